Context: an optimization exercise on an open-source flow, tuned for small area and few clock cycles. The choices shown serve that exercise and are no tape-out recipe.
Function was checked by simulation only, so behaviour that the tests miss may differ from the original.
Runs are listed by start time; runs that overlapped did not see each other's results, and the first one shown may already differ from the original design.
Not every run is shown, and edits may drop behaviour that the tests do not exercise.
Power is estimated from default activity; no workload was simulated. No driver is modelled on the clock port, so clocking that relies on it looks cheaper here than on a real chip.

===== design/flow/config.mk =====
export PLATFORM = sky130hd
export DESIGN_NAME = axi_lite_memory
export DESIGN_NICKNAME = axi_lite_memory
export VERILOG_FILES = /design/flow/design.v
export SDC_FILE = /design/flow/constraint.sdc
export NUM_CORES = 4
export LEC_CHECK = 0
export CAP_MARGIN = 20
export CORE_MARGIN = 2
export CORE_UTILIZATION = 40
export PLACE_DENSITY = 0.6
export SLEW_MARGIN = 20

===== design/flow/constraint.sdc =====
create_clock -name core_clock -period 5.0 [get_ports {clk}]
set_input_delay 1.0000 -clock core_clock [delete_from_list [all_inputs] [get_ports {clk}]]
set_output_delay 1.0000 -clock core_clock [all_outputs]
set_load 0.01 [all_outputs]

===== design/flow/design.v =====
module axi_lite_memory #(
	parameter   AXIL_DATA_WIDTH = 32,
			    AXIL_ADDR_WIDTH = 4
)(
	input wire  						clk,
	input wire  						reset,
	input wire  						arvalid,
	input wire [AXIL_ADDR_WIDTH-1:0]	araddr,
	input wire  						rready,
	output reg  						arready,
	output reg  						rvalid,
	output reg [AXIL_DATA_WIDTH-1:0]	rdata,
	output wire [1:0]					rresp,
	input wire  						awvalid,
	input wire [AXIL_ADDR_WIDTH-1:0]	awaddr,
	input wire  						wvalid,
	input wire [AXIL_DATA_WIDTH-1:0]	wdata,
	input wire [AXIL_DATA_WIDTH/8-1:0]	wstrb,
	input wire  						bready,
	output reg  						awready,
	output reg  						wready,
	output reg  						bvalid,
	output wire [1:0]					bresp
);
	localparam MEMORY_DEPTH = 2**AXIL_ADDR_WIDTH;
	reg [AXIL_DATA_WIDTH-1:0] mem [0:MEMORY_DEPTH-1];  
    reg [AXIL_ADDR_WIDTH-1:0] araddr_nxt, awaddr_nxt; 
    reg [AXIL_ADDR_WIDTH-1:0] araddr_buff, awaddr_buff;
    reg [AXIL_DATA_WIDTH-1:0] wdata_nxt;
    reg [AXIL_DATA_WIDTH-1:0] wdata_buff;
    reg [AXIL_DATA_WIDTH/8-1:0]	wstrb_nxt;
    reg [AXIL_DATA_WIDTH/8-1:0] wstrb_buff;
    reg ar_have, aw_have, w_have;
    reg r_free;    
    reg do_write;  
    integer i;
    assign bresp = 2'b00;  
    assign rresp = 2'b00;  
    always @(*)
    begin
        if (arready == 1)
        begin
            araddr_nxt = araddr;
        end
        else
        begin
            araddr_nxt = araddr_buff;
        end
        if (awready == 1)
        begin
            awaddr_nxt = awaddr;
        end
        else
        begin
            awaddr_nxt = awaddr_buff;
        end
        if (wready == 1)
        begin
            wdata_nxt = wdata;
            wstrb_nxt = wstrb;
        end
        else
        begin
            wdata_nxt = wdata_buff;
            wstrb_nxt = wstrb_buff;
        end
        ar_have  = (arvalid == 1) || (arready == 0);
        aw_have  = (awvalid == 1) || (awready == 0);
        w_have   = (wvalid == 1) || (wready == 0);
        r_free   = (rvalid == 0) || (rready == 1);
        do_write = aw_have && w_have && ((bvalid == 0) || (bready == 1));
    end
	always @(posedge clk)
	begin
		if(!reset)
		begin
			rvalid <= 1'b0;
			bvalid <= 1'b0;
			arready <= 1'b1;
			awready <= 1'b1;
			wready <= 1'b1;
		end
		else
		begin
			if (r_free)
			begin
			    rvalid <= ar_have;
			    arready <= 1'b1;
			    if (ar_have)
			    begin
				    rdata <= mem[araddr_nxt];  
			    end
			end
			else if ((arvalid == 1) && (arready == 1))
			begin
			    araddr_buff <= araddr;
			    arready <= 1'b0;
			end
			if (do_write)
			begin
			    for (i = 0; i < AXIL_DATA_WIDTH/8; i = i + 1)
			    begin
			        if (wstrb_nxt[i])
			            mem[awaddr_nxt][8*i +: 8] <= wdata_nxt[8*i +: 8];  
			    end
			    bvalid <= 1'b1;
			    awready <= 1'b1;
			    wready <= 1'b1;
			end
			else
			begin
			    if ((bvalid == 1) && (bready == 1))
			    begin
			        bvalid <= 1'b0;
			    end
			    if ((awvalid == 1) && (awready == 1))
			    begin
			        awaddr_buff <= awaddr;
			        awready <= 1'b0;
			    end
			    if ((wvalid == 1) && (wready == 1))
			    begin
			        wdata_buff <= wdata;
			        wstrb_buff <= wstrb;
			        wready <= 1'b0;
			    end
			end
		end
	end
endmodule

===== design/flow/run.sh =====
#!/bin/bash
# synth_recipe.tcl (not shown) runs the flow's synth.tcl, then flattens the netlist and writes it again
# the make line also repeats each setting of config.mk as NAME=value (left out here)
make -C /OpenROAD-flow-scripts/flow DESIGN_CONFIG=/design/flow/config.mk WORK_HOME=/design/flow/orfs CLKGATE_MAP_FILE= SYNTH_SCRIPT=/design/flow/synth_recipe.tcl finish

==> impl_metrics.csv, run 1 <==
group,metric,value,unit
logic_synthesis,synth_area_per_cell,18.2,µm²
setup_path,critPathKind,"reg -> reg",
setup_path,endpoint_kind_of_the_worst_setup_timing_path,"flip-flop",
cts,cts_setup_buffers,0,
logic_synthesis,synth_simple_gate_area_share,3.23,%
logic_synthesis,synthCells,1253,
floorplan,die-area,58800,µm²
logic_synthesis,synth-compound-area-share,4.03,%
detailed_routing,totalWireLength,49400,µm
cts,clock_tree.htree_level_count,2,
sta,post-route-min-period,3.43,ns
placement,routabilityCongestion,0.781,
setup_path,setup.reg_to_reg.worst_slack,1.57,ns
cts,tritoncts,"done",
placement,hpwl,32900,µm
logic_synthesis,netlist.top_cell.by_area,"sky130_fd_sc_hd__edfxtp_1",
grt,grt_start_max_net_pins,39,
logic_synthesis,muxShareOfSynthArea,13.2,%
run,cap_viol_max_count,0,
sta,final_critical_path_share_of_the_clock_period,68.6,%
cts,cts-root-to-sink-buffers,3,
floorplan,placeableCoreArea,56300,µm²
floorplan,std_cell_rows,87,
grt,groute.usage.overall,16.6,%
floorplan,io_pins,92,
logic_synthesis,asyncSetResetFlopFracSynth,0,%
sta,setup_viol,0,
setup_path,cells_along_the_critical_path,"mux2i_4 -> buf_12 -> buf_4 -> mux2i_1 -> o22ai_1 -> or4_1",
sta,timing.max_slew.rel_slack,39.6,%
detailed_routing,drt-wirelength-per-cell,22.7,µm
final_layout,diodes,0,
pwr,p_leak,9.10,nW
pwr,power_per_cell_area,398,nW/µm²
cts,post_cts.resized_instances,0,
detailed_routing,route.detailed.vias_per_inst,5.25,
sta,tns,0,ns
logic_synthesis,synth_top_family_by_area,"multiplexers",
final_layout,final_design_area_no_fill,26600,µm²
grt,initial_antenna_violation_count,0,
final_layout,syn2layout_area_growth,16.9,%
cts,post_cts_hold_buffer_count,0,
cts,clk_pin_slew_worst_paths,0.06,ns
logic_synthesis,mappedNetlistArea,22800,µm²
grt,grt_pass1_vias,11700,
detailed_routing,drc,0,
setup_path,maximum_fanout_count_along_the_critical_path,17,
logic_synthesis,yosysSeqAreaShare,78.0,%
floorplan,die_h,243,µm
final_layout,final_layout_size_suffix_gt1_share,12.2,%
cts,source_to_sink_clock_delay_at_the_later_pin_of_the_worst_skew_pair,0.61,ns
sta,timing_hold_violations_final,0,
grt,grt_remaining_overflow,0,
setup_path,cpMaxStageDelayCell,"sky130_fd_sc_hd__dfxtp_1",
grt,grt_first_pass_wirelength,73300,µm
placement,placedInstanceArea,24700,µm²
placement,dp_slack,1.07,ns
detailed_routing,drt-pass1-iter-count,6,
sta,least_margin_pin_slew,0.906,ns
placement,io_buffers,87,
floorplan,start_util,40.4,%
sta,finalWorstSetupSlack,1.57,ns
status,status,"no timing/DRC/antenna violations",
detailed_routing,via_count,11500,
sta,peak_freq,291,MHz
pwr,total_power,10.6,mW
logic_synthesis,number_of_flops_mapped_to_enable_cells_by_yosys,588,
placement,dp.cells,2076,
logic_synthesis,synth.lib_cells_used.distinct,25,
final_layout,num-nets-final,1431,
sta,grt_setup_unrepaired,"false",
sta,clock-skew-final,0.0137,ns
sta,report.final.slew_viol_count,0,
logic_synthesis,synth-seq-cells,593,
logic_synthesis,yosys-top-cells-area,"sky130_fd_sc_hd__edfxtp_1 (78%), sky130_fd_sc_hd__mux2i_1 (11%), sky130_fd_sc_hd__o22ai_1 (3.6%), sky130_fd_sc_hd__mux2_2 (1.8%), sky130_fd_sc_hd__nor2_1 (1.1%)",
logic_synthesis,post_synth_xor_area_fraction,0,%
cts,cts_sinks,593,
logic_synthesis,synth_top_flop_cell,"sky130_fd_sc_hd__edfxtp_1",
final_layout,final_cell_count_no_fill,2181,
setup_path,crit_path_start_kind,"flip-flop",
detailed_routing,antenna_violation_net_count_after_detailed_routing,0,
logic_synthesis,proportion_of_netlist_area_held_by_the_largest_area_contributor,77.6,%
setup_path,timing.critical_path.arrival,3.76,ns
pwr,ir_drop,262,µV
setup_path,critPathRequiredTime,5.33,ns
logic_synthesis,synthesis.yosys.warnings,1,
setup_path,max_stage_delay,0.84,ns
cts,cts-root-buf,"sky130_fd_sc_hd__clkbuf_16",
cts,cts_made_buffers,58,
logic_synthesis,synth_adder_area_share,0,%
floorplan,die_w,243,µm
min_path,min-delay-path-class,"reg -> reg",
detailed_routing,initialDrtViolationCount,806,
## cell usage after synthesis (7+ instances only)
master	n
sky130_fd_sc_hd__o22ai_1	130
sky130_fd_sc_hd__edfxtp_1	588
sky130_fd_sc_hd__nand2_1	26
sky130_fd_sc_hd__or4_1	32
sky130_fd_sc_hd__clkbuf_1	12
sky130_fd_sc_hd__mux2i_1	258
sky130_fd_sc_hd__mux2_2	37
sky130_fd_sc_hd__o21ai_1	8
sky130_fd_sc_hd__nor2_1	67
sky130_fd_sc_hd__nand2b_1	7
sky130_fd_sc_hd__buf_2	50
## layout by cell type, fill, tap and decap left out, types with 12 or more instances in the layout
cell and instances:
sky130_fd_sc_hd__edfxtp_1 588, sky130_fd_sc_hd__mux2i_1 257, sky130_fd_sc_hd__o22ai_1 130, sky130_fd_sc_hd__clkdlybuf4s50_1 87, sky130_fd_sc_hd__nor2_1 66, sky130_fd_sc_hd__clkbuf_16 61, sky130_fd_sc_hd__mux2_2 37, sky130_fd_sc_hd__buf_4 37
sky130_fd_sc_hd__or4_1 32, sky130_fd_sc_hd__nand2_1 26, sky130_fd_sc_hd__clkinv_2 12, sky130_fd_sc_hd__clkinv_1 12
## per-layer routing
| metal | track usage (%) | up-vias | share of wire, % |
|---|---|---|---|
| li1 | - | 5278 | - |
| met1 | 22.3 | 5807 | 44 |
| met2 | 27.4 | 298 | 48 |
| met3 | 3.32 | 69 | 5.9 |
| met4 | 4.90 | 0 | 2.1 |
| met5 | 0 | - | 0 |
## path summary, 6_finish.rpt
path	startpoint	endpoint	cells after the start
max reg2reg	arready	rdata[16]	6
min reg2reg	bvalid	bvalid	2
max	arready	rdata[16]	6
min	bvalid	bvalid	2
## state kept, by name, indices dropped and copies added (netlist names)
signal and count:
mem 512, rdata 32, wdata_buff 32, araddr_buff 4, awaddr_buff 4, wstrb_buff 4, arready 1, awready 1
bvalid 1, rvalid 1, wready 1
## through the flow
step / utilization, % / hold slack [ns]
after floorplan: - / 0.526
after global placement: 43.9 / 0.666
after detailed placement: 43.9 / 0.673
after CTS: 47.3 / 0.682
after global routing: 47.3 / 0.696
final: 47.3 / 0.692
## logic make-up (layout without fill, tap and decap cells)
kind of cell | after synthesis | after routing
other cells | 1 | 4
compound gates | 146 | 146
mux | 295 | 295
buf+inv | 72 | 241
simple gates | 146 | 146
flops | 593 | 593
## worst max-delay path, delay by kind of cell, from the launching register on
family | cells | cell delay, ns
DFF | 1 | 0.84
buffers and inverters | 2 | 0.58
muxes | 2 | 1.07
AOI/OAI and AO/OA | 1 | 0.10
and+or+nand+nor | 1 | 0.55
## final cells by class
cell class / count / area [µm²]
Clock buffer: 72 / 1570
Sequential cell: 593 / 17800
Tap cell: 756 / 946
Multi-Input combinational cell: 591 / 4720
Timing Repair Buffer: 130 / 1270
Fill cell: 4752 / 29700
Inverter: 6 / 22.5
Clock inverter: 33 / 332
## power by group
part / switching, mW / leakage (nW) / total (mW) / internal, mW
registers: 0.0268 / 5.35 / 5.61 / 5.58
clock network: 1.78 / 0.934 / 4.35 / 2.57
logic: 0.394 / 2.81 / 0.632 / 0.238
total: 2.20 / 9.10 / 10.6 / 8.39
Testbench counts, summed over its fixed seeds: cycles 21,423.
==> run 2: changes to the inputs <==
==> design/flow/design.v (replaced) <==
module axi_lite_memory #(
	parameter   AXIL_DATA_WIDTH = 32,
			    AXIL_ADDR_WIDTH = 4
)(
	input wire  						clk,
	input wire  						reset,
	input wire  						arvalid,
	input wire [AXIL_ADDR_WIDTH-1:0]	araddr,
	input wire  						rready,
	output reg  						arready,
	output reg  						rvalid,
	output reg [AXIL_DATA_WIDTH-1:0]	rdata,
	output wire [1:0]					rresp,
	input wire  						awvalid,
	input wire [AXIL_ADDR_WIDTH-1:0]	awaddr,
	input wire  						wvalid,
	input wire [AXIL_DATA_WIDTH-1:0]	wdata,
	input wire [AXIL_DATA_WIDTH/8-1:0]	wstrb,
	input wire  						bready,
	output reg  						awready,
	output reg  						wready,
	output reg  						bvalid,
	output wire [1:0]					bresp
);
	localparam MEMORY_DEPTH = 2**AXIL_ADDR_WIDTH;
	reg [AXIL_DATA_WIDTH-1:0] mem [0:MEMORY_DEPTH-1];  
	reg [MEMORY_DEPTH-1:0] rsel;  
	reg b_free;
	reg do_write;
	integer i;
	assign bresp = 2'b00;
	assign rresp = 2'b00;
	always @(*)
	begin
		arready  = (rvalid == 1'b0) || (rready == 1'b1);
		b_free   = (bvalid == 1'b0) || (bready == 1'b1);
		awready  = wvalid && b_free;
		wready   = awvalid && b_free;
		do_write = awvalid && wvalid && b_free;
		rdata    = {AXIL_DATA_WIDTH{1'b0}};
		for (i = 0; i < MEMORY_DEPTH; i = i + 1)
			rdata = rdata | (mem[i] & {AXIL_DATA_WIDTH{rsel[i]}});
	end
	always @(posedge clk)
	begin
		if (arready)
			for (i = 0; i < MEMORY_DEPTH; i = i + 1)
				rsel[i] <= (araddr == i);
		if (!reset)
		begin
			rvalid <= 1'b0;
			bvalid <= 1'b0;
		end
		else
		begin
			if (arready)
				rvalid <= arvalid;
			if (b_free)
				bvalid <= do_write;
		end
		if (do_write)
		begin
			for (i = 0; i < AXIL_DATA_WIDTH/8; i = i + 1)
			begin
				if (wstrb[i])
					mem[awaddr][8*i +: 8] <= wdata[8*i +: 8];
			end
		end
	end
endmodule
==> run 2 against run 1 <==
Still clean on timing, DRC and antenna; setup slack got worse by 0.67 ns; synthesized cell count is 21% lower; sequential cell count decreased by 63; synthesized area is 15% lower; critical path type is now reg -> out; largest power group unchanged; highest routed layer unchanged.
==> impl_metrics.csv, run 2 <==
group,metric,value,unit
status,status,"no timing/DRC/antenna violations",
placement,routabilityCongestion,0.789,
sta,peak_freq,244,MHz
logic_synthesis,synth_adder_area_share,0,%
logic_synthesis,netlist.top_cell.by_area,"sky130_fd_sc_hd__edfxtp_1",
cts,cts-root-buf,"sky130_fd_sc_hd__clkbuf_16",
logic_synthesis,synth_area_per_cell,19.4,µm²
floorplan,start_util,40.5,%
sta,timing.max_slew.rel_slack,32.1,%
detailed_routing,initialDrtViolationCount,1034,
logic_synthesis,yosys.cell_count.top_type,"sky130_fd_sc_hd__edfxtp_1",
setup_path,reg2regPathDepth,3,
logic_synthesis,synth_top_family_by_area,"compound AO/OA/AOI/OAI gates",
cts,post_cts_hold_buffer_count,0,
detailed_routing,via_count,10300,
cts,cts_sinks,530,
grt,grt_start_max_net_pins,33,
logic_synthesis,synth_top_flop_cell,"sky130_fd_sc_hd__edfxtp_1",
cts,cts_made_buffers,51,
logic_synthesis,yosysSeqAreaShare,82.4,%
logic_synthesis,asyncSetResetFlopFracSynth,0,%
sta,grt_setup_unrepaired,"false",
setup_path,max_stage_delay,0.70,ns
setup_path,path_delay_family,"buffers and inverters",
logic_synthesis,muxShareOfSynthArea,0,%
cts,cts-root-to-sink-buffers,3,
sta,post-route-min-period,4.10,ns
sta,tns,0,ns
grt,groute.usage.overall,18.9,%
final_layout,largest_reg_flops,512,
detailed_routing,totalWireLength,47500,µm
logic_synthesis,proportion_of_netlist_area_held_by_the_largest_area_contributor,82.2,%
final_layout,num-nets-final,1152,
logic_synthesis,synth_simple_gate_area_share,3.65,%
final_layout,fillerInstances,3990,
setup_path,crit_path_start_kind,"flip-flop",
setup_path,path_depth,5,
floorplan,die-area,50000,µm²
sta,report.final.slew_viol_count,0,
detailed_routing,antenna_violation_net_count_after_detailed_routing,0,
setup_path,maximum_fanout_count_along_the_critical_path,17,
floorplan,die_h,224,µm
final_layout,largest_register,"mem",
logic_synthesis,yosys-top-cells-area,"sky130_fd_sc_hd__edfxtp_1 (82%), sky130_fd_sc_hd__a221oi_1 (5.8%), sky130_fd_sc_hd__a22o_1 (5.8%), sky130_fd_sc_hd__nor2_1 (1.5%), sky130_fd_sc_hd__buf_6 (1.4%)",
logic_synthesis,synth-compound-area-share,11.7,%
setup_path,critPathKind,"reg -> out",
logic_synthesis,synthesis.yosys.warnings,1,
final_layout,final_layout_size_suffix_gt1_share,8.07,%
placement,hpwl,29600,µm
final_layout,syn2layout_area_growth,15.7,%
sta,final_critical_path_share_of_the_clock_period,82.0,%
pwr,power_per_cell_area,416,nW/µm²
setup_path,critPathRequiredTime,4.00,ns
grt,grt_pass1_vias,10200,
cts,cts_setup_buffers,0,
setup_path,rr_startpoint,"bvalid",
grt,grt_remaining_overflow,0,
setup_path,worstPathBufferInverterCount,2,
final_layout,largest_registers,"mem x512, rsel x16",
final_layout,final_util,46.8,%
sta,least_margin_pin_slew,1.02,ns
logic_synthesis,synth.lib_cells_used.distinct,24,
cts,clk_pin_slew_worst_paths,0.06,ns
cts,tritoncts,"done",
cts,clock_tree.htree_level_count,2,
setup_path,worst_r2r_endpoint,"mem[14][3]",
min_path,min-delay-path-class,"reg -> reg",
floorplan,std_cell_rows,80,
setup_path,timing.critical_path.arrival,3.10,ns
placement,io_buffers,87,
setup_path,setup.reg_to_reg.worst_slack,2.46,ns
sta,clock-skew-final,0.0208,ns
logic_synthesis,mappedNetlistArea,19300,µm²
pwr,ir_drop,221,µV
logic_synthesis,synthCells,995,
cts,post_cts.resized_instances,0,
logic_synthesis,post_synth_xor_area_fraction,0,%
grt,grt_first_pass_wirelength,69300,µm
setup_path,cpMaxStageDelayCell,"sky130_fd_sc_hd__edfxtp_1",
setup_path,endpoint_kind_of_the_worst_setup_timing_path,"primary output",
logic_synthesis,synth-seq-cells,530,
cts,source_to_sink_clock_delay_at_the_later_pin_of_the_worst_skew_pair,0.57,ns
setup_path,endpoint,"rdata[31]",
final_layout,mostFrequentLayoutCell,"sky130_fd_sc_hd__edfxtp_1",
logic_synthesis,number_of_flops_mapped_to_enable_cells_by_yosys,528,
pwr,p_leak,6.90,nW
logic_synthesis,synth_common_cells,"sky130_fd_sc_hd__edfxtp_1 (528), sky130_fd_sc_hd__a221oi_1 (127), sky130_fd_sc_hd__a22o_1 (127), sky130_fd_sc_hd__nor2_1 (75), sky130_fd_sc_hd__nand4_1 (37)",
detailed_routing,drt-pass1-iter-count,8,
setup_path,timing.critical_path.from,"rsel[1]",
final_layout,layout.cells.most_common_list,"sky130_fd_sc_hd__edfxtp_1 (528), sky130_fd_sc_hd__a22o_1 (127), sky130_fd_sc_hd__a221oi_1 (127), sky130_fd_sc_hd__clkdlybuf4s50_1 (87), sky130_fd_sc_hd__nor2_1 (75)",
detailed_routing,drc,0,
floorplan,die_w,224,µm
floorplan,io_pins,92,
detailed_routing,drt-wirelength-per-cell,27.0,µm
setup_path,cells_along_the_critical_path,"buf_4 -> a22o_2 -> a221oi_1 -> nand4_1 -> clkdlybuf4s50_1",
detailed_routing,route.detailed.vias_per_inst,5.85,
run,cap_viol_max_count,0,
sta,timing_hold_violations_final,0,
floorplan,placeableCoreArea,47600,µm²
sta,setup_viol,0,
grt,initial_antenna_violation_count,0,
[run 2: layer usage]
layer,vias up,GRT usage [%],share of wire [%]
met2,474,30.1,47
met4,0,4.88,2.2
met3,79,3.25,7.8
li1,4469,-,-
met5,-,0,0
met1,5255,27.3,43
[run 2: how the worst min path moves through the flow]
| stage | startpoint | end | slack [ns] | cells after the start |
|---|---|---|---|---|
| 3_5_place_dp | bvalid | bvalid | 0.58 | 2 |
| 3_3_place_gp | bvalid | bvalid | 0.58 | 2 |
| 5_1_grt | bvalid | bvalid | 0.61 | 2 |
| 6_report | bvalid | bvalid | 0.58 | 2 |
| 4_1_cts | bvalid | bvalid | 0.58 | 2 |
| 2_1_floorplan | bvalid | bvalid | 0.58 | 2 |
[run 2: worst reg2reg max path: cells and delay by family (launching register included)]
| family | cells | cell delay [ns] |
|---|---|---|
| and+or+nand+nor | 3 | 1.85 |
| DFF | 1 | 0.32 |
[run 2: stage by stage]
step / hold slack (ns) / cell area (µm²) / power [mW] / std cells / setup WS, ns
2_1_floorplan: 0.582 / 19300 / 5.28 / 998 / 2.48
3_3_place_gp: 0.578 / 20700 / 5.60 / 1663 / 1.40
3_5_place_dp: 0.579 / 20700 / 5.60 / 1663 / 1.23
4_1_cts: 0.585 / 22300 / 9.32 / 1755 / 0.875
5_1_grt: 0.611 / 22300 / 9.55 / 1755 / 0.796
6_report: 0.580 / 22300 / 9.28 / 1756 / 0.899
[run 2: area by class of cell]
| cell class | instances | area (µm²) | share of cell area, % |
|---|---|---|---|
| Multi-Input combinational cell | 411 | 2980 | 13.4 |
| Clock buffer | 64 | 1390 | 6.22 |
| Inverter | 1 | 3.75 | 0.0168 |
| Timing Repair Buffer | 106 | 1010 | 4.54 |
| Tap cell | 615 | 769 | 3.45 |
| Clock inverter | 28 | 251 | 1.13 |
| Antenna cell | 1 | 2.50 | 0.0112 |
| Sequential cell | 530 | 15900 | 71.3 |
[run 2: logic make-up (layout without fill, tap and decap cells)]
group                  Yosys count  count (layout)
AO/OA/AOI/OAI                  258             258
flip-flops                     530             530
other                            1               5
buffers and inverters           57             199
AND/OR/NAND/NOR                149             149
[run 2: power by group]
part           switching, mW  total (mW)  internal, mW
sequential            0.0259        4.94          4.91
clock                   1.57        3.77          2.21
combinational          0.349       0.564         0.215
total                   1.94        9.28          7.34
Testbench counts for the RTL of run 2, summed over its fixed seeds: cycles 21,542.
==> run 3: changes to the inputs <==
--- a/design/flow/config.mk
+++ b/design/flow/config.mk
@@ -9,4 +9,5 @@
 export CORE_MARGIN = 2
 export CORE_UTILIZATION = 40
+export CTS_BUF_LIST = sky130_fd_sc_hd__clkbuf_4
 export PLACE_DENSITY = 0.6
 export SLEW_MARGIN = 20
==> run 3 against run 2 <==
Via count grew 4.1%; register-to-register slack gained 0.04 ns; clock-buffer cell count grew 122; critical path depth is the same; sequential share of layout area grew 0.24 points; sequential power is essentially flat; final cell count grew 6.7%; hold slack is essentially flat; routed wire length grew 0.82%; synthesized cell count is the same; setup slack lost 0.27 ns; largest cell class unchanged.
==> impl_metrics.csv, run 3 <==
group,metric,value,unit
cts,source_to_sink_clock_delay_at_the_later_pin_of_the_worst_skew_pair,0.83,ns
sta,timing_hold_violations_final,0,
final_layout,layout.cells.most_common_list,"sky130_fd_sc_hd__edfxtp_1 (528), sky130_fd_sc_hd__clkbuf_4 (186), sky130_fd_sc_hd__a22o_1 (127), sky130_fd_sc_hd__a221oi_1 (127), sky130_fd_sc_hd__clkdlybuf4s50_1 (87)",
final_layout,final_design_area_no_fill,22200,µm²
cts,cts-root-buf,"sky130_fd_sc_hd__clkbuf_4",
min_path,min_path_cells,2,
final_layout,largest_reg_flops,512,
sta,report.final.slew_viol_count,0,
floorplan,io_pins,92,
placement,io_buffers,87,
logic_synthesis,asyncSetResetFlopFracSynth,0,%
floorplan,placeableCoreArea,47600,µm²
logic_synthesis,netlist.top_cell.by_area,"sky130_fd_sc_hd__edfxtp_1",
detailed_routing,antenna_violation_net_count_after_detailed_routing,0,
sta,timing.max_slew.rel_slack,32.4,%
setup_path,crit_path_start_kind,"flip-flop",
setup_path,timing.critical_path.arrival,3.37,ns
pwr,switching_share,22.0,%
setup_path,critPathKind,"reg -> out",
placement,placedInstanceArea,20700,µm²
sta,peak_freq,229,MHz
setup_path,critPathRequiredTime,4.00,ns
grt,groute.usage.overall,19.4,%
setup_path,setup.reg_to_reg.worst_slack,2.50,ns
setup_path,endpoint_kind_of_the_worst_setup_timing_path,"primary output",
final_layout,multiInputGateArea,2980,µm²
detailed_routing,drc,0,
logic_synthesis,synth_common_cells,"sky130_fd_sc_hd__edfxtp_1 (528), sky130_fd_sc_hd__a221oi_1 (127), sky130_fd_sc_hd__a22o_1 (127), sky130_fd_sc_hd__nor2_1 (75), sky130_fd_sc_hd__nand4_1 (37)",
final_layout,final_layout_size_suffix_gt1_share,17.4,%
sta,post-route-min-period,4.37,ns
cts,clock_tree.htree_level_count,4,
cts,cts_sinks,530,
grt,initial_antenna_violation_count,1,
floorplan,die_w,224,µm
pwr,p_leak,7.04,nW
logic_synthesis,yosysSeqAreaShare,82.4,%
floorplan,start_util,40.5,%
logic_synthesis,yosys-top-cells-area,"sky130_fd_sc_hd__edfxtp_1 (82%), sky130_fd_sc_hd__a221oi_1 (5.8%), sky130_fd_sc_hd__a22o_1 (5.8%), sky130_fd_sc_hd__nor2_1 (1.5%), sky130_fd_sc_hd__buf_6 (1.4%)",
detailed_routing,drt-pass1-iter-count,6,
cts,cts_setup_buffers,0,
sta,final_critical_path_share_of_the_clock_period,87.5,%
detailed_routing,route.detailed.vias_per_inst,5.71,
floorplan,die-area,50000,µm²
setup_path,reg2regPathDepth,3,
grt,grt_first_pass_wirelength,70100,µm
final_layout,num-nets-final,1235,
logic_synthesis,mappedNetlistArea,19300,µm²
logic_synthesis,synth.lib_cells_used.distinct,24,
logic_synthesis,synth-seq-cells,530,
grt,grt_start_max_net_pins,33,
logic_synthesis,number_of_flops_mapped_to_enable_cells_by_yosys,528,
grt,grt_remaining_overflow,0,
logic_synthesis,yosys.cell_count.top_type,"sky130_fd_sc_hd__edfxtp_1",
final_layout,fillerInstances,4111,
cts,post_cts_hold_buffer_count,0,
pwr,power_per_cell_area,402,nW/µm²
sta,whs,0.581,ns
floorplan,die_h,224,µm
grt,grt_pass1_vias,10900,
cts,clk_pin_slew_worst_paths,0.06,ns
cts,cts-root-to-sink-buffers,3,
pwr,part_of_the_power_in_combinational_logic,6.3,%
final_layout,layout.area.seq,15900,µm²
cts,post_cts.resized_instances,0,
cts,tritoncts,"done",
detailed_routing,via_count,10700,
setup_path,maximum_fanout_count_along_the_critical_path,17,
detailed_routing,drt-wirelength-per-cell,25.5,µm
sta,clock-skew-final,0.0388,ns
pwr,sequentialPowerShare,55.3,%
cts,cts_made_buffers,134,
pwr,net-switching-power,1.97,mW
placement,routabilityCongestion,0.789,
pwr,p_int,6.98,mW
placement,hpwl,29600,µm
pwr,ir_drop,156,µV
logic_synthesis,synthesis.yosys.warnings,1,
floorplan,std_cell_rows,80,
detailed_routing,totalWireLength,47800,µm
sta,grt_setup_unrepaired,"false",
sta,setup_viol,0,
final_layout,syn2layout_area_growth,15.3,%
pwr,total_power,8.94,mW
final_layout,largest_registers,"mem x512, rsel x16",
sta,tns,0,ns
logic_synthesis,proportion_of_netlist_area_held_by_the_largest_area_contributor,82.2,%
min_path,min-delay-path-class,"reg -> reg",
final_layout,largest_register,"mem",
sta,least_margin_pin_slew,1.01,ns
logic_synthesis,synthCells,995,
logic_synthesis,synth_top_flop_cell,"sky130_fd_sc_hd__edfxtp_1",
final_layout,mostFrequentLayoutCell,"sky130_fd_sc_hd__edfxtp_1",
pwr,clock_power_share,38.4,%
run,cap_viol_max_count,0,
detailed_routing,initialDrtViolationCount,1035,
logic_synthesis,synth_area_per_cell,19.4,µm²
status,status,"no timing/DRC/antenna violations",
-- run 3: cell counts after synthesis --
Identical to the previous run, type by type.
-- run 3: final timing paths --
kind,start,end
worst max-delay path,rsel[1],rdata[31]
worst min-delay path,bvalid,bvalid
worst max register to register,bvalid,mem[11][6]
worst min register to register,bvalid,bvalid
-- run 3: cells by family (layout without fill, tap and decap cells) --
kind of cell    Yosys count  after routing  share of synthesized area (%)
buf+inv                  57            317                           2.17
compound gates          258            258                           11.7
simple gates            149            149                           3.65
other cells               1              5                         0.0194
flops                   530            530                           82.4
-- run 3: worst max-delay path, stage by stage, from the launching register on --
cell	delay, ns
sky130_fd_sc_hd__edfxtp_1	0.73
sky130_fd_sc_hd__buf_4	0.37
sky130_fd_sc_hd__a22o_2	0.28
sky130_fd_sc_hd__a221oi_1	0.38
sky130_fd_sc_hd__nand4_1	0.25
sky130_fd_sc_hd__clkdlybuf4s50_1	0.55
-- run 3: through the flow --
| step | std cells | setup slack, ns | util [%] |
|---|---|---|---|
| floorplan | 998 | 2.48 | - |
| detailed placement | 1663 | 1.23 | 43.4 |
| global placement | 1663 | 1.40 | 43.4 |
| finish | 1874 | 0.625 | 46.7 |
| CTS | 1873 | 0.590 | 46.7 |
| global route | 1874 | 0.528 | 46.7 |
-- run 3: area by class of cell --
| type | count | share of cell area (%) |
|---|---|---|
| clock inverter | 24 | 0.760 |
| tap | 615 | 3.46 |
| multi-input combinational | 411 | 13.4 |
| sequential | 530 | 71.5 |
| timing repair buffer | 106 | 4.56 |
| inverter | 1 | 0.0169 |
| antenna | 1 | 0.0113 |
| clock buffer | 186 | 6.28 |
-- run 3: power groups by stage --
stage          clock network (mW)  logic (mW)  registers [mW]
6_report                     3.44       0.563            4.94
5_1_grt                      3.74       0.600            4.94
4_1_cts                      3.52       0.570            4.94
3_5_place_dp                    0       0.568            5.03
3_3_place_gp                    0       0.566            5.03
2_1_floorplan                   0       0.262            5.02
-- run 3: layer usage --
| metal | routed length (µm) | global-route usage (%) |
|---|---|---|
| met2 | 22800 | 30.3 |
| met1 | 20200 | 26.7 |
| met5 | 0 | 0 |
| met4 | 1000 | 7.20 |
| met3 | 3810 | 4.47 |
==> run 4: changes to the inputs <==
==> design/flow/flow/run.sh (new file) <==
#!/bin/bash
# Standard ORFS layout, with two changes that only shrink buffering:
#  - ports are buffered with the smallest buffer (buf_1) instead of clkdlybuf4s50_1;
#  - CTS uses clkbuf_16 leaf clusters of up to 28 sinks and no dummy loads.
set -euo pipefail
cd "$(dirname "$0")/.."
export BUFFER_PORTS_ARGS="-buffer_cell sky130_fd_sc_hd__buf_1"
export CTS_ARGS="-sink_clustering_enable -repair_clock_nets -dont_use_dummy_load -buf_list sky130_fd_sc_hd__clkbuf_16 -sink_clustering_size 28 -sink_clustering_max_diameter 200"
bash standard.sh finish > flow_standard.log 2>&1
==> design/flow/standard.sh (new file) <==
#!/bin/bash
# synth_recipe.tcl (not shown) runs the flow's synth.tcl, then flattens the netlist and writes it again
# the make line also repeats each setting of config.mk as NAME=value (left out here)
make -C /OpenROAD-flow-scripts/flow DESIGN_CONFIG=/design/flow/config.mk WORK_HOME=/design/flow/orfs CLKGATE_MAP_FILE= SYNTH_SCRIPT=/design/flow/synth_recipe.tcl "${@:-finish}"
--- a/design/flow/config.mk
+++ b/design/flow/config.mk
@@ -9,5 +9,4 @@
 export CORE_MARGIN = 2
 export CORE_UTILIZATION = 40
-export CTS_BUF_LIST = sky130_fd_sc_hd__clkbuf_4
 export PLACE_DENSITY = 0.6
 export SLEW_MARGIN = 20
removed: design/flow/run.sh
==> run 4 against run 3 <==
Critical endpoint is now rdata[18]; non-clock buffer count decreased by 1; highest routed layer unchanged; still clean on timing, DRC and antenna; setup slack improved by 0.74 ns; die area stayed put; routed wire length fell by 2.2%.
==> impl_metrics.csv, run 4 <==
group,metric,value,unit
sta,clock-skew-final,0.0210,ns
cts,cts_made_buffers,22,
detailed_routing,drt-pass1-iter-count,5,
grt,grt_start_max_net_pins,33,
setup_path,critPathRequiredTime,4.00,ns
sta,post-route-min-period,3.63,ns
sta,least_margin_pin_slew,0.969,ns
placement,dp.cells,1662,
sta,whs,0.607,ns
min_path,min-delay-path-class,"reg -> reg",
grt,global_route.peak_usage_layer,"met2",
logic_synthesis,synth_common_cells,"sky130_fd_sc_hd__edfxtp_1 (528), sky130_fd_sc_hd__a221oi_1 (127), sky130_fd_sc_hd__a22o_1 (127), sky130_fd_sc_hd__nor2_1 (75), sky130_fd_sc_hd__nand4_1 (37)",
final_layout,multiInputGateArea,2980,µm²
detailed_routing,initialDrtViolationCount,958,
logic_synthesis,netlist.top_cell.by_area,"sky130_fd_sc_hd__edfxtp_1",
cts,tritoncts,"done",
logic_synthesis,synthCells,995,
final_layout,mostFrequentLayoutCell,"sky130_fd_sc_hd__edfxtp_1",
cts,cts_setup_buffers,0,
grt,grt.met2_usage,30.6,%
detailed_routing,antenna_violation_net_count_after_detailed_routing,0,
logic_synthesis,number_of_flops_mapped_to_enable_cells_by_yosys,528,
final_layout,final_cell_count_no_fill,1684,
cts,clock_tree.htree_level_count,1,
detailed_routing,route.detailed.vias_per_inst,5.96,
cts,cts-root-to-sink-buffers,3,
setup_path,maximum_fanout_count_along_the_critical_path,17,
placement,placedInstanceArea,20100,µm²
detailed_routing,via_count,10000,
placement,hpwl,29800,µm
cts,cts_sinks,530,
final_layout,final_design_area_no_fill,20700,µm²
logic_synthesis,mappedNetlistArea,19300,µm²
detailed_routing,totalWireLength,46800,µm
grt,grt_util_met1,26.3,%
floorplan,die_h,224,µm
setup_path,worstPathBufferInverterCount,2,
logic_synthesis,yosys.cell_count.top_type,"sky130_fd_sc_hd__edfxtp_1",
grt,groute.usage.overall,18.5,%
floorplan,std_cell_rows,80,
logic_synthesis,synth-seq-cells,530,
cts,source_to_sink_clock_delay_at_the_later_pin_of_the_worst_skew_pair,0.56,ns
setup_path,path_delay_family,"flip-flops",
setup_path,critPathKind,"reg -> out",
sta,grt_setup_unrepaired,"false",
final_layout,layout.cells.most_common_list,"sky130_fd_sc_hd__edfxtp_1 (528), sky130_fd_sc_hd__a22o_1 (127), sky130_fd_sc_hd__a221oi_1 (127), sky130_fd_sc_hd__buf_1 (87), sky130_fd_sc_hd__nor2_1 (75)",
setup_path,max_stage_delay,0.70,ns
sta,setup_viol,0,
final_layout,largest_reg_flops,512,
final_layout,largest_register,"mem",
detailed_routing,drc,0,
setup_path,endpoint_kind_of_the_worst_setup_timing_path,"primary output",
floorplan,die-area,50000,µm²
setup_path,crit_path_start_kind,"flip-flop",
sta,tns,0,ns
logic_synthesis,yosys-top-cells-area,"sky130_fd_sc_hd__edfxtp_1 (82%), sky130_fd_sc_hd__a221oi_1 (5.8%), sky130_fd_sc_hd__a22o_1 (5.8%), sky130_fd_sc_hd__nor2_1 (1.5%), sky130_fd_sc_hd__buf_6 (1.4%)",
sta,final_critical_path_share_of_the_clock_period,72.6,%
final_layout,final_layout_size_suffix_gt1_share,4.02,%
pwr,ir_drop,248,µV
floorplan,io_pins,92,
cts,clk_pin_slew_worst_paths,0.11,ns
logic_synthesis,synth_top_flop_cell,"sky130_fd_sc_hd__edfxtp_1",
grt,grt_pass1_vias,9956,
cts,cts-root-buf,"sky130_fd_sc_hd__clkbuf_16",
pwr,power_per_cell_area,360,nW/µm²
sta,timing_hold_violations_final,0,
logic_synthesis,yosysSeqAreaShare,82.4,%
sta,peak_freq,275,MHz
grt,initial_antenna_violation_count,0,
logic_synthesis,synth_area_per_cell,19.4,µm²
cts,post_cts_hold_buffer_count,0,
sta,timing.max_slew.rel_slack,35.2,%
run,cap_viol_max_count,0,
pwr,p_leak,6.11,nW
final_layout,syn2layout_area_growth,7.15,%
final_layout,layout.area.seq,15900,µm²
floorplan,start_util,40.5,%
grt,grt_first_pass_wirelength,67400,µm
setup_path,cells_along_the_critical_path,"buf_4 -> a22o_1 -> a221oi_1 -> nand4_1 -> buf_1",
setup_path,cpMaxStageDelayCell,"sky130_fd_sc_hd__edfxtp_1",
final_layout,largest_registers,"mem x512, rsel x16",
logic_synthesis,synth.lib_cells_used.distinct,24,
placement,io_buffers,87,
status,status,"no timing/DRC/antenna violations",
floorplan,placeableCoreArea,47600,µm²
floorplan,die_w,224,µm
grt,met3_usage,2.28,%
sta,report.final.slew_viol_count,0,
final_layout,num-nets-final,1122,
logic_synthesis,synthesis.yosys.warnings,1,
final_layout,diodes,0,
cts,post_cts.resized_instances,0,
logic_synthesis,asyncSetResetFlopFracSynth,0,%
detailed_routing,drt-wirelength-per-cell,27.8,µm
placement,routabilityCongestion,0.798,
final_layout,fillerInstances,4172,
grt,grt_remaining_overflow,0,
setup_path,timing.critical_path.arrival,2.63,ns
logic_synthesis,proportion_of_netlist_area_held_by_the_largest_area_contributor,82.2,%
-- run 4: cell counts after synthesis --
Identical to the previous run, type by type.
-- run 4: per-layer routing --
metal | share of wire, % | vias to the layer above
met2 | 48 | 402
met4 | 2.2 | 0
met1 | 43 | 5215
met3 | 6.8 | 53
li1 | - | 4365
met5 | 0 | -
-- run 4: final cells by class --
type	instances	area share, %
multi-input combinational	411	14.4
tap	615	3.72
inverter	1	0.0182
clock buffer	22	2.66
timing repair buffer	105	2.23
sequential	530	76.9
-- run 4: tightest hold or removal path, stage by stage (launching register included) --
cell and delay, ns:
sky130_fd_sc_hd__dfxtp_1 0.34, sky130_fd_sc_hd__nand2b_2 0.13, sky130_fd_sc_hd__a21boi_0 0.10
-- run 4: worst paths after layout --
kind | from | to | slack [ns] | depth (start not counted)
worst max-delay path | rsel[15] | rdata[18] | 1.37 | 5
worst min-delay path | bvalid | bvalid | 0.61 | 2
worst max register to register | bvalid | mem[9][27] | 2.51 | 3
worst min register to register | bvalid | bvalid | 0.61 | 2
-- run 4: cells by family (layout without fill, tap and decap cells) --
kind of cell,after synthesis,after routing,synth area share (%)
flip-flops,530,530,82.4
AO/OA/AOI/OAI,258,258,11.7
AND/OR/NAND/NOR,149,149,3.65
buffers and inverters,57,128,2.17
other,1,4,0.0194
-- run 4: where the power goes --
part	switching (mW)	leakage, nW	internal, mW	total, mW
combinational	0.363	1.04	0.143	0.506
sequential	0.00941	4.81	4.91	4.92
clock	1.22	0.271	0.794	2.01
total	1.59	6.11	5.84	7.43
-- run 4: per-stage QoR --
step | worst slack, ns | util, % | total power [mW]
after floorplan | 2.48 | - | 5.28
after global placement | 1.73 | 42.2 | 5.53
after detailed placement | 1.69 | 42.2 | 5.53
after CTS | 1.32 | 43.4 | 7.47
after global routing | 1.21 | 43.4 | 7.65
final | 1.37 | 43.4 | 7.43
==> run 5: changes to the inputs <==
--- a/design/flow/design.v
+++ b/design/flow/design.v
@@ -25,7 +25,14 @@
 	localparam MEMORY_DEPTH = 2**AXIL_ADDR_WIDTH;
 	reg [AXIL_DATA_WIDTH-1:0] mem [0:MEMORY_DEPTH-1];  
-	reg [MEMORY_DEPTH-1:0] rsel;  
-	reg b_free;
-	reg do_write;
+	reg [MEMORY_DEPTH-1:0] rsel;
+	reg [AXIL_ADDR_WIDTH-1:0]   awaddr_buff;
+	reg [AXIL_DATA_WIDTH-1:0]   wdata_buff;
+	reg [AXIL_DATA_WIDTH/8-1:0] wstrb_buff;
+	reg aw_full, w_full;
+	reg commit;    
+	reg aw_wait;   
+	reg w_wait;    
+	reg b_free;    
+	reg aw_take, w_take, complete;
 	integer i;
 	assign bresp = 2'b00;
@@ -34,11 +41,16 @@
 	begin
 		arready  = (rvalid == 1'b0) || (rready == 1'b1);
-		b_free   = (bvalid == 1'b0) || (bready == 1'b1);
-		awready  = wvalid && b_free;
-		wready   = awvalid && b_free;
-		do_write = awvalid && wvalid && b_free;
 		rdata    = {AXIL_DATA_WIDTH{1'b0}};
 		for (i = 0; i < MEMORY_DEPTH; i = i + 1)
 			rdata = rdata | (mem[i] & {AXIL_DATA_WIDTH{rsel[i]}});
+		commit   = aw_full && w_full;
+		aw_wait  = w_full && !commit;
+		w_wait   = aw_full && !commit;
+		b_free   = (bvalid == 1'b0) || (bready == 1'b1);
+		awready  = (!aw_full || commit) && (b_free || !(wvalid || aw_wait));
+		wready   = (!w_full || commit) && (b_free || !(awvalid || w_wait));
+		aw_take  = awvalid && awready;
+		w_take   = wvalid && wready;
+		complete = (aw_take && (w_take || aw_wait)) || (w_take && w_wait);
 	end
 	always @(posedge clk)
@@ -47,8 +59,17 @@
 			for (i = 0; i < MEMORY_DEPTH; i = i + 1)
 				rsel[i] <= (araddr == i);
+		if (aw_take)
+			awaddr_buff <= awaddr;
+		if (w_take)
+		begin
+			wdata_buff <= wdata;
+			wstrb_buff <= wstrb;
+		end
 		if (!reset)
 		begin
-			rvalid <= 1'b0;
-			bvalid <= 1'b0;
+			rvalid  <= 1'b0;
+			bvalid  <= 1'b0;
+			aw_full <= 1'b0;
+			w_full  <= 1'b0;
 		end
 		else
@@ -57,12 +78,14 @@
 				rvalid <= arvalid;
 			if (b_free)
-				bvalid <= do_write;
+				bvalid <= complete;
+			aw_full <= aw_take || (aw_full && !commit);
+			w_full  <= w_take || (w_full && !commit);
 		end
-		if (do_write)
+		if (commit)
 		begin
 			for (i = 0; i < AXIL_DATA_WIDTH/8; i = i + 1)
 			begin
-				if (wstrb[i])
-					mem[awaddr][8*i +: 8] <= wdata[8*i +: 8];
+				if (wstrb_buff[i])
+					mem[awaddr_buff][8*i +: 8] <= wdata_buff[8*i +: 8];
 			end
 		end
==> design/flow/flow/run.sh (replaced) <==
#!/bin/bash
# Standard ORFS layout, with two changes that only shrink buffering:
#  - ports are buffered with the smallest buffer (buf_1) instead of clkdlybuf4s50_1;
#  - CTS uses clkbuf_16 leaf clusters of up to 32 sinks and no dummy loads.
set -euo pipefail
cd "$(dirname "$0")/.."
export BUFFER_PORTS_ARGS="-buffer_cell sky130_fd_sc_hd__buf_1"
export CTS_ARGS="-sink_clustering_enable -repair_clock_nets -dont_use_dummy_load -buf_list sky130_fd_sc_hd__clkbuf_16 -sink_clustering_size 32 -sink_clustering_max_diameter 200"
bash standard.sh finish > flow_standard.log 2>&1
==> run 5 against run 4 <==
Sequential share of layout area increased by 0.29 points; final cell count rose by 7.8%; clock power rose by 4%; synthesized cell count increased by 6.4%; critical path depth did not move; die area grew 6.7%; highest routed layer is now met5; clock-buffer cell count shrank 1; routed wire length rose by 11%; total power is 7.5% higher; critical path type unchanged; via count is 8.1% higher.
==> impl_metrics.csv, run 5 <==
group,metric,value,unit
detailed_routing,drt-pass1-iter-count,6,
setup_path,critPathRequiredTime,4.00,ns
setup_path,path_delay_family,"flip-flops",
final_layout,mostFrequentLayoutCell,"sky130_fd_sc_hd__edfxtp_1",
cts,cts_setup_buffers,0,
final_layout,final_design_area_no_fill,22200,µm²
logic_synthesis,mappedNetlistArea,20600,µm²
setup_path,timing.critical_path.arrival,2.70,ns
sta,clock-skew-final,0.0176,ns
grt,grt_start_max_net_pins,37,
final_layout,largest_registers,"mem x512, wdata_buff x32, rsel x16",
pwr,clock_power_share,26.3,%
setup_path,endpoint_kind_of_the_worst_setup_timing_path,"primary output",
cts,cts-root-to-sink-buffers,3,
detailed_routing,route.detailed.vias_per_inst,5.97,
detailed_routing,antenna_violation_net_count_after_detailed_routing,0,
floorplan,die_h,231,µm
sta,peak_freq,270,MHz
floorplan,io_pins,92,
sta,setup_viol,0,
run,cap_viol_max_count,0,
detailed_routing,via_count,10800,
setup_path,reg2regPathDepth,2,
logic_synthesis,number_of_flops_mapped_to_enable_cells_by_yosys,568,
setup_path,timing.critical_path.from,"rsel[6]",
cts,clock_tree.htree_level_count,1,
pwr,net-switching-power,1.74,mW
final_layout,num-nets-final,1189,
detailed_routing,drt-wirelength-per-cell,28.6,µm
sta,timing.max_slew.rel_slack,20.7,%
logic_synthesis,yosys-top-cells-area,"sky130_fd_sc_hd__edfxtp_1 (83%), sky130_fd_sc_hd__a22o_1 (5.4%), sky130_fd_sc_hd__a221oi_1 (5.3%), sky130_fd_sc_hd__nor2_1 (1.4%), sky130_fd_sc_hd__nand4_1 (1.0%)",
placement,hpwl,30400,µm
final_layout,final_cell_count_no_fill,1816,
logic_synthesis,asyncSetResetFlopFracSynth,0,%
setup_path,rr_startpoint,"aw_full",
setup_path,cells_along_the_critical_path,"buf_4 -> a22o_1 -> a221oi_1 -> nand4_1 -> buf_1",
setup_path,endpoint,"rdata[8]",
cts,cts_made_buffers,21,
sta,post-route-min-period,3.70,ns
cts,post_cts.resized_instances,0,
pwr,power_per_cell_area,360,nW/µm²
setup_path,maximum_fanout_count_along_the_critical_path,19,
logic_synthesis,synth-seq-cells,572,
setup_path,setup.reg_to_reg.worst_slack,2.35,ns
grt,grt_first_pass_wirelength,74200,µm
sta,least_margin_pin_slew,1.19,ns
pwr,switching_share,21.7,%
logic_synthesis,proportion_of_netlist_area_held_by_the_largest_area_contributor,82.8,%
pwr,total_power,7.99,mW
pwr,p_leak,6.57,nW
detailed_routing,totalWireLength,51900,µm
cts,post_cts_hold_buffer_count,0,
pwr,p_int,6.25,mW
min_path,min-delay-path-class,"in -> reg",
grt,initial_antenna_violation_count,0,
placement,routabilityCongestion,0.788,
cts,clk_pin_slew_worst_paths,0.12,ns
floorplan,die-area,53300,µm²
floorplan,placeableCoreArea,51100,µm²
logic_synthesis,yosysSeqAreaShare,83.2,%
sta,report.final.slew_viol_count,0,
placement,io_buffers,87,
final_layout,largest_register,"mem",
sta,timing_hold_violations_final,0,
final_layout,layout.cells.most_common_list,"sky130_fd_sc_hd__edfxtp_1 (568), sky130_fd_sc_hd__a22o_1 (128), sky130_fd_sc_hd__a221oi_1 (124), sky130_fd_sc_hd__buf_1 (87), sky130_fd_sc_hd__nor2_1 (62)",
setup_path,critPathKind,"reg -> out",
setup_path,worstPathBufferInverterCount,2,
final_layout,diodes,0,
logic_synthesis,synth_top_flop_cell,"sky130_fd_sc_hd__edfxtp_1",
sta,finalWorstSetupSlack,1.30,ns
floorplan,die_w,231,µm
cts,source_to_sink_clock_delay_at_the_later_pin_of_the_worst_skew_pair,0.57,ns
setup_path,crit_path_start_kind,"flip-flop",
grt,grt_remaining_overflow,0,
pwr,part_of_the_power_in_combinational_logic,5.4,%
setup_path,cpMaxStageDelayCell,"sky130_fd_sc_hd__edfxtp_1",
final_layout,final_util,43.4,%
grt,groute.usage.overall,19.3,%
detailed_routing,initialDrtViolationCount,1341,
final_layout,largest_reg_flops,512,
sta,whs,0.589,ns
final_layout,final_layout_size_suffix_gt1_share,5.63,%
sta,tns,0,ns
logic_synthesis,synth_common_cells,"sky130_fd_sc_hd__edfxtp_1 (568), sky130_fd_sc_hd__a22o_1 (128), sky130_fd_sc_hd__a221oi_1 (124), sky130_fd_sc_hd__nor2_1 (77), sky130_fd_sc_hd__nand4_1 (33)",
pwr,sequentialPowerShare,68.2,%
grt,grt_pass1_vias,10600,
logic_synthesis,synth.lib_cells_used.distinct,27,
logic_synthesis,synthesis.yosys.warnings,1,
cts,cts_sinks,572,
setup_path,worst_r2r_endpoint,"mem[6][19]",
placement,placedInstanceArea,21700,µm²
setup_path,path_depth,5,
status,status,"no timing/DRC/antenna violations",
final_layout,syn2layout_area_growth,7.76,%
sta,grt_setup_unrepaired,"false",
cts,cts-root-buf,"sky130_fd_sc_hd__clkbuf_16",
logic_synthesis,yosys.cell_count.top_type,"sky130_fd_sc_hd__edfxtp_1",
logic_synthesis,synth_area_per_cell,19.4,µm²
logic_synthesis,synthCells,1059,
floorplan,std_cell_rows,83,
placement,dp_slack,1.88,ns
cts,tritoncts,"done",
floorplan,start_util,40.3,%
setup_path,max_stage_delay,0.77,ns
detailed_routing,drc,0,
logic_synthesis,netlist.top_cell.by_area,"sky130_fd_sc_hd__edfxtp_1",
sta,final_critical_path_share_of_the_clock_period,74.0,%
final_layout,fillerInstances,4430,
placement,dp.cells,1795,
pwr,ir_drop,240,µV
## run 5: cell count changes in the layout (fill, tap and decap cells not counted), sizes merged, moves of 3 or more
| cell | before | now |
|---|---|---|
| nand4 | 37 | 33 |
| nor2b | 3 | 7 |
| buf | 105 | 110 |
| nand2b | 6 | 9 |
| a21oi | 0 | 4 |
| edfxtp | 528 | 568 |
| nand3 | 7 | 10 |
| inv | 1 | 4 |
## run 5: logic make-up (layout without fill, tap and decap cells)
group / after synthesis / count (layout) / share of synthesized area (%)
DFF: 572 / 572 / 83.2
buffers and inverters: 61 / 135 / 1.79
other: 1 / 4 / 0.0182
AOI/OAI and AO/OA: 270 / 270 / 11.5
and+or+nand+nor: 155 / 155 / 3.53
## run 5: area by class of cell
class | instances | area [µm²] | area share [%]
Sequential cell | 572 | 17100 | 77.2
Multi-Input combinational cell | 429 | 3150 | 14.2
Timing Repair Buffer | 110 | 515 | 2.32
Clock buffer | 21 | 526 | 2.37
Inverter | 4 | 15.0 | 0.0676
Tap cell | 680 | 851 | 3.83
## run 5: how the worst min path moves through the flow
| stage | start | end | slack [ns] | cells past startpoint |
|---|---|---|---|---|
| global route | wdata[24] | wdata_buff[24] | 0.57 | 1 |
| detailed placement | w_full | w_full | 0.59 | 2 |
| finish | wdata[31] | wdata_buff[31] | 0.59 | 1 |
| global placement | w_full | w_full | 0.58 | 2 |
| CTS | wdata[31] | wdata_buff[31] | 0.58 | 1 |
| floorplan | w_full | w_full | 0.52 | 2 |
## run 5: power by group through the flow
stage                     clock network (mW)  registers (mW)  logic [mW]
final                                   2.10            5.45       0.434
after floorplan                            0            5.50       0.274
after global routing                    2.28            5.47       0.472
after global placement                     0            5.55       0.435
after CTS                               2.13            5.45       0.439
after detailed placement                   0            5.56       0.437
## run 5: per-layer routing
| layer | global-route usage (%) | share of wire (%) | routed length, µm |
|---|---|---|---|
| met5 | 0.643 | 0.087 | 45 |
| met2 | 30.1 | 46 | 23900 |
| met4 | 4.21 | 1.9 | 966 |
| met3 | 4.37 | 9.1 | 4730 |
| met1 | 27.6 | 43 | 22300 |
Testbench counts for the RTL of run 5, summed over its fixed seeds: cycles 21,542.
==> run 6: changes to the inputs <==
==> design/flow/flow/run.sh (replaced) <==
#!/bin/bash
# Standard ORFS layout (standard.sh), with three changes:
#  - synthesis maps logic with an area-oriented abc script (flow/my_synth.tcl);
#  - ports are buffered with the smallest buffer (buf_1) instead of clkdlybuf4s50_1;
#  - CTS uses clkbuf_16 leaf clusters of up to 32 sinks and no dummy loads.
set -euo pipefail
cd "$(dirname "$0")/.."
work=$PWD
export MY_ABC_SCRIPT=$work/flow/area_map.abc
export FLOW_SYNTH_TCL=$work/synth_recipe.tcl
export BUFFER_PORTS_ARGS="-buffer_cell sky130_fd_sc_hd__buf_1"
export CTS_ARGS="-sink_clustering_enable -repair_clock_nets -dont_use_dummy_load -buf_list sky130_fd_sc_hd__clkbuf_16 -sink_clustering_size 32 -sink_clustering_max_diameter 200"
bash standard.sh SYNTH_SCRIPT=$work/flow/my_synth.tcl finish > flow_standard.log 2>&1
==> design/flow/flow/area_map.abc (new file) <==
&get -n
&st
&dch
&nf -a
&st
&dch
&nf -a
&put
==> design/flow/flow/my_synth.tcl (new file) <==
# The standard flow's synthesis (synth_recipe.tcl, which sources ORFS's synth.tcl) with one change:
# abc's technology-mapping script is an area-oriented one (area_map.abc) instead of
# ORFS's abc_speed.script. Flip-flop mapping (dfflibmap), flattening and renaming
# are the standard flow's own, so the registers are the standard synthesis's.
proc abc {args} {
  set i [lsearch -exact $args -script]
  if {$i >= 0 && [string match *abc_speed.script [lindex $args [expr {$i + 1}]]]} {
    lset args [expr {$i + 1}] $::env(MY_ABC_SCRIPT)
  }
  yosys abc {*}$args
}
source $::env(FLOW_SYNTH_TCL)
==> run 6 against run 5 <==
Clock-buffer cell count did not move; critical path depth is the same; die area fell by 2.8%; combinational power fell by 5.5%; critical endpoint is now rdata[5]; global-route usage up 0.90 points; hold slack better by 0.0047 ns; sequential share of layout area grew 0.93 points; largest cell class unchanged.
==> impl_metrics.csv, run 6 <==
group,metric,value,unit
run,cap_viol_max_count,0,
setup_path,endpoint_kind_of_the_worst_setup_timing_path,"primary output",
grt,initial_antenna_violation_count,0,
floorplan,std_cell_rows,81,
setup_path,path_delay_family,"flip-flops",
grt,grt_remaining_overflow,0,
sta,clock-skew-final,0.00711,ns
logic_synthesis,synth_common_cells,"sky130_fd_sc_hd__edfxtp_1 (568), sky130_fd_sc_hd__a222oi_1 (108), sky130_fd_sc_hd__nor2_1 (77), sky130_fd_sc_hd__a22oi_1 (50), sky130_fd_sc_hd__nand2_1 (32)",
setup_path,critPathKind,"reg -> out",
cts,source_to_sink_clock_delay_at_the_later_pin_of_the_worst_skew_pair,0.56,ns
final_layout,num-nets-final,1175,
sta,final_critical_path_share_of_the_clock_period,75.2,%
setup_path,cpMaxStageDelayCell,"sky130_fd_sc_hd__edfxtp_1",
sta,report.final.slew_viol_count,0,
cts,cts-root-buf,"sky130_fd_sc_hd__clkbuf_16",
final_layout,fillerInstances,4182,
logic_synthesis,synth_area_per_cell,20.3,µm²
logic_synthesis,synthesis.yosys.warnings,1,
cts,cts_sinks,572,
sta,tns,0,ns
pwr,power_per_cell_area,363,nW/µm²
placement,dp.cells,1762,
floorplan,die-area,51800,µm²
placement,routabilityCongestion,0.777,
placement,hpwl,30100,µm
detailed_routing,totalWireLength,52100,µm
logic_synthesis,mappedNetlistArea,20000,µm²
cts,cts_setup_buffers,0,
detailed_routing,drt-pass1-iter-count,8,
final_layout,mostFrequentLayoutCell,"sky130_fd_sc_hd__edfxtp_1",
status,status,"no timing/DRC/antenna violations",
sta,grt_setup_unrepaired,"false",
sta,peak_freq,266,MHz
logic_synthesis,synth_simple_gate_area_share,5.22,%
floorplan,die_h,228,µm
grt,grt_start_max_net_pins,37,
cts,clk_pin_slew_worst_paths,0.11,ns
floorplan,die_w,228,µm
logic_synthesis,synth.lib_cells_used.distinct,23,
placement,placedInstanceArea,21400,µm²
sta,timing_hold_violations_final,0,
grt,groute.usage.overall,20.2,%
logic_synthesis,yosys.cell_count.top_type,"sky130_fd_sc_hd__edfxtp_1",
pwr,p_leak,6.40,nW
setup_path,rr_startpoint,"aw_full",
sta,post-route-min-period,3.76,ns
detailed_routing,antenna_violation_net_count_after_detailed_routing,0,
final_layout,diodes,0,
grt,grt_first_pass_wirelength,74100,µm
final_layout,largest_reg_flops,512,
min_path,holdPathEnd,"wdata_buff[9]",
logic_synthesis,synth_top_family_by_area,"compound AO/OA/AOI/OAI gates",
logic_synthesis,yosys-top-cells-area,"sky130_fd_sc_hd__edfxtp_1 (85%), sky130_fd_sc_hd__a222oi_1 (5.4%), sky130_fd_sc_hd__a22oi_1 (1.9%), sky130_fd_sc_hd__nor2_1 (1.4%), sky130_fd_sc_hd__and4_1 (0.88%)",
pwr,ir_drop,211,µV
logic_synthesis,asyncSetResetFlopFracSynth,0,%
logic_synthesis,synthCells,986,
cts,tritoncts,"done",
final_layout,multiInputGateArea,2870,µm²
final_layout,final_layout_size_suffix_gt1_share,5.53,%
setup_path,crit_path_start_kind,"flip-flop",
setup_path,max_stage_delay,0.90,ns
detailed_routing,drt-wirelength-per-cell,29.2,µm
final_layout,layout.area.seq,17100,µm²
setup_path,maximum_fanout_count_along_the_critical_path,20,
logic_synthesis,post_synth_xor_area_fraction,0,%
setup_path,setup.reg_to_reg.worst_slack,2.42,ns
min_path,hp-start,"wdata[9]",
setup_path,worst_r2r_endpoint,"mem[10][15]",
cts,post_cts.resized_instances,0,
detailed_routing,route.detailed.vias_per_inst,6.02,
final_layout,largest_registers,"mem x512, wdata_buff x32, rsel x16",
setup_path,worstPathBufferInverterCount,2,
final_layout,final_design_area_no_fill,21900,µm²
final_layout,layout.cells.most_common_list,"sky130_fd_sc_hd__edfxtp_1 (568), sky130_fd_sc_hd__a222oi_1 (108), sky130_fd_sc_hd__buf_1 (87), sky130_fd_sc_hd__nor2_1 (66), sky130_fd_sc_hd__a22oi_1 (50)",
logic_synthesis,number_of_flops_mapped_to_enable_cells_by_yosys,568,
detailed_routing,via_count,10700,
logic_synthesis,proportion_of_netlist_area_held_by_the_largest_area_contributor,85.2,%
floorplan,start_util,40.7,%
floorplan,io_pins,92,
min_path,min-delay-path-class,"in -> reg",
floorplan,placeableCoreArea,49200,µm²
sta,timing.max_slew.rel_slack,23.4,%
logic_synthesis,yosysSeqAreaShare,85.6,%
setup_path,reg2regPathDepth,2,
logic_synthesis,netlist.top_cell.by_area,"sky130_fd_sc_hd__edfxtp_1",
detailed_routing,drc,0,
final_layout,final_util,44.6,%
setup_path,critPathRequiredTime,4.00,ns
sta,least_margin_pin_slew,1.14,ns
logic_synthesis,synth-compound-area-share,8.93,%
sta,setup_viol,0,
cts,cts_made_buffers,21,
setup_path,timing.critical_path.arrival,2.76,ns
logic_synthesis,synth_top_flop_cell,"sky130_fd_sc_hd__edfxtp_1",
min_path,min_path_cells,1,
detailed_routing,initialDrtViolationCount,1886,
final_layout,final_cell_count_no_fill,1786,
logic_synthesis,muxShareOfSynthArea,0,%
cts,post_cts_hold_buffer_count,0,
logic_synthesis,synth_adder_area_share,0,%
grt,grt_pass1_vias,10500,
final_layout,largest_register,"mem",
setup_path,cells_along_the_critical_path,"buf_4 -> a222oi_1 -> and3_1 -> nand4_1 -> buf_1",
cts,cts-root-to-sink-buffers,3,
final_layout,syn2layout_area_growth,9.61,%
placement,io_buffers,87,
cts,clock_tree.htree_level_count,1,
logic_synthesis,synth-seq-cells,572,
-- run 6: cell families after synthesis --
family          count (synthesis)
flops                         572
simple gates                  209
compound gates                198
buf+inv                         6
other cells                     1
-- run 6: layout make-up --
| cell class | instances | area share, % |
|---|---|---|
| Clock buffer | 21 | 2.40 |
| Multi-Input combinational cell | 411 | 13.1 |
| Inverter | 2 | 0.0342 |
| Timing Repair Buffer | 116 | 2.53 |
| Tap cell | 664 | 3.79 |
| Sequential cell | 572 | 78.1 |
-- run 6: worst max-delay path by stage --
stage / startpoint / endpoint / slack (ns) / cells after the start
floorplan: awvalid / wdata_buff[0] / 2.43 / 2
global placement: rsel[5] / rdata[25] / 1.75 / 5
detailed placement: rsel[15] / rdata[13] / 1.85 / 5
CTS: rsel[8] / rdata[1] / 1.22 / 5
global route: rsel[0] / rdata[30] / 1.13 / 5
finish: rsel[12] / rdata[5] / 1.24 / 5
-- run 6: metrics by stage --
step	total power, mW	setup slack [ns]	hold WS [ns]
global route	8.17	1.13	0.582
floorplan	5.72	2.43	0.616
finish	7.95	1.24	0.594
global placement	5.97	1.75	0.599
detailed placement	5.98	1.85	0.609
CTS	7.97	1.22	0.577
-- run 6: metal layers --
| layer | vias up | global-route usage [%] | part of all wire [%] |
|---|---|---|---|
| met5 | - | 0 | 0 |
| met4 | 0 | 3.96 | 1.6 |
| met3 | 45 | 3.61 | 9.9 |
| met2 | 598 | 32.2 | 47 |
| met1 | 5541 | 29.3 | 41 |
| li1 | 4561 | - | - |
-- run 6: report_power, final --
part           leakage, nW  total (mW)  switching [mW]  internal [mW]
registers             5.20        5.46           0.125           5.33
logic                0.939       0.410           0.270          0.140
clock network        0.259        2.08            1.32          0.765
total                 6.40        7.95            1.71           6.24
==> run 7: changes to the inputs <==
--- a/design/flow/design.v
+++ b/design/flow/design.v
@@ -25,4 +25,5 @@
 	localparam MEMORY_DEPTH = 2**AXIL_ADDR_WIDTH;
 	reg [AXIL_DATA_WIDTH-1:0] mem [0:MEMORY_DEPTH-1];  
+	reg [AXIL_ADDR_WIDTH-1:0] araddr_q;
 	reg [MEMORY_DEPTH-1:0] rsel;
 	reg [AXIL_ADDR_WIDTH-1:0]   awaddr_buff;
@@ -43,5 +44,8 @@
 		rdata    = {AXIL_DATA_WIDTH{1'b0}};
 		for (i = 0; i < MEMORY_DEPTH; i = i + 1)
+		begin
+			rsel[i] = (araddr_q == i);
 			rdata = rdata | (mem[i] & {AXIL_DATA_WIDTH{rsel[i]}});
+		end
 		commit   = aw_full && w_full;
 		aw_wait  = w_full && !commit;
@@ -57,6 +61,5 @@
 	begin
 		if (arready)
-			for (i = 0; i < MEMORY_DEPTH; i = i + 1)
-				rsel[i] <= (araddr == i);
+			araddr_q <= araddr;
 		if (aw_take)
 			awaddr_buff <= awaddr;
==> run 7 against run 6 <==
Hold slack worse by 0.0051 ns; synthesized area down 1.3%; first-iteration DRC count up 1.3%; register-to-register slack better by 0.08 ns; setup slack worse by 0.53 ns; design area down 0.49%; clock-buffer cell count unchanged; sequential power down 3%; critical path depth unchanged; sequential cell count down 12; clock skew up 0.042 ns; via count down 0.23%; critical path type unchanged; largest cell class unchanged; largest power group unchanged.
==> impl_metrics.csv, run 7 <==
group,metric,value,unit
logic_synthesis,synth_top_family_by_area,"compound AO/OA/AOI/OAI gates",
final_layout,largest_register,"mem",
sta,final_critical_path_share_of_the_clock_period,85.9,%
grt,groute.usage.overall,20.1,%
logic_synthesis,synth_area_per_cell,20.1,µm²
cts,clk_pin_slew_worst_paths,0.11,ns
pwr,net-switching-power,1.62,mW
min_path,min_path_cells,1,
cts,cts-root-to-sink-buffers,3,
placement,routabilityCongestion,0.755,
logic_synthesis,proportion_of_netlist_area_held_by_the_largest_area_contributor,84.5,%
pwr,p_leak,6.31,nW
setup_path,worst_r2r_endpoint,"mem[1][10]",
logic_synthesis,post_synth_xor_area_fraction,0,%
cts,clock_tree.htree_level_count,1,
pwr,switching_share,21.0,%
min_path,hp-start,"wdata[6]",
setup_path,setup.reg_to_reg.worst_slack,2.50,ns
final_layout,layout.cells.most_common_list,"sky130_fd_sc_hd__edfxtp_1 (556), sky130_fd_sc_hd__a222oi_1 (87), sky130_fd_sc_hd__buf_1 (87), sky130_fd_sc_hd__a22oi_1 (68), sky130_fd_sc_hd__nor2_1 (55)",
sta,report.final.slew_viol_count,0,
setup_path,endpoint_kind_of_the_worst_setup_timing_path,"primary output",
floorplan,die_w,226,µm
logic_synthesis,yosys-top-cells-area,"sky130_fd_sc_hd__edfxtp_1 (85%), sky130_fd_sc_hd__a222oi_1 (4.4%), sky130_fd_sc_hd__a22oi_1 (2.6%), sky130_fd_sc_hd__nor2_1 (1.3%), sky130_fd_sc_hd__and4_1 (1.0%)",
sta,post-route-min-period,4.29,ns
min_path,min-delay-path-class,"in -> reg",
floorplan,die-area,51200,µm²
sta,peak_freq,233,MHz
sta,setup_viol,0,
final_layout,final_layout_size_suffix_gt1_share,7.23,%
pwr,part_of_the_power_in_combinational_logic,4.5,%
placement,dp.cells,1763,
detailed_routing,drc,0,
run,cap_viol_max_count,0,
cts,cts_made_buffers,21,
final_layout,largest_reg_flops,512,
sta,timing_hold_violations_final,0,
logic_synthesis,yosysSeqAreaShare,85.0,%
floorplan,placeableCoreArea,48800,µm²
cts,post_cts_hold_buffer_count,0,
placement,hpwl,29100,µm
sta,tns,0,ns
cts,tritoncts,"done",
grt,grt_remaining_overflow,0,
detailed_routing,antenna_violation_net_count_after_detailed_routing,0,
logic_synthesis,synth_adder_area_share,0,%
logic_synthesis,number_of_flops_mapped_to_enable_cells_by_yosys,556,
logic_synthesis,synthesis.yosys.warnings,1,
sta,least_margin_pin_slew,1.11,ns
final_layout,syn2layout_area_growth,10.5,%
logic_synthesis,muxShareOfSynthArea,0,%
cts,post_cts.resized_instances,0,
detailed_routing,drt-pass1-iter-count,8,
grt,initial_antenna_violation_count,0,
final_layout,final_cell_count_no_fill,1785,
logic_synthesis,synth-compound-area-share,9.11,%
setup_path,rr_startpoint,"w_full",
pwr,power_per_cell_area,354,nW/µm²
final_layout,num-nets-final,1174,
placement,io_buffers,87,
cts,cts_sinks,560,
final_layout,diodes,0,
floorplan,std_cell_rows,81,
setup_path,maximum_fanout_count_along_the_critical_path,32,
setup_path,timing.critical_path.arrival,3.29,ns
sta,whs,0.589,ns
cts,cts-root-buf,"sky130_fd_sc_hd__clkbuf_16",
detailed_routing,route.detailed.vias_per_inst,6.01,
cts,cts_setup_buffers,0,
pwr,sequentialPowerShare,68.8,%
sta,timing.max_slew.rel_slack,25.5,%
logic_synthesis,netlist.top_cell.by_area,"sky130_fd_sc_hd__edfxtp_1",
detailed_routing,initialDrtViolationCount,1910,
logic_synthesis,synth_simple_gate_area_share,5.73,%
setup_path,crit_path_start_kind,"flip-flop",
grt,grt_pass1_vias,10500,
sta,clock-skew-final,0.0486,ns
status,status,"no timing/DRC/antenna violations",
setup_path,reg2regPathDepth,2,
pwr,ir_drop,219,µV
logic_synthesis,mappedNetlistArea,19700,µm²
logic_synthesis,synth_common_cells,"sky130_fd_sc_hd__edfxtp_1 (556), sky130_fd_sc_hd__a222oi_1 (87), sky130_fd_sc_hd__a22oi_1 (68), sky130_fd_sc_hd__nor2_1 (68), sky130_fd_sc_hd__nand2_1 (37)",
pwr,p_int,6.10,mW
grt,grt_first_pass_wirelength,73500,µm
setup_path,critPathRequiredTime,4.00,ns
floorplan,die_h,226,µm
final_layout,final_design_area_no_fill,21800,µm²
floorplan,start_util,40.4,%
sta,grt_setup_unrepaired,"false",
setup_path,critPathKind,"reg -> out",
detailed_routing,totalWireLength,51300,µm
placement,placedInstanceArea,21300,µm²
logic_synthesis,synthCells,982,
logic_synthesis,synth-seq-cells,560,
min_path,holdPathEnd,"wdata_buff[6]",
final_layout,largest_registers,"mem x512, wdata_buff x32",
logic_synthesis,synth_top_flop_cell,"sky130_fd_sc_hd__edfxtp_1",
logic_synthesis,asyncSetResetFlopFracSynth,0,%
final_layout,mostFrequentLayoutCell,"sky130_fd_sc_hd__edfxtp_1",
logic_synthesis,synth.lib_cells_used.distinct,25,
grt,grt_start_max_net_pins,37,
detailed_routing,drt-wirelength-per-cell,28.7,µm
pwr,clock_power_share,26.7,%
logic_synthesis,yosys.cell_count.top_type,"sky130_fd_sc_hd__edfxtp_1",
cts,source_to_sink_clock_delay_at_the_later_pin_of_the_worst_skew_pair,0.57,ns
floorplan,io_pins,92,
detailed_routing,via_count,10700,
-- run 7: cell families (layout without fill, tap and decap cells) --
group,after synthesis,count (layout)
AO/OA/AOI/OAI,205,205
other,1,4
AND/OR/NAND/NOR,210,210
flip-flops,560,560
buffers and inverters,6,142
-- run 7: routing by layer --
metal | GRT usage (%) | vias to the layer above | wire length, µm
met5 | 0 | - | 0
met4 | 3.71 | 0 | 703
met3 | 2.93 | 50 | 4500
met2 | 32.2 | 572 | 24300
met1 | 29.5 | 5538 | 21800
li1 | - | 4560 | -
-- run 7: metrics by stage --
step           utilization (%)  worst slack [ns]  power [mW]
6_report                  44.7             0.706        7.73
5_1_grt                   44.7             0.506        7.95
4_1_cts                   44.6             0.647        7.76
3_5_place_dp              43.5              1.23        5.77
3_3_place_gp              43.5              1.36        5.76
2_1_floorplan                -            0.0503        5.56
-- run 7: power by group through the flow --
| stage | Sequential [mW] | Combinational [mW] | Clock, mW |
|---|---|---|---|
| final | 5.31 | 0.351 | 2.06 |
| after CTS | 5.31 | 0.355 | 2.09 |
| after global routing | 5.33 | 0.380 | 2.24 |
| after global placement | 5.41 | 0.352 | 0 |
| after detailed placement | 5.42 | 0.354 | 0 |
| after floorplan | 5.38 | 0.188 | 0 |
-- run 7: critical path: stages (launching register included) --
cell and delay (ns):
sky130_fd_sc_hd__edfxtp_1 0.82, sky130_fd_sc_hd__and4b_2 1.09, sky130_fd_sc_hd__a222oi_1 0.26, sky130_fd_sc_hd__and4_1 0.24
sky130_fd_sc_hd__nand4_1 0.14, sky130_fd_sc_hd__buf_1 0.17
-- run 7: worst max-delay path by stage --
stage                      endpoint  cells after the start  slack, ns        start
after floorplan           rdata[13]                      4       0.05  araddr_q[0]
after global placement    rdata[28]                      5       1.36  araddr_q[3]
after CTS                 rdata[28]                      5       0.65  araddr_q[3]
after detailed placement  rdata[28]                      5       1.23  araddr_q[3]
after global routing      rdata[28]                      5       0.51  araddr_q[3]
final                     rdata[28]                      5       0.71  araddr_q[2]
-- run 7: final cells by class --
cell class | count | area, µm²
clock buffers | 21 | 526
fillers | 4263 | 27000
multi-input cells | 419 | 3110
well taps | 664 | 831
inverters | 2 | 7.51
repair buffers | 119 | 574
flip-flops and latches | 560 | 16800
Testbench counts for the RTL of run 7, summed over its fixed seeds: cycles 21,542.
==> run 8: changes to the inputs <==
--- a/design/flow/design.v
+++ b/design/flow/design.v
@@ -36,5 +36,28 @@
 	reg b_free;    
 	reg aw_take, w_take, complete;
-	integer i;
+	integer i, w;
+	reg  [AXIL_DATA_WIDTH/8-1:0] wen   [0:MEMORY_DEPTH-1];
+	wire [AXIL_DATA_WIDTH-1:0]   mem_nxt [0:MEMORY_DEPTH-1];
+	genvar gw, gl;
+	generate
+		for (gw = 0; gw < MEMORY_DEPTH; gw = gw + 1)
+		begin : g_word
+			for (gl = 0; gl < AXIL_DATA_WIDTH/8; gl = gl + 1)
+			begin : g_lane
+				wire en_n;
+				axi_lite_memory_inv u_inv (
+					.a(wen[gw][gl]),
+					.y(en_n)
+				);
+				axi_lite_memory_lane u_lane (
+					.en(wen[gw][gl]),
+					.en_n(en_n),
+					.d(wdata_buff[8*gl +: 8]),
+					.q(mem[gw][8*gl +: 8]),
+					.y(mem_nxt[gw][8*gl +: 8])
+				);
+			end
+		end
+	endgenerate
 	assign bresp = 2'b00;
 	assign rresp = 2'b00;
@@ -57,4 +80,6 @@
 		w_take   = wvalid && wready;
 		complete = (aw_take && (w_take || aw_wait)) || (w_take && w_wait);
+		for (i = 0; i < MEMORY_DEPTH; i = i + 1)
+			wen[i] = {AXIL_DATA_WIDTH/8{commit && (awaddr_buff == i)}} & wstrb_buff;
 	end
 	always @(posedge clk)
@@ -85,12 +110,21 @@
 			w_full  <= w_take || (w_full && !commit);
 		end
-		if (commit)
-		begin
-			for (i = 0; i < AXIL_DATA_WIDTH/8; i = i + 1)
-			begin
-				if (wstrb_buff[i])
-					mem[awaddr_buff][8*i +: 8] <= wdata_buff[8*i +: 8];
-			end
-		end
+		for (w = 0; w < MEMORY_DEPTH; w = w + 1)
+			mem[w] <= mem_nxt[w];
 	end
 endmodule
+module axi_lite_memory_lane (
+	input wire       en,
+	input wire       en_n,
+	input wire [7:0] d,
+	input wire [7:0] q,
+	output wire [7:0] y
+);
+	assign y = (d & {8{en}}) | (q & {8{en_n}});
+endmodule
+module axi_lite_memory_inv (
+	input wire  a,
+	output wire y
+);
+	assign y = ~a;
+endmodule
==> design/flow/flow/run.sh (replaced) <==
#!/bin/bash
# Standard ORFS layout (standard.sh), with three changes:
#  - synthesis maps logic with an area-oriented abc script (flow/my_synth.tcl);
#  - ports are buffered with the smallest buffer (buf_1) instead of clkdlybuf4s50_1;
#  - CTS uses clkbuf_16 leaf clusters of up to 28 sinks and no dummy loads.
set -euo pipefail
cd "$(dirname "$0")/.."
work=$PWD
export MY_ABC_SCRIPT=$work/flow/area_map.abc
export FLOW_SYNTH_TCL=$work/synth_recipe.tcl
export BUFFER_PORTS_ARGS="-buffer_cell sky130_fd_sc_hd__buf_1"
export CTS_ARGS="-sink_clustering_enable -repair_clock_nets -dont_use_dummy_load -buf_list sky130_fd_sc_hd__clkbuf_16 -sink_clustering_size 28 -sink_clustering_max_diameter 200"
bash standard.sh SYNTH_SCRIPT=$work/flow/my_synth.tcl finish > flow_standard.log 2>&1
--- a/design/flow/config.mk
+++ b/design/flow/config.mk
@@ -8,5 +8,6 @@
 export CAP_MARGIN = 20
 export CORE_MARGIN = 2
-export CORE_UTILIZATION = 40
-export PLACE_DENSITY = 0.6
+export CORE_UTILIZATION = 70
+export PLACE_DENSITY = 0.85
 export SLEW_MARGIN = 20
+export SYNTH_HIERARCHICAL = 1
==> run 8 against run 7 <==
Clock skew shrank 0.036 ns; design area shrank 2.7%; largest cell class unchanged; first-iteration DRC count grew 44%; final cell count grew 17%; routed wire length grew 21%; clock-buffer cell count grew 2; register-to-register slack lost 0.89 ns; highest routed layer is now met5; setup slack lost 0.099 ns; via count grew 52%; non-clock buffer count grew 2; utilization grew 32 points.
==> impl_metrics.csv, run 8 <==
group,metric,value,unit
detailed_routing,antenna_violation_net_count_after_detailed_routing,0,
detailed_routing,route.detailed.vias_per_inst,7.82,
setup_path,reg2regPathDepth,5,
final_layout,final_design_area_no_fill,21200,µm²
logic_synthesis,muxShareOfSynthArea,0,%
logic_synthesis,synthCells,1562,
detailed_routing,wirelength_met1,22700,µm
logic_synthesis,synthesis.yosys.warnings,11,
sta,tns,0,ns
cts,clock_tree.htree_level_count,1,
setup_path,timing.critical_path.arrival,3.39,ns
grt,grt_pass1_vias,15800,
logic_synthesis,synth_area_per_cell,12.5,µm²
placement,hpwl,39400,µm
logic_synthesis,synth_adder_area_share,0,%
pwr,p_leak,7.83,nW
detailed_routing,drt-pass1-iter-count,7,
sta,report.final.slew_viol_count,0,
pwr,part_of_the_power_in_combinational_logic,6.9,%
setup_path,crit_path_start_kind,"flip-flop",
logic_synthesis,yosys.cell_count.top_type,"sky130_fd_sc_hd__a22o_1",
cts,post_cts.resized_instances,0,
status,status,"no timing/DRC/antenna violations",
sta,clock-skew-final,0.0131,ns
final_layout,largest_reg_flops,512,
pwr,ir_drop,266,µV
detailed_routing,totalWireLength,62200,µm
logic_synthesis,synth_common_cells,"sky130_fd_sc_hd__a22o_1 (534), sky130_fd_sc_hd__dfxtp_1 (516), sky130_fd_sc_hd__a222oi_1 (87)",
pwr,p_int,6.01,mW
logic_synthesis,synth.lib_cells_used.distinct,29,
pwr,switching_share,24.1,%
sta,post-route-min-period,4.39,ns
sta,final_critical_path_share_of_the_clock_period,87.9,%
logic_synthesis,proportion_of_netlist_area_held_by_the_largest_area_contributor,53.0,%
logic_synthesis,asyncSetResetFlopFracSynth,0,%
cts,cts-root-to-sink-buffers,3,
detailed_routing,drt-wirelength-per-cell,29.8,µm
detailed_routing,initialDrtViolationCount,2748,
final_layout,final_layout_size_suffix_gt1_share,4.05,%
min_path,min-delay-path-class,"reg -> reg",
detailed_routing,routed-wl-met3,8590,µm
detailed_routing,drc,0,
sta,peak_freq,228,MHz
logic_synthesis,synth-compound-area-share,32.2,%
run,cap_viol_max_count,0,
cts,cts_setup_buffers,0,
placement,routabilityCongestion,0.919,
logic_synthesis,mappedNetlistArea,19500,µm²
pwr,net-switching-power,1.90,mW
setup_path,endpoint_kind_of_the_worst_setup_timing_path,"primary output",
floorplan,start_util,70.6,%
final_layout,largest_register,"mem",
logic_synthesis,yosys-top-cells-area,"sky130_fd_sc_hd__dfxtp_1 (53%), sky130_fd_sc_hd__a22o_1 (24%), sky130_fd_sc_hd__edfxtp_1 (6.8%), sky130_fd_sc_hd__a222oi_1 (4.5%), sky130_fd_sc_hd__a22oi_1 (2.5%)",
floorplan,placeableCoreArea,27600,µm²
cts,clk_pin_slew_worst_paths,0.10,ns
final_layout,largest_registers,"mem x512, wdata_buff x32",
grt,grt_first_pass_wirelength,92700,µm
setup_path,critPathRequiredTime,4.00,ns
grt,initial_antenna_violation_count,2,
logic_synthesis,post_synth_xor_area_fraction,0,%
logic_synthesis,synth-seq-cells,560,
setup_path,cells_along_the_critical_path,"and4b_1 -> buf_4 -> a222oi_1 -> and4_1 -> nand3_1 -> buf_1",
pwr,power_per_cell_area,372,nW/µm²
setup_path,maximum_fanout_count_along_the_critical_path,17,
floorplan,std_cell_rows,61,
logic_synthesis,synth_top_family_by_area,"compound AO/OA/AOI/OAI gates",
sta,timing.max_slew.rel_slack,27.5,%
final_layout,syn2layout_area_growth,8.89,%
sta,setup_viol,0,
placement,placedInstanceArea,20700,µm²
sta,least_margin_pin_slew,1.09,ns
floorplan,io_pins,92,
logic_synthesis,number_of_flops_mapped_to_enable_cells_by_yosys,44,
detailed_routing,dr_wl_met2,27000,µm
pwr,clock_power_share,27.1,%
cts,cts_sinks,560,
final_layout,num-nets-final,1758,
setup_path,cpMaxStageDelayCell,"sky130_fd_sc_hd__and4b_1",
sta,whs,0.482,ns
sta,timing_hold_violations_final,0,
logic_synthesis,netlist.top_cell.by_area,"sky130_fd_sc_hd__dfxtp_1",
grt,grt_start_max_net_pins,37,
pwr,sequentialPowerShare,66.0,%
floorplan,die_h,171,µm
floorplan,die-area,29200,µm²
cts,cts_made_buffers,23,
cts,tritoncts,"done",
logic_synthesis,synth_top_flop_cell,"sky130_fd_sc_hd__dfxtp_1",
floorplan,die_w,171,µm
min_path,min_path_cells,1,
final_layout,diodes,0,
cts,cts-root-buf,"sky130_fd_sc_hd__clkbuf_16",
final_layout,layout.cells.most_common_list,"sky130_fd_sc_hd__a22o_1 (534), sky130_fd_sc_hd__dfxtp_1 (516), sky130_fd_sc_hd__a222oi_1 (87), sky130_fd_sc_hd__buf_1 (87)",
detailed_routing,via_count,16300,
logic_synthesis,yosysSeqAreaShare,59.7,%
final_layout,mostFrequentLayoutCell,"sky130_fd_sc_hd__a22o_1",
grt,grt_remaining_overflow,0,
grt,groute.usage.overall,41.5,%
cts,post_cts_hold_buffer_count,0,
setup_path,max_stage_delay,0.93,ns
setup_path,critPathKind,"reg -> out",
placement,io_buffers,87,
detailed_routing,top_signal_layer_used,"met5",
logic_synthesis,synth_simple_gate_area_share,6.66,%
cts,source_to_sink_clock_delay_at_the_later_pin_of_the_worst_skew_pair,0.57,ns
sta,grt_setup_unrepaired,"false",
[run 8: path summary, 6_finish.rpt]
kind | startpoint | to | slack [ns]
max | araddr_q[2] | rdata[6] | 0.61
min reg2reg | mem[14][26] | mem[14][26] | 0.48
max reg2reg | w_full | mem[3][16] | 1.61
min | mem[14][26] | mem[14][26] | 0.48
[run 8: through the flow]
stage                     total power [mW]  util, %  setup slack (ns)  instances
after floorplan                       5.55        -            0.0165       1565
after global placement                5.78     74.8              1.35       2060
after detailed placement              5.82     74.8              1.23       2060
after CTS                             7.86     76.9             0.606       2083
after global routing                  8.11     76.9             0.500       2083
final                                 7.91     76.9             0.607       2083
[run 8: layout make-up]
cell class                      count  area (µm²)
Clock buffer                       23         576
Fill cell                        1857        6390
Inverter                           66         248
Multi-Input combinational cell    935        7710
Sequential cell                   560       11700
Tap cell                          378         473
Timing Repair Buffer              121         582
[run 8: cell families after synthesis]
family,Yosys count
AOI/OAI and AO/OA,716
buffers and inverters,70
and+or+nand+nor,215
other,1
DFF,560
[run 8: power by group through the flow]
stage	Clock (mW)	Sequential [mW]	Combinational, mW
finish	2.14	5.22	0.544
global placement	0	5.28	0.503
floorplan	0	5.18	0.372
global route	2.28	5.25	0.577
CTS	2.13	5.20	0.530
detailed placement	0	5.30	0.526
[run 8: layer usage]
metal  vias to the layer above  global-route usage, %
met5                         -                      0
met4                         4                   23.5
met3                       318                   10.4
met2                      1379                   63.0
met1                      7779                   54.4
li1                       6800                      -
[run 8: per-module statistics from Yosys (local to each module, per instance)]
module,cell area (µm²),copies in the design,flip-flops and latches,cells
axi_lite_memory,14800,1,560,986
axi_lite_memory_inv,3.75,64,0,1
axi_lite_memory_lane,70.1,64,0,8
[run 8: worst max-delay path, delay by kind of cell (launching register included)]
family                 cells  cell delay, ns
AO/OA/AOI/OAI              1            0.13
buffers and inverters      2            0.59
flip-flops                 1            0.82
AND/OR/NAND/NOR            3            1.28
Testbench counts for the RTL of run 8, summed over its fixed seeds: cycles 21,542.
==> run 9: changes to the inputs <==
--- a/design/flow/design.v
+++ b/design/flow/design.v
@@ -37,4 +37,21 @@
 	reg aw_take, w_take, complete;
 	integer i, w;
+	wire [AXIL_ADDR_WIDTH-1:0]   araddr_nxt, awaddr_nxt;
+	wire [AXIL_DATA_WIDTH-1:0]   wdata_nxt;
+	wire [AXIL_DATA_WIDTH/8-1:0] wstrb_nxt;
+	wire arready_n, aw_take_n, w_take_n;
+	axi_lite_memory_inv u_ar_inv (.a(arready), .y(arready_n));
+	axi_lite_memory_inv u_aw_inv (.a(aw_take), .y(aw_take_n));
+	axi_lite_memory_inv u_w_inv  (.a(w_take),  .y(w_take_n));
+	axi_lite_memory_lane #(.W(AXIL_ADDR_WIDTH)) u_ar_hold (
+		.en(arready), .en_n(arready_n), .d(araddr), .q(araddr_q), .y(araddr_nxt)
+	);
+	axi_lite_memory_lane #(.W(AXIL_ADDR_WIDTH)) u_aw_hold (
+		.en(aw_take), .en_n(aw_take_n), .d(awaddr), .q(awaddr_buff), .y(awaddr_nxt)
+	);
+	axi_lite_memory_lane #(.W(AXIL_DATA_WIDTH + AXIL_DATA_WIDTH/8)) u_w_hold (
+		.en(w_take), .en_n(w_take_n), .d({wstrb, wdata}), .q({wstrb_buff, wdata_buff}),
+		.y({wstrb_nxt, wdata_nxt})
+	);
 	reg  [AXIL_DATA_WIDTH/8-1:0] wen   [0:MEMORY_DEPTH-1];
 	wire [AXIL_DATA_WIDTH-1:0]   mem_nxt [0:MEMORY_DEPTH-1];
@@ -85,13 +102,8 @@
 	always @(posedge clk)
 	begin
-		if (arready)
-			araddr_q <= araddr;
-		if (aw_take)
-			awaddr_buff <= awaddr;
-		if (w_take)
-		begin
-			wdata_buff <= wdata;
-			wstrb_buff <= wstrb;
-		end
+		araddr_q    <= araddr_nxt;
+		awaddr_buff <= awaddr_nxt;
+		wdata_buff  <= wdata_nxt;
+		wstrb_buff  <= wstrb_nxt;
 		if (!reset)
 		begin
@@ -114,12 +126,14 @@
 	end
 endmodule
-module axi_lite_memory_lane (
-	input wire       en,
-	input wire       en_n,
-	input wire [7:0] d,
-	input wire [7:0] q,
-	output wire [7:0] y
+module axi_lite_memory_lane #(
+	parameter W = 8
+)(
+	input wire         en,
+	input wire         en_n,
+	input wire [W-1:0] d,
+	input wire [W-1:0] q,
+	output wire [W-1:0] y
 );
-	assign y = (d & {8{en}}) | (q & {8{en_n}});
+	assign y = (d & {W{en}}) | (q & {W{en_n}});
 endmodule
 module axi_lite_memory_inv (
==> run 9 against run 8 <==
Via count increased by 1.1%; clock-buffer cell count unchanged; largest power group unchanged; synthesized cell count increased by 3.0%; clock skew increased by 0.0019 ns; hold slack about the same; die area decreased by 0.22%; synthesized area decreased by 0.22%; critical endpoint is now rdata[24]; combinational power increased by 28%; design area decreased by 0.30%; sequential share of layout area decreased by 1.9 points.
==> impl_metrics.csv, run 9 <==
group,metric,value,unit
floorplan,start_util,70.6,%
setup_path,endpoint_kind_of_the_worst_setup_timing_path,"primary output",
final_layout,mostFrequentLayoutCell,"sky130_fd_sc_hd__a22o_1",
logic_synthesis,mappedNetlistArea,19500,µm²
logic_synthesis,synth-seq-cells,560,
floorplan,die_h,171,µm
logic_synthesis,synth_top_flop_cell,"sky130_fd_sc_hd__dfxtp_1",
grt,grt_first_pass_wirelength,93100,µm
detailed_routing,initialDrtViolationCount,2910,
min_path,min_path_cells,1,
logic_synthesis,synth.lib_cells_used.distinct,28,
final_layout,final_cell_count_no_fill,2124,
logic_synthesis,synth_common_cells,"sky130_fd_sc_hd__a22o_1 (578), sky130_fd_sc_hd__dfxtp_1 (560), sky130_fd_sc_hd__a222oi_1 (87), sky130_fd_sc_hd__clkinv_1 (69)",
detailed_routing,antenna_violation_net_count_after_detailed_routing,0,
setup_path,cpMaxStageDelayCell,"sky130_fd_sc_hd__dfxtp_1",
sta,least_margin_pin_slew,1.29,ns
floorplan,die_w,171,µm
setup_path,max_stage_delay,0.84,ns
floorplan,std_cell_rows,61,
cts,cts_made_buffers,23,
setup_path,critPathKind,"reg -> out",
final_layout,multiInputGateArea,8100,µm²
placement,hpwl,38900,µm
status,status,"no timing/DRC/antenna violations",
detailed_routing,totalWireLength,62100,µm
floorplan,die-area,29200,µm²
final_layout,final_util,76.9,%
sta,setup_viol,0,
setup_path,reg2regPathDepth,5,
pwr,p_leak,7.82,nW
cts,cts-root-to-sink-buffers,3,
detailed_routing,via_count,16500,
final_layout,syn2layout_area_growth,8.81,%
final_layout,fillerInstances,1791,
logic_synthesis,proportion_of_netlist_area_held_by_the_largest_area_contributor,57.6,%
final_layout,largest_reg_flops,512,
cts,tritoncts,"done",
cts,cts-root-buf,"sky130_fd_sc_hd__clkbuf_16",
setup_path,path_delay_family,"simple AND/OR/NAND/NOR gates",
final_layout,diodes,0,
setup_path,maximum_fanout_count_along_the_critical_path,27,
final_layout,layout.area.seq,11200,µm²
cts,post_cts.resized_instances,0,
floorplan,placeableCoreArea,27600,µm²
floorplan,io_pins,92,
final_layout,final_layout_size_suffix_gt1_share,3.61,%
sta,timing_hold_violations_final,0,
logic_synthesis,asyncSetResetFlopFracSynth,0,%
min_path,holdPathEnd,"mem[12][11]",
final_layout,layout.cells.most_common_list,"sky130_fd_sc_hd__a22o_1 (578), sky130_fd_sc_hd__dfxtp_1 (560), sky130_fd_sc_hd__a222oi_1 (87), sky130_fd_sc_hd__buf_1 (87), sky130_fd_sc_hd__clkinv_1 (69)",
setup_path,crit_path_start_kind,"flip-flop",
cts,cts_setup_buffers,0,
sta,tns,0,ns
sta,grt_setup_unrepaired,"false",
sta,report.final.slew_viol_count,0,
cts,source_to_sink_clock_delay_at_the_later_pin_of_the_worst_skew_pair,0.57,ns
cts,post_cts_hold_buffer_count,0,
logic_synthesis,synthesis.yosys.warnings,11,
cts,clock_tree.htree_level_count,1,
sta,timing.max_slew.rel_slack,13.3,%
logic_synthesis,number_of_flops_mapped_to_enable_cells_by_yosys,0,
sta,final_critical_path_share_of_the_clock_period,82.2,%
setup_path,timing.critical_path.arrival,3.11,ns
setup_path,rr_startpoint,"aw_full",
final_layout,largest_register,"mem",
grt,grt_remaining_overflow,0,
setup_path,setup.reg_to_reg.worst_slack,1.62,ns
grt,initial_antenna_violation_count,1,
logic_synthesis,yosys-top-cells-area,"sky130_fd_sc_hd__dfxtp_1 (58%), sky130_fd_sc_hd__a22o_1 (26%), sky130_fd_sc_hd__a222oi_1 (4.5%), sky130_fd_sc_hd__a22oi_1 (2.5%), sky130_fd_sc_hd__and2_0 (2.1%)",
min_path,min-delay-path-class,"reg -> reg",
setup_path,cells_along_the_critical_path,"nor4b_2 -> buf_12 -> a222oi_1 -> and4_1 -> nand3_1 -> buf_1",
sta,clock-skew-final,0.0149,ns
logic_synthesis,synth_area_per_cell,12.1,µm²
min_path,hp-start,"mem[12][11]",
final_layout,largest_registers,"mem x512, wdata_buff x32",
setup_path,worst_r2r_endpoint,"mem[3][0]",
detailed_routing,drt-pass1-iter-count,10,
setup_path,worstPathBufferInverterCount,2,
logic_synthesis,yosysSeqAreaShare,57.6,%
placement,routabilityCongestion,0.909,
grt,grt_start_max_net_pins,37,
grt,grt_pass1_vias,15700,
sta,peak_freq,243,MHz
placement,io_buffers,87,
pwr,ir_drop,321,µV
cts,clk_pin_slew_worst_paths,0.11,ns
final_layout,num-nets-final,1799,
cts,cts_sinks,560,
logic_synthesis,netlist.top_cell.by_area,"sky130_fd_sc_hd__dfxtp_1",
run,cap_viol_max_count,0,
detailed_routing,route.detailed.vias_per_inst,7.75,
logic_synthesis,yosys.cell_count.top_type,"sky130_fd_sc_hd__a22o_1",
sta,post-route-min-period,4.11,ns
detailed_routing,drt-wirelength-per-cell,29.2,µm
logic_synthesis,synthCells,1609,
detailed_routing,drc,0,
setup_path,critPathRequiredTime,4.00,ns
grt,groute.usage.overall,41.5,%
pwr,power_per_cell_area,393,nW/µm²
placement,dp.cells,2101,
-- run 9: logic make-up after synthesis --
family,synth area share (%)
AO/OA/AOI/OAI,34.2
flip-flops,57.6
AND/OR/NAND/NOR,6.68
buffers and inverters,1.48
other,0.0193
-- run 9: worst max-delay path by stage --
stage	slack [ns]	depth (start not counted)	start	endpoint
after floorplan	0.08	4	araddr_q[3]	rdata[2]
after global placement	1.58	6	araddr_q[1]	rdata[24]
after detailed placement	1.51	6	araddr_q[1]	rdata[24]
after CTS	0.91	6	araddr_q[1]	rdata[24]
after global routing	0.70	6	araddr_q[1]	rdata[24]
final	0.89	6	araddr_q[1]	rdata[24]
-- run 9: layout make-up --
| type | count | area share, % |
|---|---|---|
| multi-input combinational | 979 | 38.2 |
| tap | 378 | 2.23 |
| inverter | 69 | 1.22 |
| sequential | 560 | 52.9 |
| clock buffer | 23 | 2.72 |
| timing repair buffer | 115 | 2.65 |
-- run 9: modules after synthesis, one instance, submodules excluded, excerpt --
module                copies in the design  flops+latches
axi_lite_memory_lane                    64              0
axi_lite_memory                          1            560
axi_lite_memory_inv                     67              0
-- run 9: per-stage QoR --
| stage | cell area, µm² | total power, mW | hold slack, ns | setup WS, ns |
|---|---|---|---|---|
| floorplan | 19500 | 5.81 | 0.434 | 0.0751 |
| global placement | 20600 | 6.17 | 0.451 | 1.58 |
| detailed placement | 20600 | 6.21 | 0.452 | 1.51 |
| CTS | 21200 | 8.26 | 0.482 | 0.909 |
| global route | 21200 | 8.53 | 0.490 | 0.700 |
| finish | 21200 | 8.32 | 0.482 | 0.890 |
-- run 9: report_power, final --
group / internal [mW] / switching (mW) / total (mW)
combinational: 0.381 / 0.319 / 0.699
sequential: 4.91 / 0.564 / 5.48
clock: 0.831 / 1.32 / 2.15
total: 6.12 / 2.20 / 8.32
-- run 9: layer usage --
metal  routed length, µm  GRT usage, %  vias up
li1                    -             -     6959
met5                   0             0        -
met3                8290          8.74      257
met2               27300          63.8     1402
met1               23100          56.0     7847
met4                3430          20.5        0
Testbench counts for the RTL of run 9, summed over its fixed seeds: cycles 21,542.
==> run 10: changes to the inputs <==
--- a/design/flow/design.v
+++ b/design/flow/design.v
@@ -55,4 +55,5 @@
 	);
 	reg  [AXIL_DATA_WIDTH/8-1:0] wen   [0:MEMORY_DEPTH-1];
+	reg  [AXIL_DATA_WIDTH/8-1:0] wen_n [0:MEMORY_DEPTH-1];
 	wire [AXIL_DATA_WIDTH-1:0]   mem_nxt [0:MEMORY_DEPTH-1];
 	genvar gw, gl;
@@ -62,12 +63,7 @@
 			for (gl = 0; gl < AXIL_DATA_WIDTH/8; gl = gl + 1)
 			begin : g_lane
-				wire en_n;
-				axi_lite_memory_inv u_inv (
-					.a(wen[gw][gl]),
-					.y(en_n)
-				);
 				axi_lite_memory_lane u_lane (
 					.en(wen[gw][gl]),
-					.en_n(en_n),
+					.en_n(wen_n[gw][gl]),
 					.d(wdata_buff[8*gl +: 8]),
 					.q(mem[gw][8*gl +: 8]),
@@ -98,5 +94,8 @@
 		complete = (aw_take && (w_take || aw_wait)) || (w_take && w_wait);
 		for (i = 0; i < MEMORY_DEPTH; i = i + 1)
-			wen[i] = {AXIL_DATA_WIDTH/8{commit && (awaddr_buff == i)}} & wstrb_buff;
+		begin
+			wen[i]   = {AXIL_DATA_WIDTH/8{commit && (awaddr_buff == i)}} & wstrb_buff;
+			wen_n[i] = ~wen[i];
+		end
 	end
 	always @(posedge clk)
==> run 10 against run 9 <==
Setup slack got worse by 0.29 ns; clock power about the same; design area decreased by 1.0%; via count increased by 2.4%; clock skew increased by 0.0090 ns; utilization increased by 0.68 points; sequential power about the same; highest routed layer unchanged.
==> impl_metrics.csv, run 10 <==
group,metric,value,unit
status,status,"no timing/DRC/antenna violations",
sta,setup_viol,0,
placement,hpwl,40300,µm
final_layout,final_cell_count_no_fill,2075,
detailed_routing,via_count,16900,
logic_synthesis,synth_common_cells,"sky130_fd_sc_hd__a22o_1 (575), sky130_fd_sc_hd__dfxtp_1 (560), sky130_fd_sc_hd__a222oi_1 (101), sky130_fd_sc_hd__nand2_1 (91), sky130_fd_sc_hd__a22oi_1 (54)",
detailed_routing,initialDrtViolationCount,3376,
detailed_routing,totalWireLength,64300,µm
setup_path,critPathKind,"reg -> out",
floorplan,start_util,71.4,%
sta,tns,0,ns
final_layout,largest_registers,"mem x512, wdata_buff x32",
setup_path,path_depth,6,
sta,clock-skew-final,0.0240,ns
floorplan,die_h,170,µm
placement,io_buffers,87,
final_layout,layout.cells.most_common_list,"sky130_fd_sc_hd__a22o_1 (575), sky130_fd_sc_hd__dfxtp_1 (560), sky130_fd_sc_hd__a222oi_1 (101), sky130_fd_sc_hd__nand2_1 (91), sky130_fd_sc_hd__buf_1 (87)",
detailed_routing,antenna_violation_net_count_after_detailed_routing,0,
final_layout,diodes,0,
grt,grt_pass1_vias,16100,
logic_synthesis,synth_area_per_cell,12.1,µm²
placement,dp_slack,1.29,ns
logic_synthesis,yosys-top-cells-area,"sky130_fd_sc_hd__dfxtp_1 (58%), sky130_fd_sc_hd__a22o_1 (26%), sky130_fd_sc_hd__a222oi_1 (5.2%), sky130_fd_sc_hd__a22oi_1 (2.1%), sky130_fd_sc_hd__nand2_1 (1.8%)",
floorplan,placeableCoreArea,27000,µm²
setup_path,path_delay_family,"simple AND/OR/NAND/NOR gates",
logic_synthesis,proportion_of_netlist_area_held_by_the_largest_area_contributor,58.1,%
sta,final_critical_path_share_of_the_clock_period,88.1,%
logic_synthesis,asyncSetResetFlopFracSynth,0,%
min_path,min_path_cells,1,
placement,dp.cells,2052,
floorplan,die_w,170,µm
detailed_routing,drc,0,
min_path,hp-start,"mem[1][15]",
setup_path,endpoint_kind_of_the_worst_setup_timing_path,"primary output",
grt,groute.usage.overall,43.2,%
logic_synthesis,synthesis.yosys.warnings,13,
run,cap_viol_max_count,0,
logic_synthesis,synthCells,1595,
placement,placedInstanceArea,20400,µm²
cts,clock_tree.htree_level_count,1,
sta,peak_freq,227,MHz
pwr,p_leak,7.82,nW
setup_path,maximum_fanout_count_along_the_critical_path,18,
floorplan,std_cell_rows,60,
floorplan,io_pins,92,
min_path,min-delay-path-class,"reg -> reg",
setup_path,cpMaxStageDelayCell,"sky130_fd_sc_hd__and4b_1",
cts,clk_pin_slew_worst_paths,0.10,ns
logic_synthesis,yosysSeqAreaShare,58.1,%
final_layout,mostFrequentLayoutCell,"sky130_fd_sc_hd__a22o_1",
cts,post_cts.resized_instances,0,
grt,initial_antenna_violation_count,0,
detailed_routing,drt-pass1-iter-count,12,
sta,post-route-min-period,4.40,ns
setup_path,worstPathBufferInverterCount,2,
grt,grt_remaining_overflow,0,
sta,timing.max_slew.rel_slack,24.4,%
setup_path,setup.reg_to_reg.worst_slack,2.08,ns
placement,routabilityCongestion,0.935,
final_layout,final_design_area_no_fill,21000,µm²
cts,source_to_sink_clock_delay_at_the_later_pin_of_the_worst_skew_pair,0.57,ns
detailed_routing,drt-wirelength-per-cell,31.0,µm
setup_path,max_stage_delay,0.95,ns
sta,report.final.slew_viol_count,0,
grt,grt_start_max_net_pins,38,
final_layout,largest_reg_flops,512,
detailed_routing,route.detailed.vias_per_inst,8.13,
final_layout,syn2layout_area_growth,8.59,%
sta,grt_setup_unrepaired,"false",
cts,cts-root-buf,"sky130_fd_sc_hd__clkbuf_16",
logic_synthesis,mappedNetlistArea,19300,µm²
setup_path,reg2regPathDepth,5,
logic_synthesis,synth_top_flop_cell,"sky130_fd_sc_hd__dfxtp_1",
setup_path,crit_path_start_kind,"flip-flop",
cts,cts_sinks,560,
cts,tritoncts,"done",
cts,cts_setup_buffers,0,
logic_synthesis,number_of_flops_mapped_to_enable_cells_by_yosys,0,
sta,least_margin_pin_slew,1.13,ns
cts,post_cts_hold_buffer_count,0,
final_layout,final_util,77.6,%
setup_path,timing.critical_path.arrival,3.40,ns
cts,cts_made_buffers,23,
logic_synthesis,synth.lib_cells_used.distinct,26,
setup_path,critPathRequiredTime,4.00,ns
final_layout,final_layout_size_suffix_gt1_share,3.75,%
setup_path,cells_along_the_critical_path,"and4b_1 -> buf_4 -> a222oi_1 -> and3_1 -> nand4_1 -> buf_1",
setup_path,timing.critical_path.from,"araddr_q[0]",
logic_synthesis,netlist.top_cell.by_area,"sky130_fd_sc_hd__dfxtp_1",
sta,finalWorstSetupSlack,0.595,ns
logic_synthesis,synth-seq-cells,560,
sta,timing_hold_violations_final,0,
pwr,ir_drop,385,µV
final_layout,largest_register,"mem",
floorplan,die-area,28900,µm²
grt,grt_first_pass_wirelength,96400,µm
pwr,power_per_cell_area,397,nW/µm²
setup_path,rr_startpoint,"aw_full",
final_layout,num-nets-final,1787,
cts,cts-root-to-sink-buffers,3,
logic_synthesis,yosys.cell_count.top_type,"sky130_fd_sc_hd__a22o_1",
==> run 10: cells by family (layout without fill, tap and decap cells) <==
kind of cell	count (synthesis)	count (layout)	synth area share, %
AOI/OAI and AO/OA	755	755	34.5
DFF	560	560	58.1
and+or+nand+nor	222	222	6.25
buffers and inverters	57	193	1.19
other	1	4	0.0194
==> run 10: through the flow <==
stage,power (mW),hold WS [ns]
3_3_place_gp,6.17,0.451
2_1_floorplan,5.82,0.438
6_report,8.33,0.482
3_5_place_dp,6.21,0.452
5_1_grt,8.54,0.493
4_1_cts,8.25,0.482
==> run 10: routing by layer <==
layer / share of wire [%] / track usage [%]
met1: 36 / 57.1
met2: 43 / 65.2
met3: 14 / 10.0
met4: 6.9 / 25.3
met5: 0 / 0
==> run 10: cell type report <==
type	count	area, µm²
Tap cell	341	427
Timing Repair Buffer	117	552
Multi-Input combinational cell	981	8000
Fill cell	1758	6070
Sequential cell	560	11200
Inverter	53	199
Clock buffer	23	576
==> run 10: path summary, 6_finish.rpt <==
check	endpoint
min reg2reg	mem[1][15]
min	mem[1][15]
max reg2reg	mem[2][30]
max	rdata[17]
==> run 10: per-module statistics from Yosys (local to each module, per instance), excerpt <==
module,copies in the design,cells,area (µm²)
axi_lite_memory,1,1036,14400
axi_lite_memory_lane,64,8,70.1
axi_lite_memory_inv,3,1,3.75
==> run 10: power by group <==
part	switching, mW	internal [mW]
registers	0.564	4.91
logic	0.324	0.380
clock network	1.32	0.831
total	2.20	6.12
==> run 10: worst reg2reg max path, cell delays in order (launching register included) <==
cell,delay [ns]
sky130_fd_sc_hd__dfxtp_1,0.52
sky130_fd_sc_hd__nand4b_1,0.24
sky130_fd_sc_hd__nor3_1,0.91
sky130_fd_sc_hd__nand2_1,0.59
sky130_fd_sc_hd__clkinv_1,0.40
sky130_fd_sc_hd__a22o_1,0.20
Testbench counts for the RTL of run 10, summed over its fixed seeds: cycles 21,542.
==> run 11: changes to the inputs <==
==> design/flow/flow/run.sh (replaced) <==
#!/bin/bash
# Standard ORFS layout (standard.sh), with three changes:
#  - synthesis maps logic with an area-oriented abc script (flow/my_synth.tcl);
#  - ports are buffered with the smallest buffer (buf_1) instead of clkdlybuf4s50_1;
#  - CTS uses clkbuf_16 leaf clusters of up to 30 sinks and no dummy loads.
set -euo pipefail
cd "$(dirname "$0")/.."
work=$PWD
export MY_ABC_SCRIPT=$work/flow/area_map.abc
export FLOW_SYNTH_TCL=$work/synth_recipe.tcl
export BUFFER_PORTS_ARGS="-buffer_cell sky130_fd_sc_hd__buf_1"
export CTS_ARGS="-sink_clustering_enable -repair_clock_nets -dont_use_dummy_load -buf_list sky130_fd_sc_hd__clkbuf_16 -sink_clustering_size 30 -sink_clustering_max_diameter 200"
bash standard.sh SYNTH_SCRIPT=$work/flow/my_synth.tcl finish > flow_standard.log 2>&1
==> run 11 against run 10 <==
Combinational power hardly changed; clock skew is 0.0065 ns higher; design area is 0.12% lower; largest cell class unchanged; highest routed layer unchanged.
==> impl_metrics.csv, run 11 <==
group,metric,value,unit
status,status,"no timing/DRC/antenna violations",
detailed_routing,via_count,16800,
min_path,min-delay-path-class,"reg -> reg",
cts,cts-root-buf,"sky130_fd_sc_hd__clkbuf_16",
sta,post-route-min-period,4.40,ns
setup_path,endpoint_kind_of_the_worst_setup_timing_path,"primary output",
setup_path,worstPathBufferInverterCount,2,
pwr,p_int,6.09,mW
final_layout,layout.cells.most_common_list,"sky130_fd_sc_hd__a22o_1 (575), sky130_fd_sc_hd__dfxtp_1 (560), sky130_fd_sc_hd__a222oi_1 (101), sky130_fd_sc_hd__nand2_1 (91), sky130_fd_sc_hd__buf_1 (87)",
setup_path,critPathKind,"reg -> out",
final_layout,fillerInstances,1768,
logic_synthesis,synthesis.yosys.warnings,13,
placement,dp.cells,2052,
floorplan,std_cell_rows,60,
pwr,switching_share,26.4,%
grt,grt_first_pass_wirelength,96600,µm
sta,least_margin_pin_slew,1.14,ns
final_layout,largest_reg_flops,512,
logic_synthesis,netlist.top_cell.by_area,"sky130_fd_sc_hd__dfxtp_1",
final_layout,largest_registers,"mem x512, wdata_buff x32",
grt,initial_antenna_violation_count,1,
grt,grt_pass1_vias,16200,
floorplan,die_w,170,µm
logic_synthesis,yosysSeqAreaShare,58.1,%
sta,final_critical_path_share_of_the_clock_period,88.1,%
logic_synthesis,synthCells,1595,
sta,setup_viol,0,
logic_synthesis,mappedNetlistArea,19300,µm²
floorplan,die_h,170,µm
logic_synthesis,yosys.cell_count.top_type,"sky130_fd_sc_hd__a22o_1",
sta,report.final.slew_viol_count,0,
placement,io_buffers,87,
final_layout,final_cell_count_no_fill,2074,
sta,timing_hold_violations_final,0,
setup_path,cells_along_the_critical_path,"and4b_1 -> buf_4 -> a222oi_1 -> and3_1 -> nand4_1 -> buf_1",
detailed_routing,initialDrtViolationCount,3248,
final_layout,diodes,0,
logic_synthesis,yosys-top-cells-area,"sky130_fd_sc_hd__dfxtp_1 (58%), sky130_fd_sc_hd__a22o_1 (26%), sky130_fd_sc_hd__a222oi_1 (5.2%), sky130_fd_sc_hd__a22oi_1 (2.1%), sky130_fd_sc_hd__nand2_1 (1.8%)",
pwr,ir_drop,282,µV
cts,post_cts_hold_buffer_count,0,
logic_synthesis,synth_common_cells,"sky130_fd_sc_hd__a22o_1 (575), sky130_fd_sc_hd__dfxtp_1 (560), sky130_fd_sc_hd__a222oi_1 (101), sky130_fd_sc_hd__nand2_1 (91), sky130_fd_sc_hd__a22oi_1 (54)",
setup_path,max_stage_delay,0.94,ns
cts,clock_tree.htree_level_count,1,
sta,grt_setup_unrepaired,"false",
logic_synthesis,synth.lib_cells_used.distinct,26,
pwr,net-switching-power,2.18,mW
final_layout,largest_register,"mem",
grt,grt.met2_usage,65.9,%
grt,met3_usage,10.6,%
final_layout,mostFrequentLayoutCell,"sky130_fd_sc_hd__a22o_1",
placement,routabilityCongestion,0.935,
setup_path,setup.reg_to_reg.worst_slack,2.06,ns
logic_synthesis,asyncSetResetFlopFracSynth,0,%
setup_path,cpMaxStageDelayCell,"sky130_fd_sc_hd__and4b_1",
setup_path,timing.critical_path.arrival,3.40,ns
grt,global_route.peak_usage_layer,"met2",
cts,tritoncts,"done",
grt,grt_remaining_overflow,0,
sta,timing.max_slew.rel_slack,23.4,%
cts,cts_made_buffers,22,
detailed_routing,drt-wirelength-per-cell,31.1,µm
grt,grt_util_met1,56.7,%
floorplan,start_util,71.4,%
pwr,p_leak,7.81,nW
pwr,clock_power_share,25.3,%
setup_path,maximum_fanout_count_along_the_critical_path,18,
cts,source_to_sink_clock_delay_at_the_later_pin_of_the_worst_skew_pair,0.57,ns
pwr,sequentialPowerShare,66.2,%
logic_synthesis,synth_area_per_cell,12.1,µm²
pwr,power_per_cell_area,395,nW/µm²
sta,whs,0.477,ns
floorplan,placeableCoreArea,27000,µm²
cts,cts_sinks,560,
grt,groute.usage.overall,43.3,%
placement,hpwl,40300,µm
floorplan,io_pins,92,
detailed_routing,route.detailed.vias_per_inst,8.09,
detailed_routing,totalWireLength,64500,µm
logic_synthesis,proportion_of_netlist_area_held_by_the_largest_area_contributor,58.1,%
floorplan,die-area,28900,µm²
sta,peak_freq,227,MHz
final_layout,num-nets-final,1786,
setup_path,crit_path_start_kind,"flip-flop",
cts,post_cts.resized_instances,0,
run,cap_viol_max_count,0,
cts,cts-root-to-sink-buffers,3,
cts,cts_setup_buffers,0,
grt,grt_start_max_net_pins,38,
logic_synthesis,number_of_flops_mapped_to_enable_cells_by_yosys,0,
final_layout,final_layout_size_suffix_gt1_share,3.69,%
sta,tns,0,ns
final_layout,syn2layout_area_growth,8.46,%
pwr,part_of_the_power_in_combinational_logic,8.5,%
cts,clk_pin_slew_worst_paths,0.11,ns
logic_synthesis,synth_top_flop_cell,"sky130_fd_sc_hd__dfxtp_1",
detailed_routing,drc,0,
detailed_routing,drt-pass1-iter-count,9,
setup_path,critPathRequiredTime,4.00,ns
setup_path,path_delay_family,"simple AND/OR/NAND/NOR gates",
sta,clock-skew-final,0.0304,ns
final_layout,final_util,77.5,%
logic_synthesis,synth-seq-cells,560,
detailed_routing,antenna_violation_net_count_after_detailed_routing,0,
[run 11: logic make-up (layout without fill, tap and decap cells)]
family	Yosys count	after routing	share of synthesized area [%]
AOI/OAI and AO/OA	755	755	34.5
DFF	560	560	58.1
buffers and inverters	57	192	1.19
and+or+nand+nor	222	222	6.25
other	1	4	0.0194
[run 11: final timing paths]
path	start	to	cells past startpoint
setup / recovery	araddr_q[1]	rdata[17]	6
hold / removal	mem[8][0]	mem[8][0]	1
setup reg to reg	w_full	wdata_buff[12]	7
hold reg to reg	mem[8][0]	mem[8][0]	1
[run 11: worst register-to-register path: stages (launching register included)]
cell                       delay, ns
sky130_fd_sc_hd__dfxtp_1        0.51
sky130_fd_sc_hd__nor2b_1        0.11
sky130_fd_sc_hd__o21ai_0        0.25
sky130_fd_sc_hd__and3_2         0.21
sky130_fd_sc_hd__buf_4          0.42
sky130_fd_sc_hd__clkinv_1       0.62
sky130_fd_sc_hd__buf_4          0.43
sky130_fd_sc_hd__a22o_1         0.24
[run 11: final cells by class]
cell class                 count  area, µm²  area share [%]
timing repair buffer         117        552            2.64
tap                          341        427            2.04
inverter                      53        199           0.950
sequential                   560      11200            53.6
multi-input combinational    981       8000            38.2
clock buffer                  22        551            2.63
[run 11: per-module statistics from Yosys (local to each module, per instance), a selection]
module	cells	times used	flops+latches	area [µm²]
axi_lite_memory	1036	1	560	14400
axi_lite_memory_lane	8	64	0	70.1
axi_lite_memory_inv	1	3	0	3.75
[run 11: power groups by stage]
stage               Sequential [mW]  Clock (mW)  Combinational [mW]
floorplan                      5.33           0               0.486
global placement               5.52           0               0.650
detailed placement             5.53           0               0.680
CTS                            5.44        2.08               0.684
global route                   5.51        2.23               0.745
finish                         5.48        2.09               0.704
[run 11: per-layer routing]
metal | part of all wire (%) | wire [µm]
met1 | 36 | 23000
met3 | 15 | 9370
met5 | 0 | 0
met2 | 43 | 27800
met4 | 6.6 | 4260
[run 11: through the flow]
step           setup slack (ns)  total power, mW  area (µm²)
6_report                  0.596             8.27       20900
5_1_grt                   0.481             8.49       20900
4_1_cts                   0.714             8.20       20900
3_5_place_dp               1.29             6.21       20400
3_3_place_gp               1.40             6.17       20400
2_1_floorplan            0.0974             5.82       19300

[separate check: timing with driven ports]
The results above use ideal ports. As a check the final layouts listed here were re-extracted and re-timed, cells and wires unchanged.
Step 1 sets driving cells, clkbuf_16 on the clock port and buf_2 on the other inputs (assumed; they add their load-dependent delay and slew).
Step 2, shift: input delay + t, output delay - t, t = (earliest + latest rising clock arrival at the registers) / 2. This alone moves slack from input paths to output paths.
Three values: no drivers, after step 1, after step 2; two values: the first two.
run	shift t [ns]	setup slack, ns	cell pins on the clock port's net
run 1	0.657	1.569 / 1.569 / 1.087	1
run 2	0.615	0.899 / 0.846 / 1.268	1
run 3	0.861	0.625 / 0.572 / 1.285	1
run 4	0.595	1.370 / 1.316 / 1.722	1
run 5	0.621	1.300 / 1.238 / 1.858	1
run 6	0.619	1.239 / 1.181 / 1.800	1
run 7	0.603	0.706 / 0.652 / 1.256	1
run 8	0.613	0.607 / 0.552 / 1.165	1
run 9	0.615	0.890 / 0.835 / 1.450	1
run 10	0.611	0.595 / 0.543 / 1.154	1
run 11	0.607	0.596 / 0.544 / 1.151	1
After both steps setup and hold are still met in every run listed. For run 1, which loses most, drivers alone change the setup slack by 0.000 ns; drivers and shift together by -0.482 ns.
